What follows belongs to an exercise in optimizing a design on an open flow for small area; a production flow would make more cautious choices. Only simulation tests tie the RTL to the original design; equivalence was not proved. The runs stand in the order in which they began. Some may have run side by side, so a run need not build on the results above it, and the first need not be the original design. Not every run is shown, and edits may drop behaviour that the tests do not exercise. No driver is modelled on the clock port, so clocking that relies on it looks cheaper here than on a real chip. No activity file was given, so power comes from the tool's default toggle rates.

===== design/flow/design.v =====
`timescale 1ns / 1ps
module Top_Module(clk,reset,op_WriteBack,imem_addr,imem_rdata,
                  dmem_addr,dmem_wdata,dmem_we,dmem_rdata,wb_we,wb_rd);
    input clk;
    input reset;
    output [31:0] op_WriteBack;
    output [31:0] imem_addr;
    input  [31:0] imem_rdata;
    output [9:0]  dmem_addr;
    output [31:0] dmem_wdata;
    output [3:0]  dmem_we;
    input  [31:0] dmem_rdata;
    output        wb_we;
    output [4:0]  wb_rd;
    reg [31:0] pc;           
    reg [31:0] if_ins;       
    reg [31:0] if_pc;        
    reg [31:0] rs1_q;        
    reg        ph_n, ph_p;   
    reg [31:0] e_d1;         
    reg [31:0] e_s2;         
    reg [31:7] e_ins;        
    reg        e_rw, e_mr, e_mw;             
    reg        e_jmp, e_ld;                  
    reg        e_src, e_immS, e_immJ;        
    reg        e_isig;                       
    reg        e_rri, e_subR;                
    reg [31:0] m_alu, m_d2, m_d1, m_pc;
    reg [4:0]  m_rd;
    reg [2:0]  m_f3;
    reg        m_rw, m_mw, m_ld, m_jmp, m_isig;
    reg [31:0] w_val;
    reg [4:0]  w_rd;
    reg        w_rw;
    wire [31:0] wdat = w_val & {32{~reset}};
    wire [31:0] rv [0:31];
    assign rv[0] = 32'd0;
    genvar gi;
    generate
        for (gi = 1; gi < 32; gi = gi + 1) begin : g_rf
            reg [31:0] r;
            always @(negedge clk)
                if (reset | (w_rw & (w_rd == gi)))
                    r <= wdat;
            assign rv[gi] = r;
        end
    endgenerate
    always @(negedge clk) ph_n <= ~reset & ~ph_n;
    always @(posedge clk) ph_p <= ph_n;
    wire first_half = ph_n ^ ph_p;
    wire [4:0] rs1 = if_ins[19:15];
    wire [4:0] rs2 = if_ins[24:20];
    wire [4:0] rsel = first_half ? rs1 : rs2;
    wire [31:0] rport = (w_rw & (w_rd == rsel)) ? w_val : rv[rsel];
    always @(posedge clk) rs1_q <= rport;
    wire [31:0] rs2_v = rport;
    wire [6:0] op = if_ins[6:0];
    wire [2:0] f3 = if_ins[14:12];
    wire isR    = (op == 7'b0110011);
    wire isI    = (op == 7'b0010011);
    wire isL    = (op == 7'b0000011);
    wire isJAL  = (op == 7'b1101111);
    wire isJALR = (op == 7'b1100111);
    wire isS    = (op == 7'b0100011);
    wire isB    = (op == 7'b1100011);
    wire isU    = (op == 7'b0110111) | (op == 7'b0010111);
    wire isJ    = isJAL | isJALR;
    wire c_rw   = isR | isI | isL | isJ;
    wire c_src  = isI | isL | isJ | isS;
    wire c_isig = isI | isL | isJALR | isS | isB | isU;
    wire [31:0] immB = {{20{if_ins[31]}}, if_ins[7], if_ins[30:25], if_ins[11:8], 1'b0};
    wire [31:0] immJ = {{12{if_ins[31]}}, if_ins[19:12], if_ins[20], if_ins[30:21], 1'b0};
    wire [31:0] immI = {{21{if_ins[31]}}, if_ins[30:20]};
    wire [31:0] imm_t = isB ? immB : (isJAL ? immJ : immI);
    wire [4:0] rs1E = e_ins[19:15];
    wire [4:0] rs2E = e_ins[24:20];
    wire mM  = m_rw & (m_rd != 5'd0);
    wire mW  = w_rw & (w_rd != 5'd0);
    wire fA_M = mM & (m_rd == rs1E);
    wire fA_W = mW & (w_rd == rs1E);
    wire mM2  = mM & (m_rd == rs2E);
    wire fB_M = mM2 & ~m_isig;
    wire fB_W = mW & ~mM2 & (w_rd == rs2E);
    wire [31:0] ba = fA_M ? m_d1 : rs1_q;
    wire [31:0] bb = (~fA_M & mM2) ? m_d2 : rs2_v;
    wire [32:0] bdiff = {1'b0, ba} - {1'b0, bb};
    wire b_eq  = (bdiff[31:0] == 32'd0);
    wire b_ltu = bdiff[32];
    wire b_lt  = (ba[31] ^ bb[31]) ? ba[31] : bdiff[31];
    reg  b_cond;
    always @(*) begin
        case (f3)
            3'd0: b_cond = b_eq;
            3'd1: b_cond = ~b_eq;
            3'd4: b_cond = b_lt;
            3'd5: b_cond = ~b_lt;
            3'd6: b_cond = b_ltu;
            3'd7: b_cond = ~b_ltu;
            default: b_cond = 1'b0;
        endcase
    end
    wire hz  = e_mr & ((e_ins[11:7] == rs1) | (e_ins[11:7] == rs2));
    wire sel = ~hz & ((isB & b_cond) | isJ);
    wire [31:0] target = if_pc + imm_t;
    assign imem_addr = sel ? target : pc;
    always @(negedge clk) begin
        if (reset) pc <= 32'd0;
        else if (hz) pc <= if_pc;
        else pc <= imem_addr + 32'd4;
        if_ins[31:1] <= imem_rdata[31:1];
        if_ins[0]    <= imem_rdata[0] & ~reset;
        if_pc        <= pc;
    end
    always @(negedge clk) begin
        e_rw  <= c_rw & ~hz & ~reset;
        e_mr  <= isL  & ~hz & ~reset;
        e_mw  <= isS  & ~hz & ~reset;
        e_d1  <= rs1_q;
        e_s2  <= c_src ? if_pc : rs2_v;
        e_ins <= if_ins[31:7];
        e_jmp <= isJ;
        e_ld  <= isL;
        e_src <= c_src;
        e_immS <= isS;
        e_immJ <= isJAL;
        e_isig <= c_isig;
        e_rri  <= isR | isI;
        e_subR <= isR & if_ins[30];
    end
    wire [2:0] ef3 = e_ins[14:12];
    wire [31:0] immE;
    assign immE[31:12] = e_immJ ? {{12{e_ins[31]}}, e_ins[19:12]} : {20{e_ins[31]}};
    assign immE[11]    = e_immJ ? e_ins[20] : e_ins[31];
    assign immE[10:5]  = e_ins[30:25];
    assign immE[4:1]   = e_immS ? e_ins[11:8] : e_ins[24:21];
    assign immE[0]     = e_immS ? e_ins[7] : (e_immJ ? 1'b0 : e_ins[20]);
    wire [31:0] A = fA_M ? m_alu : (fA_W ? w_val : e_d1);
    wire [31:0] B = fB_M ? m_alu : (fB_W ? w_val : (e_src ? immE : e_s2));
    wire sub = e_rri & (((ef3 == 3'd0) & e_subR) | (ef3 == 3'd2) | (ef3 == 3'd3));
    wire [32:0] sum = {1'b0, A} + {1'b0, B ^ {32{sub}}} + {32'd0, sub};
    wire slt  = sum[31];
    wire sltu = ~sum[32];
    wire shl = (ef3 == 3'd1);
    reg  [31:0] A_rev, sh_rev;
    wire [31:0] sh_in = shl ? A_rev : A;
    wire [31:0] sh_out = sh_in >> B[4:0];
    integer k;
    always @(*) begin
        for (k = 0; k < 32; k = k + 1) begin
            A_rev[k]  = A[31-k];
            sh_rev[k] = sh_out[31-k];
        end
    end
    reg [31:0] alu;
    always @(*) begin
        if (e_rri) begin
            case (ef3)
                3'd0: alu = sum[31:0];
                3'd1: alu = sh_rev;
                3'd2: alu = {31'd0, slt};
                3'd3: alu = {31'd0, sltu};
                3'd4: alu = A ^ B;
                3'd5: alu = sh_out;
                3'd6: alu = A | B;
                default: alu = A & B;
            endcase
        end else begin
            alu = ((ef3 == 3'd3) | (ef3 == 3'd6) | (ef3 == 3'd7)) ? 32'd0 : sum[31:0];
        end
    end
    always @(negedge clk) begin
        m_rw  <= e_rw & ~reset;
        m_mw  <= e_mw & ~reset;
        m_alu <= alu;
        m_d2  <= B;
        m_d1  <= e_d1;
        m_pc  <= e_s2;
        m_rd  <= e_ins[11:7];
        m_f3  <= ef3;
        m_ld  <= e_ld;
        m_jmp <= e_jmp;
        m_isig <= e_isig;
    end
    assign dmem_addr  = m_alu[9:0];
    assign dmem_wdata = m_d2;
    assign dmem_we = ~m_mw ? 4'b0000 :
                     (m_f3 == 3'd0) ? 4'b0001 :
                     (m_f3 == 3'd1) ? 4'b0011 :
                     (m_f3 == 3'd2) ? 4'b1111 : 4'b0000;
    reg [31:0] ld;
    always @(*) begin
        case (m_f3)
            3'd0: ld = {{24{dmem_rdata[7]}}, dmem_rdata[7:0]};
            3'd1: ld = {{16{dmem_rdata[15]}}, dmem_rdata[15:0]};
            3'd2: ld = dmem_rdata;
            3'd4: ld = {24'd0, dmem_rdata[7:0]};
            3'd5: ld = {16'd0, dmem_rdata[15:0]};
            default: ld = 32'd0;
        endcase
    end
    always @(negedge clk) begin
        w_rw  <= m_rw & ~reset;
        w_rd  <= m_rd;
        w_val <= m_jmp ? m_pc : (m_ld ? ld : m_alu);
    end
    assign op_WriteBack = w_val;
    assign wb_we = w_rw;
    assign wb_rd = w_rd;
endmodule

===== design/flow/run.sh =====
#!/bin/bash
# synth_recipe.tcl (not shown) runs the flow's synth.tcl, then flattens the netlist and writes it again
# the make line also repeats each setting of config.mk as NAME=value (left out here)
make -C /OpenROAD-flow-scripts/flow DESIGN_CONFIG=/design/flow/config.mk WORK_HOME=/design/flow/orfs CLKGATE_MAP_FILE= SYNTH_SCRIPT=/design/flow/synth_recipe.tcl finish

===== design/flow/config.mk =====
export PLATFORM = sky130hd
export DESIGN_NAME = Top_Module
export DESIGN_NICKNAME = Top_Module
export VERILOG_FILES = /design/flow/design.v
export SDC_FILE = /design/flow/constraint.sdc
export NUM_CORES = 4
export LEC_CHECK = 0
export CAP_MARGIN = 20
export CORE_MARGIN = 2
export CORE_UTILIZATION = 40
export SLEW_MARGIN = 20

===== design/flow/constraint.sdc =====
create_clock -name core_clock -period 30.0 [get_ports {clk}]
set_input_delay 6.0000 -clock core_clock [delete_from_list [all_inputs] [get_ports {clk}]]
set_output_delay 6.0000 -clock core_clock [all_outputs]
set_load 0.01 [all_outputs]

==> results.tsv, run 1 <==
metric	value	unit
status	no timing/DRC/antenna violations	
critPathMaxStageDelay	510	ps
critPathArrivalTime	23740	ps
drc_errors	0	
grt_antenna_before_repair	18	
fp.dieW	395	um
io_buffers	181	
cts.path.max_buffers	3	
relSlewSlack	24.3	%
worstSetupPathType	flop to output port	
fill_cells	13400	
dp_hpwl	168	mm
irDropWorstVdd	59.1	uV
ant_nets	0	
finalSetupViolCount	0	
cts_tree	built	
yosys.area_share.xor_xnor	2.26	%
dp_cells	7239	
intPower	0.00454	W
vias	53300	
postLayoutCoreUtil	52.3	%
cp-start-kind	flop	
netlist_top_cells_area	edfxtp_1 49%, dfxtp_1 13%, ha_1 3.3%	
path_buf_inv	10	
cts_buffers	157	
die-area	156000	sq um
p_switching	0.00275	W
io_pins	182	
yosys.cell_types.count	99	
ys_seq_area_share	62.1	%
worst_skew_pair.late_latency	820	ps
cts.clk_slew.worst_paths	30	ps
syn_nets	5232	
fin_cells	8976	
maxSlewViolCount	0	
crit_required	24000	ps
tightest_slew	1130	ps
routed_via_density	5.93	
powerDensity	91.7	nW/um^2
hp-class	flop to flop	
crit_path_frequent_cell	buf_4	
crit_slowest_cell	fa_1	
synth_top_family_by_area	compound AO/OA/AOI/OAI gates	
wl	260	mm
grt_pass1_vias	53400	
syn_avg_cell_area	12.2	sq um
holdBufCountCts	0	
synth_edf_count	992	
crit_fanout	9	
routedWlPerCell	28.9	um
end_kind	output port	
drive_gt1_share	13.9	%
grt_overflow	0	
grt_usage	32.3	%
fin_worst_skew	82.2	ps
r2r_slack	4260	ps
power_frac_seq	37.4	%
gp_congestion	1.01	
clock_sinks	1401	
rsz0062_at_grt	yes	
synth_common_cells	992 x edfxtp_1, 412 x nand2_1, 409 x dfxtp_1, 269 x a21oi_1, 244 x clkbuf_1	
synth_area	61200	sq um
ys_ff_latch	1401	
p_comb_share	25.6	%
synth_fa_ha_area_share	3.38	%
synth_largest_area_cell	edfxtp_1	
die_h	395	um
swShare	37.7	%
netlist_instances	5003	
cts_max_level	4	
synthArstFlopShare	0	%
num_rows	143	
drt-initial-drc-count	7497	
hold_viol	0	
crit_family	compound AO/OA/AOI/OAI gates	
core	152000	sq um
synth.most_common_cell	edfxtp_1	
start_util	40.3	%
final_nets	7046	
drt-pass1-iter-count	8	
synth-simple-area-share	8.91	%
ys.flop_type	edfxtp_1	
power.leakage	35.5	nW
grt_max_degree	66	
synth-compound-area-share	17.0	%
synth.area.mux_share	3.29	%
yosys.area.top_type_share	48.7	%
clockPowerShare	37.0	%
synth_warnings	1	
cap_viol_max_count	0	
area_growth	29.9	%
cts-root-buf	clkbuf_16	
grt_pass1_wl	364	mm
==> flip-flops by register name, indices dropped and copies added (netlist names), 3 cells and up <==
name,cells
w_val,32
m_pc,32
g_rf.r,992
pc,32
e_ins,25
m_d1,32
m_rd,5
rs1_q,32
m_d2,32
m_f3,3
e_d1,32
m_alu,32
w_rd,5
if_ins,32
if_pc,32
e_s2,32
==> cells in the final DEF, fill, tap and decap left out, drive strengths merged, types with 34 or more instances in the layout <==
master         count
inv             1591
edfxtp           992
nand2            414
dfxtp            409
buf              406
a21oi            271
o21ai            262
nor2             221
clkbuf           186
a22oi            176
a22o             160
ha               159
a221oi           154
clkdlybuf4s50    148
mux2i            148
xnor2            111
nand4            110
nand3            108
nor2b             69
a21o              52
a211oi            48
xor2              47
mux2              47
nor4              46
a31oi             46
o31ai             44
nor3              40
o22ai             36
a222oi            35
o31a              34
==> through the flow <==
step                      hold slack, ps  power (W)  TNS [ps]  instance area, sq um  setup slack (ps)
after floorplan                      310    0.00389         0                 61200              1640
after global placement               311    0.00475         0                 67600              31.9
after detailed placement             320    0.00475     -1800                 67600              -118
after CTS                            326    0.00723     -63.0                 78900             -63.0
after global routing                 317    0.00766      -324                 79400             -47.1
final                                325    0.00729         0                 79500               255
==> timing repair <==
| action | in CTS | in global routing |
|---|---|---|
| buffers inserted | 60 | 17 |
| setup endpoints to repair | 32 | 32 |
| pin swaps | 45 | 50 |
| cloned | 3 | 3 |
| resized for setup | 112 | 105 |
==> cells by family (layout without fill, tap and decap cells) <==
logic type	count (synthesis)	in the layout
AOI/OAI and AO/OA	1470	1470
xor gates and xnor gates	158	158
adders and majority gates	163	163
buffers and inverters	478	2412
DFF	1401	1401
muxes	195	195
other	0	7
and+or+nand+nor	1138	1140
==> routing by layer <==
| metal | global-route usage (%) | vias up | part of all wire (%) |
|---|---|---|---|
| li1 | - | 22900 | - |
| met1 | 41.3 | 26100 | 38 |
| met2 | 49.6 | 3554 | 45 |
| met3 | 9.93 | 638 | 12 |
| met4 | 16.4 | 18 | 4.7 |
| met5 | 0 | - | 0.045 |
==> area by class of cell <==
type                            instances  area (sq um)  share of cell area, %
Multi-Input combinational cell       3126         22600                   28.4
Clock buffer                          169          4090                   5.15
Antenna cell                            7          17.5                 0.0220
Tap cell                             2030          2540                   3.20
Inverter                              173           649                  0.817
Sequential cell                      1401         38000                   47.8
Clock inverter                       1480          6260                   7.88
Timing Repair Buffer                  590          5310                   6.68
==> path summary, 6_finish.rpt <==
| path | from | endpoint | depth (start not counted) |
|---|---|---|---|
| worst max-delay path | ph_n | imem_addr[31] | 44 |
| worst max register to register | ph_p | pc[28] | 53 |
| worst min register to register | e_jmp | m_jmp | 0 |
| worst min-delay path | e_jmp | m_jmp | 0 |
==> power groups by stage <==
stage	Clock [W]	Sequential [W]	Combinational, W
CTS	0.00273	0.00271	0.00179
global route	0.00294	0.00274	0.00197
global placement	0.000271	0.00273	0.00175
finish	0.00270	0.00272	0.00187
floorplan	0.000271	0.00264	0.000981
detailed placement	0.000271	0.00273	0.00175
==> run 2: changes to the inputs <==
--- a/design/flow/design.v
+++ b/design/flow/design.v
@@ -41,3 +41,3 @@
             reg [31:0] r;
-            always @(negedge clk)
+            always @(posedge clk)
                 if (reset | (w_rw & (w_rd == gi)))
@@ -52,4 +52,11 @@
     wire [4:0] rs2 = if_ins[24:20];
-    wire [4:0] rsel = first_half ? rs1 : rs2;
-    wire [31:0] rport = (w_rw & (w_rd == rsel)) ? w_val : rv[rsel];
+    reg  [31:0] rsum;
+    integer j;
+    always @(*) begin
+        rsum = 32'd0;
+        for (j = 1; j < 32; j = j + 1)
+            rsum = rsum | (rv[j] & {32{first_half ? (rs1 == j) : (rs2 == j)}});
+    end
+    wire hit = w_rw & (first_half ? (w_rd == rs1) : (w_rd == rs2));
+    wire [31:0] rport = hit ? w_val : rsum;
     always @(posedge clk) rs1_q <= rport;
@@ -85,6 +92,5 @@
     wire [31:0] bb = (~fA_M & mM2) ? m_d2 : rs2_v;
-    wire [32:0] bdiff = {1'b0, ba} - {1'b0, bb};
-    wire b_eq  = (bdiff[31:0] == 32'd0);
-    wire b_ltu = bdiff[32];
-    wire b_lt  = (ba[31] ^ bb[31]) ? ba[31] : bdiff[31];
+    wire b_eq  = (ba == bb);
+    wire b_ltu = (ba < bb);
+    wire b_lt  = (ba[31] ^ bb[31]) ? ba[31] : b_ltu;
     reg  b_cond;
@@ -105,2 +111,4 @@
     assign imem_addr = sel ? target : pc;
+    wire [31:2] pc_inc;
+    inc30 u_inc(.a(imem_addr[31:2]), .s(pc_inc));
     always @(negedge clk) begin
@@ -108,3 +116,3 @@
         else if (hz) pc <= if_pc;
-        else pc <= imem_addr + 32'd4;
+        else pc <= {pc_inc, imem_addr[1:0]};
         if_ins[31:1] <= imem_rdata[31:1];
@@ -139,3 +147,4 @@
     wire sub = e_rri & (((ef3 == 3'd0) & e_subR) | (ef3 == 3'd2) | (ef3 == 3'd3));
-    wire [32:0] sum = {1'b0, A} + {1'b0, B ^ {32{sub}}} + {32'd0, sub};
+    wire [32:0] sum;
+    rca #(32) u_alu_add(.a(A), .b(B ^ {32{sub}}), .ci(sub), .s(sum[31:0]), .co(sum[32]));
     wire slt  = sum[31];
@@ -209 +218,30 @@
 endmodule
+module rca #(parameter W = 32) (a, b, ci, s, co);
+    input  [W-1:0] a, b;
+    input          ci;
+    output [W-1:0] s;
+    output         co;
+    wire [W:0] c;
+    assign c[0] = ci;
+    genvar i;
+    generate
+        for (i = 0; i < W; i = i + 1) begin : g
+            assign s[i]   = a[i] ^ b[i] ^ c[i];
+            assign c[i+1] = (a[i] & b[i]) | (c[i] & (a[i] ^ b[i]));
+        end
+    endgenerate
+    assign co = c[W];
+endmodule
+module inc30(a, s);
+    input  [29:0] a;
+    output [29:0] s;
+    wire [30:0] c;
+    assign c[0] = 1'b1;
+    genvar i;
+    generate
+        for (i = 0; i < 30; i = i + 1) begin : g
+            assign s[i]   = a[i] ^ c[i];
+            assign c[i+1] = a[i] & c[i];
+        end
+    endgenerate
+endmodule
--- a/design/flow/config.mk
+++ b/design/flow/config.mk
@@ -9,3 +9,5 @@
 export CORE_MARGIN = 2
-export CORE_UTILIZATION = 40
+export CORE_UTILIZATION = 60
+export CTS_CLUSTER_DIAMETER = 60
+export CTS_CLUSTER_SIZE = 20
 export SLEW_MARGIN = 20
==> results.tsv, run 2 <==
metric	value	unit
status	no timing/DRC/antenna violations	
die_h	319	um
holdBufCountCts	0	
io_buffers	181	
powerDensity	83.6	nW/um^2
fin_cells	6543	
relSlewSlack	9.56	%
placed_area	63900	sq um
end_kind	output port	
worst_skew_pair.late_latency	740	ps
area_growth	15.9	%
grt_antenna_before_repair	22	
finalSetupViolCount	0	
crit_fanout	62	
io_pins	182	
drive_gt1_share	11.5	%
largest_register_ffs	992	
fin_area	68900	sq um
synth_largest_area_cell	edfxtp_1	
maxSlewViolCount	0	
use_met1	63.1	%
routedWlPerCell	36.1	um
r2r_cells	53	
drt-pass1-iter-count	9	
ys.flop_type	edfxtp_1	
min_from	e_ld	
die-area	102000	sq um
gr-usage-met3	14.1	%
regMostFlops	g_rf.r	
gp_congestion	1.05	
cp-start-kind	flop	
grt_busiest_layer	met2	
grt_overflow	0	
r2r_start	ph_p	
cts_max_level	3	
cts_tree	built	
syn_avg_cell_area	12.9	sq um
synth_area	59500	sq um
fill_cells	6784	
cap_viol_max_count	0	
vias	46500	
netlist_top_cells_area	edfxtp_1 50%, dfxtp_1 14%, ha_1 3.3%	
crit_required	24000	ps
timing.rr.end	pc[31]	
postLayoutCoreUtil	70.1	%
final_nets	5428	
routed_via_density	7.11	
grt_usage	45.6	%
worstSetupPathType	flop to output port	
synth.most_common_cell	edfxtp_1	
dp_hpwl	152	mm
fin_worst_skew	45.5	ps
final_common_cell	edfxtp_1	
critPathArrivalTime	23690	ps
finalSetupTns	0	ps
dp_cells	5968	
netlist_instances	4593	
clock_sinks	1401	
drt-initial-drc-count	9030	
use_met2	64.2	%
yosys.area.top_type_share	50.1	%
synth_common_cells	992 x edfxtp_1, 409 x dfxtp_1, 351 x nand2_1, 266 x a21oi_1, 223 x nor2_1	
drc_errors	0	
irDropWorstVdd	83.2	uV
fp.dieW	319	um
ys_seq_area_share	63.9	%
grt_pass1_wl	325	mm
grt_max_degree	88	
tightest_slew	1350	ps
ys_ff_latch	1401	
synth_warnings	1	
yosys.cell_types.count	85	
wl	236	mm
syn_nets	4846	
hp-class	flop to flop	
hold_viol	0	
start_util	60.5	%
hold_path_end	m_ld	
power.leakage	27.5	nW
synthArstFlopShare	0	%
synth_edf_count	992	
core	98300	sq um
cts-root-buf	clkbuf_16	
cts.path.max_buffers	3	
num_rows	115	
grt_pass1_vias	43900	
cts.clk_slew.worst_paths	40	ps
holdPathStages	0	
ant_nets	0	
cts_buffers	96	
r2r_slack	1080	ps
final_cell_mix	992 x edfxtp_1, 481 x inv_1, 406 x dfxtp_1	
[run 2: cell types whose count changed in the layout (fill, tap and decap cells not counted), moves of 33 or more]
cell       previous run  this run
a22oi_1             175       213
buf_4               357       199
clkbuf_16           164       102
inv_1              1574       481
mux2_2               44        90
mux2i_1             146       179
nand2_1             387       334
nand4_1             109        71
nor3_1               35        71
o21ai_0             218       142
xnor2_1             110        58
[run 2: kinds of logic (layout without fill, tap and decap cells)]
| group | after synthesis | count (layout) | synth area share [%] |
|---|---|---|---|
| simple gates | 969 | 971 | 7.57 |
| buf+inv | 394 | 1047 | 2.68 |
| other cells | 0 | 8 | 0 |
| flops | 1401 | 1401 | 63.9 |
| compound gates | 1263 | 1263 | 15.0 |
| mux | 277 | 277 | 4.99 |
| xor+xnor | 102 | 102 | 1.50 |
| fa+ha+maj | 187 | 187 | 4.34 |
[run 2: stage by stage]
step	worst slack (ps)	hold slack, ps	total power, W
after global routing	-11.5	331	0.00592
final	310	315	0.00576
after detailed placement	1250	314	0.00414
after CTS	430	326	0.00566
after floorplan	3630	310	0.00343
after global placement	1290	310	0.00413
[run 2: how the worst max path moves through the flow]
stage | slack, ps | to | from
after floorplan | 3630 | imem_addr[2] | ph_n
after global placement | 1290 | imem_addr[27] | ph_n
after detailed placement | 1250 | imem_addr[27] | ph_n
after CTS | 430 | imem_addr[27] | ph_n
after global routing | -10 | imem_addr[26] | ph_n
final | 310 | imem_addr[27] | ph_n
[run 2: cell type report]
class                   count  area [sq um]  share of cell area (%)
clock inverters           431          2110                    3.07
diodes                      8          20.0                  0.0290
inverters                 106           398                   0.577
flip-flops and latches   1401         38000                    55.1
well taps                1287          1610                    2.34
repair buffers            394          3590                    5.21
multi-input cells        2800         20600                    29.9
clock buffers             116          2620                    3.80
[run 2: power by group]
group,switching [W],internal (W),total (W)
logic,0.000952,0.000479,0.00143
registers,0.000237,0.00247,0.00271
clock network,0.000872,0.000754,0.00163
[run 2: routing by layer]
layer / part of all wire, % / up-vias / routed length [um]
li1: - / 18900 / -
met1: 36 / 22600 / 84200
met2: 42 / 4293 / 98100
met3: 16 / 749 / 38800
met4: 6.4 / 16 / 15100
met5: 0.045 / - / 107
[run 2: worst max-delay path, cell delays in order (launching register included)]
cell and delay (ps):
dfxtp_1 380, xor2_2 460, nor3b_1 140, a31oi_2 860
nor2_4 360, buf_4 370, a22o_1 280, a221oi_1 280
nand4_1 280, nor3_1 690, a21oi_1 290, mux2i_1 230
ha_1 180, nand4_1 220, nor2_1 150, nand2_1 80
nor4_1 420, nand3_1 270, xnor2_1 190, a31oi_1 170
o21ai_1 130, nand2_2 80, buf_4 460, mux2_2 420
clkdlybuf4s50_1 490
[run 2: what timing repair did]
action / in CTS / in global routing
buffers inserted: 0 / 16
setup endpoints to repair: 0 / 32
resized for setup: 0 / 1
==> run 3: changes to the inputs <==
==> design/flow/flow/run.sh (new file) <==
#!/bin/bash
# Layout flow: the standard ORFS flow (standard.sh, standard synthesis
# unchanged), except that the port buffers are the smallest buffer cell
# (sky130_fd_sc_hd__buf_1) instead of the cell buffer_ports picks itself.
# The full make output, which holds every tool's output, goes to
# standard_flow.log in the folder this runs in; ORFS's per-step logs are
# under orfs/logs/.
set -euo pipefail
bash standard.sh "BUFFER_PORTS_ARGS=-buffer_cell sky130_fd_sc_hd__buf_1" finish > standard_flow.log 2>&1
==> design/flow/standard.sh (new file) <==
#!/bin/bash
# synth_recipe.tcl (not shown) runs the flow's synth.tcl, then flattens the netlist and writes it again
# the make line also repeats each setting of config.mk as NAME=value (left out here)
make -C /OpenROAD-flow-scripts/flow DESIGN_CONFIG=/design/flow/config.mk WORK_HOME=/design/flow/orfs CLKGATE_MAP_FILE= SYNTH_SCRIPT=/design/flow/synth_recipe.tcl "${@:-finish}"
removed: design/flow/run.sh
==> results.tsv, run 3 <==
metric	value	unit
status	no timing/DRC/antenna violations	
cts-root-buf	clkbuf_16	
fill_cells	6993	
cts_max_level	3	
powerDensity	85.4	nW/um^2
cts.clk_slew.worst_paths	40	ps
io_buffers	181	
drt-pass1-iter-count	8	
cts_buffers	104	
yosys.cell_types.count	85	
ys_seq_area_share	63.9	%
swShare	35.9	%
syn_nets	4846	
crit_slowest_cell	nor2_4	
ys.flop_type	edfxtp_1	
p_comb_share	23.7	%
crit_fanout	32	
io_pins	182	
synth_edf_count	992	
intPower	0.00373	W
routed_via_density	7.07	
cts_tree	built	
relSlewSlack	10.1	%
cp-start-kind	flop	
fin_area	68000	sq um
cts.path.max_buffers	3	
finalSetupTns	0	ps
die_h	319	um
synth_common_cells	992 x edfxtp_1, 409 x dfxtp_1, 351 x nand2_1, 266 x a21oi_1, 223 x nor2_1	
critPathArrivalTime	23880	ps
ys_ff_latch	1401	
clockPowerShare	29.8	%
worst_skew_pair.late_latency	750	ps
final_nets	5433	
rsz0062_at_grt	no	
maxSlewViolCount	0	
irDropWorstVdd	60.0	uV
largest_register_ffs	992	
yosys.area.top_type_share	50.1	%
hold_viol	0	
routedWlPerCell	35.7	um
gp_congestion	1.08	
netlist_instances	4593	
synth_area	59500	sq um
drc_errors	0	
start_util	60.5	%
worstSetupPathType	flop to output port	
cap_viol_max_count	0	
final_cell_mix	992 x edfxtp_1, 479 x inv_1, 406 x dfxtp_1	
power.leakage	27.2	nW
netlist_top_cells_area	edfxtp_1 50%, dfxtp_1 14%, ha_1 3.3%	
num_rows	115	
path_buf_inv	5	
fin_worst_skew	44.1	ps
grt_pass1_vias	43700	
drt-initial-drc-count	9064	
power_frac_seq	46.5	%
crit_path_frequent_cell	buf_4	
clock_sinks	1401	
end_kind	output port	
synthArstFlopShare	0	%
hp-class	flop to flop	
critPathMaxStageDelay	880	ps
regMostFlops	g_rf.r	
holdBufCountCts	0	
grt_max_degree	65	
tightest_slew	1350	ps
crit_required	24000	ps
vias	46300	
wl	234	mm
syn_avg_cell_area	12.9	sq um
area_growth	14.4	%
grt_overflow	0	
grt_pass1_wl	323	mm
core	98300	sq um
drive_gt1_share	11.8	%
die-area	102000	sq um
grt_usage	45.2	%
synth_warnings	1	
final_common_cell	edfxtp_1	
crit_family	compound AO/OA/AOI/OAI gates	
fp.dieW	319	um
synth_largest_area_cell	edfxtp_1	
grt_antenna_before_repair	22	
ant_nets	0	
p_switching	0.00208	W
synth.most_common_cell	edfxtp_1	
dp_hpwl	151	mm
placed_area	62800	sq um
finalSetupViolCount	0	
==> run 3: cell counts after synthesis <==
No cell type changed its count.
==> run 3: area by class of cell <==
cell class	instances	area, sq um	share of cell area, %
Clock buffer	112	2690	3.95
Tap cell	1287	1610	2.37
Timing Repair Buffer	392	2340	3.44
Inverter	106	398	0.585
Clock inverter	447	2410	3.54
Multi-Input combinational cell	2799	20600	30.3
Antenna cell	5	12.5	0.0184
Sequential cell	1401	38000	55.8
==> run 3: logic make-up (layout without fill, tap and decap cells) <==
family          Yosys count  in the layout  share of synthesized area [%]
simple gates            969            970                           7.57
mux                     277            277                           4.99
xor+xnor                102            102                           1.50
other cells               0              5                              0
buf+inv                 394           1057                           2.68
fa+ha+maj               187            187                           4.34
compound gates         1263           1263                           15.0
flops                  1401           1401                           63.9
==> run 3: timing repair <==
action	CTS	global route
gates resized for setup	0	2
hold endpoints to repair	0	0
endpoints found under the setup margin	0	17
buffers inserted	0	13
==> run 3: path summary, 6_finish.rpt <==
check        slack [ps]  cells after the start             to    from
max reg2reg         880                     56         pc[31]    ph_p
min reg2reg         310                      0         m_isig  e_isig
min                 310                      0         m_isig  e_isig
max                 120                     27  imem_addr[21]    ph_n
==> run 3: per-layer routing <==
| metal | up-vias | global-route usage (%) | part of all wire (%) |
|---|---|---|---|
| met2 | 4192 | 63.6 | 42 |
| met4 | 20 | 22.1 | 5.8 |
| li1 | 18900 | - | - |
| met1 | 22400 | 63.2 | 37 |
| met5 | - | 0 | 0.056 |
| met3 | 734 | 14.6 | 16 |
==> run 3: power groups by stage <==
stage	logic [W]	registers [W]	clock network, W
finish	0.00138	0.00270	0.00173
global route	0.00142	0.00271	0.00183
CTS	0.00130	0.00269	0.00173
detailed placement	0.00129	0.00272	0.0000758
global placement	0.00128	0.00272	0.0000758
floorplan	0.000726	0.00263	0.0000758
==> run 3: metrics by stage <==
stage / utilization (%) / hold WS, ps / power (W) / cells / worst slack [ps]
final: 69.2 / 310 / 0.00581 / 6549 / 121
after global routing: 69.2 / 318 / 0.00596 / 6546 / 10.2
after CTS: 69.0 / 312 / 0.00571 / 6530 / 156
after detailed placement: 63.9 / 312 / 0.00409 / 5972 / 925
after global placement: 63.8 / 310 / 0.00408 / 5972 / 981
after floorplan: - / 310 / 0.00343 / 4593 / 3630
==> run 4: changes to the inputs <==
==> design/flow/flow/run.sh (replaced) <==
#!/bin/bash
# Layout flow: the standard ORFS flow (standard.sh, standard synthesis
# unchanged) with two changes:
#  - the port buffers are the smallest buffer cell (sky130_fd_sc_hd__buf_1)
#    instead of the cell buffer_ports picks itself;
#  - CTS keeps the one clock inverter of the falling-edge registers and
#    builds a clock tree for its output (flow/keep_clock_inverter.tcl),
#    instead of copying the inverter once per register.
# The full make output, which holds every tool's output, goes to
# standard_flow.log in the folder this runs in; ORFS's per-step logs are
# under orfs/logs/.
set -euo pipefail
here=$(pwd)
bash standard.sh \
  "BUFFER_PORTS_ARGS=-buffer_cell sky130_fd_sc_hd__buf_1" \
  "PRE_CTS_TCL=$here/flow/keep_clock_inverter.tcl" \
  finish > standard_flow.log 2>&1
==> design/flow/flow/keep_clock_inverter.tcl (new file) <==
# Sourced by ORFS's cts.tcl as PRE_CTS_TCL, before it calls
# repair_clock_inverters. That step would copy the single clock inverter
# (which feeds the falling-edge registers) next to every one of those
# registers. Instead the inverter is kept, and clock_tree_synthesis builds a
# buffer tree for its output net as it does for clk.
proc repair_clock_inverters {args} {
  puts "repair_clock_inverters: skipped; the clock inverter's net gets its own tree"
}
--- a/design/flow/config.mk
+++ b/design/flow/config.mk
@@ -12,2 +12,3 @@
 export CTS_CLUSTER_SIZE = 20
+export SETUP_SLACK_MARGIN = 0.1
 export SLEW_MARGIN = 20
==> results.tsv, run 4 <==
metric	value	unit
finalSetupViolCount	0	
hold_viol	0	
die-area	102000	sq um
io_pins	182	
io_buffers	181	
r2r_slack	1970	ps
synth_area	59500	sq um
grt_pass1_vias	41900	
grt_pass1_wl	323	mm
fin_worst_skew	190	ps
synth_largest_area_cell	edfxtp_1	
yosys.area.top_type_share	50.1	%
grt_usage	45.4	%
final_nets	5123	
ys.flop_type	edfxtp_1	
synth_common_cells	992 x edfxtp_1, 409 x dfxtp_1, 351 x nand2_1, 266 x a21oi_1, 223 x nor2_1	
irDropWorstVdd	55.6	uV
largest_register_ffs	992	
synthArstFlopShare	0	%
synth.most_common_cell	edfxtp_1	
cap_viol_max_count	0	
yosys.cell_types.count	85	
drive_gt1_share	13.5	%
drt-pass1-iter-count	10	
hp-class	flop to flop	
gr-usage-met3	14.3	%
hold_path_end	m_d1[31]	
die_h	319	um
crit_required	24000	ps
rsz0062_at_grt	no	
gp_congestion	1.08	
synth_warnings	1	
netlist_instances	4593	
regMostFlops	g_rf.r	
num_rows	115	
ant_nets	0	
end_kind	output port	
cp-start-kind	flop	
dp_hpwl	151	mm
vias	45200	
grt_busiest_layer	met1	
syn_avg_cell_area	12.9	sq um
wl	234	mm
grt_max_degree	65	
syn_nets	4846	
hold_slack	323	ps
drc_errors	0	
start_util	60.5	%
ys_ff_latch	1401	
powerDensity	83.5	nW/um^2
netlist_top_cells_area	edfxtp_1 50%, dfxtp_1 14%, ha_1 3.3%	
critPathArrivalTime	23660	ps
worst_skew_pair.late_latency	1510	ps
cts.clk_slew.worst_paths	90	ps
cts_tree	built	
finalSetupTns	0	ps
r2r_cells	55	
final_cell_mix	992 x edfxtp_1, 406 x dfxtp_1, 332 x nand2_1	
grt_overflow	0	
use_met1	64.2	%
power.leakage	25.5	nW
routedWlPerCell	37.7	um
drt-initial-drc-count	9224	
synth_edf_count	992	
final_common_cell	edfxtp_1	
worstSetupPathType	flop to output port	
core	98300	sq um
routed_via_density	7.28	
r2r_start	ph_p	
timing.rr.end	pc[31]	
fp.dieW	319	um
min_from	e_d1[31]	
ys_seq_area_share	63.9	%
tightest_slew	1240	ps
grt_antenna_before_repair	19	
maxSlewViolCount	0	
relSlewSlack	17.4	%
area_growth	12.8	%
crit_fanout	32	
status	no timing/DRC/antenna violations	
use_met2	63.3	%
holdPathStages	0	
[run 4: cells by family (layout without fill, tap and decap cells)]
kind of cell	Yosys count	count (layout)	share of synthesized area, %
flops	1401	1401	63.9
compound gates	1263	1263	15.0
simple gates	969	972	7.57
buf+inv	394	711	2.68
mux	277	277	4.99
fa+ha+maj	187	187	4.34
xor+xnor	102	102	1.50
other cells	0	7	0
[run 4: power breakdown]
part           switching [W]  internal (W)  total (W)
logic               0.000948      0.000433    0.00138
clock network       0.000745      0.000779    0.00152
registers           0.000231       0.00247    0.00270
[run 4: critical path, stage by stage, from the launching register on]
cell and delay [ps]:
dfxtp_1 440, xor2_4 420, buf_4 270, o21ai_0 180, nand2_2 400, nor2_4 100, buf_4 300, a22o_1 290
a221oi_1 250, nand4_1 230, nor3_2 340, a21oi_1 180, mux2i_1 230, ha_1 290, a21o_1 190, a21o_1 170
a211oi_1 510, o31ai_1 150, a21o_1 190, o21ai_1 370, xnor2_1 110, o21ai_1 250, buf_4 230, nand2_4 200
buf_4 330, o21ai_0 300, buf_1 200
[run 4: cell type report]
type	count	area, sq um
antenna	7	17.5
clock buffer	129	3080
clock inverter	36	518
fill	7002	31200
inverter	107	402
multi-input combinational	2801	20700
sequential	1401	38000
tap	1287	1610
timing repair buffer	439	2780
[run 4: how the worst max path moves through the flow]
| stage | cells after the start | start | to |
|---|---|---|---|
| finish | 26 | ph_n | imem_addr[23] |
| global route | 25 | ph_n | imem_addr[20] |
| CTS | 27 | ph_n | imem_addr[23] |
| detailed placement | 23 | ph_n | imem_addr[23] |
| global placement | 23 | ph_n | imem_addr[17] |
| floorplan | 24 | ph_n | imem_addr[2] |
[run 4: routing by layer]
metal,vias to the layer above,share of wire (%)
li1,18200,-
met1,22000,36
met2,4154,41
met3,764,16
met4,16,6.2
met5,-,0.053
[run 4: through the flow]
stage          std cells  util, %  total power (W)  setup WS, ps  instance area (sq um)
2_1_floorplan       4593        -          0.00343          3630                  59500
3_3_place_gp        5972     63.8          0.00408           981                  62700
3_5_place_dp        5972     63.9          0.00409           925                  62800
4_1_cts             6168     67.9          0.00551           101                  66700
5_1_grt             6200     68.2          0.00573           105                  67100
6_report            6207     68.2          0.00560           345                  67100
[run 4: what timing repair did]
action | 4_1_cts | 5_1_grt
cloned | 3 | 0
gates resized for setup | 9 | 8
hold buffers | 0 | 0
pin swaps | 14 | 14
setup buffers | 28 | 32
setup endpoints to repair | 32 | 32
==> run 5: changes to the inputs <==
--- a/design/flow/design.v
+++ b/design/flow/design.v
@@ -52,8 +52,11 @@
     wire [4:0] rs2 = if_ins[24:20];
+    reg  [31:1] rterm [0:31];    
     reg  [31:0] rsum;
-    integer j;
-    always @(*) begin
-        rsum = 32'd0;
-        for (j = 1; j < 32; j = j + 1)
-            rsum = rsum | (rv[j] & {32{first_half ? (rs1 == j) : (rs2 == j)}});
+    integer j, b;
+    always @(*) begin
+        for (b = 0; b < 32; b = b + 1) begin
+            for (j = 1; j < 32; j = j + 1)
+                rterm[b][j] = rv[j][b] & (first_half ? (rs1 == j) : (rs2 == j));
+            rsum[b] = |rterm[b];
+        end
     end
==> design/flow/flow/run.sh (replaced) <==
#!/bin/bash
# Layout flow: the standard ORFS flow (standard.sh) with two changes.
#  - Synthesis is the standard synthesis script (synth_recipe.tcl), run
#    as is, except that Yosys's abc step maps the logic with an area-oriented
#    ABC script (flow/abc_area.script: &dch -f then &nf -a) instead of ORFS's
#    delay-oriented abc_speed.script. abc only maps combinational logic, so
#    the registers (names, count, cell types) are those of the standard
#    synthesis.
#  - The port buffers are the smallest buffer cell (sky130_fd_sc_hd__buf_1)
#    instead of the cell buffer_ports picks itself.
# The full make output, which holds every tool's output, goes to
# standard_flow.log in the folder this runs in; ORFS's per-step logs are
# under orfs/logs/.
set -euo pipefail
here=$(pwd)
{
  echo "# synth_recipe.tcl, with Yosys's abc given flow/abc_area.script"
  echo "proc abc {args} {"
  echo "  set i [lsearch -exact \$args -script]"
  echo "  if {\$i >= 0} { lset args [expr {\$i + 1}] {$here/flow/abc_area.script} }"
  echo "  yosys abc {*}\$args"
  echo "}"
  cat synth_recipe.tcl
} > area_synth.tcl
bash standard.sh \
  "SYNTH_SCRIPT=$here/area_synth.tcl" \
  "BUFFER_PORTS_ARGS=-buffer_cell sky130_fd_sc_hd__buf_1" \
  finish > standard_flow.log 2>&1
==> design/flow/flow/abc_area.script (new file) <==
&get -n
&st
&dch -f
&nf -a -R 1000
&put
topo
stime -c
buffer -c
upsize -c
dnsize -c
--- a/design/flow/config.mk
+++ b/design/flow/config.mk
@@ -12,3 +12,2 @@
 export CTS_CLUSTER_SIZE = 20
-export SETUP_SLACK_MARGIN = 0.1
 export SLEW_MARGIN = 20
removed: design/flow/flow/keep_clock_inverter.tcl
==> results.tsv, run 5 <==
metric	value	unit
io_buffers	181	
netlist_top_cells_area	edfxtp_1 52%, dfxtp_1 14%, ha_1 3.4%	
synth_largest_area_cell	edfxtp_1	
p_comb_share	21.6	%
num_rows	112	
crit_required	24000	ps
fin_area	64700	sq um
critPathArrivalTime	23470	ps
grt_usage	35.9	%
r2r_start	ph_p	
fill_cells	6807	
regArea	38000	sq um
irDropWorstVdd	73.3	uV
cts.clk_slew.worst_paths	50	ps
drt-pass1-iter-count	9	
final_cell_mix	992 x edfxtp_1, 480 x inv_1, 407 x dfxtp_1	
start_util	60.7	%
tightest_slew	1130	ps
ant_nets	0	
wl	176	mm
synth.most_common_cell	edfxtp_1	
hold_viol	0	
cts_max_level	3	
cts-root-buf	clkbuf_16	
final_common_cell	edfxtp_1	
swShare	34.2	%
drt-initial-drc-count	6243	
netlist_instances	4302	
cts_tree	built	
clock_sinks	1401	
gp_congestion	1.01	
crit_fanout	61	
clockPowerShare	30.3	%
synthArstFlopShare	0	%
drive_gt1_share	9.79	%
synth_warnings	2	
maxSlewViolCount	0	
min_from	e_d1[18]	
holdPathStages	0	
syn_nets	4555	
multi_input_area	17900	sq um
rsz0062_at_grt	no	
cts_buffers	105	
worstSetupPathType	flop to output port	
grt_overflow	0	
placed_area	59400	sq um
power.total	0.00569	W
hp-class	flop to flop	
vias	39800	
synth_area	56800	sq um
critPathLaunch	ph_n	
relSlewSlack	24.5	%
die_h	312	um
yosys.area.top_type_share	52.4	%
r2r_cells	55	
core	93600	sq um
io_pins	182	
final_nets	5077	
p_switching	0.00194	W
grt_max_degree	97	
drc_errors	0	
ys.flop_type	edfxtp_1	
yosys.cell_types.count	63	
grt_pass1_wl	256	mm
die-area	97200	sq um
cts.path.max_buffers	3	
dp_hpwl	116	mm
fp.dieW	312	um
grt_antenna_before_repair	13	
syn_avg_cell_area	13.2	sq um
largest_register_ffs	992	
powerDensity	87.9	nW/um^2
holdBufCountCts	0	
finalSetupViolCount	0	
synth_common_cells	992 x edfxtp_1, 409 x dfxtp_1, 338 x nand2_1, 287 x nor2_1, 240 x a21oi_1	
cap_viol_max_count	0	
status	no timing/DRC/antenna violations	
post_cts_buffers	0	
power_frac_seq	48.2	%
ys_ff_latch	1401	
grt_pass1_vias	38500	
power.leakage	26.1	nW
area_growth	13.9	%
routedWlPerCell	28.5	um
intPower	0.00374	W
routed_via_density	6.45	
synth_edf_count	992	
fin_worst_skew	43.7	ps
finalSetupTns	0	ps
worst_skew_pair.late_latency	730	ps
cp-start-kind	flop	
regMostFlops	g_rf.r	
ys_seq_area_share	66.9	%
end_kind	output port	
## run 5: changes by cell type in the layout (fill, tap and decap cells not counted), moves of 46 or more
cell | previous run | this run
a22o_1 | 138 | 48
nor2_1 | 189 | 280
a22oi_1 | 213 | 167
inv_1 | 103 | 480
a221oi_1 | 147 | 36
a222oi_1 | 34 | 175
buf_4 | 244 | 124
## run 5: layout make-up
class | count | share of cell area [%]
timing repair buffer | 311 | 2.66
antenna | 4 | 0.0155
inverter | 105 | 0.617
multi-input combinational | 2524 | 27.6
tap | 1254 | 2.43
sequential | 1401 | 58.7
clock buffer | 110 | 4.20
clock inverter | 453 | 3.75
## run 5: cell families after synthesis
family	count (synthesis)	synth area share (%)
fa+ha+maj	187	4.54
compound gates	1053	12.9
mux	202	3.66
xor+xnor	99	1.53
buf+inv	377	2.68
flops	1401	66.9
simple gates	983	7.88
## run 5: path summary, 6_finish.rpt
kind / end / slack, ps
max: imem_addr[6] / 530
min: m_d1[18] / 320
max reg2reg: pc[30] / 1770
min reg2reg: m_d1[18] / 320
## run 5: worst max-delay path, stage by stage, from the launching register on
cell and delay, ps:
dfxtp_1 380, xor2_2 390, mux2i_1 500, nand2b_1 520
nor3_4 210, buf_4 310, a22oi_1 240, nand3_1 150
a2111oi_1 1000, nand4_1 190, o21ai_0 210, nand2_1 90
o21ai_0 100, ha_1 150, and2_1 190, nand4_1 150
nor4_1 600, o31ai_1 210, nand4_1 140, nor2_1 70
mux2_2 280, o21ai_0 190, a31oi_1 230, o21ai_4 200
buf_4 450, mux2_2 420, buf_1 130
## run 5: what timing repair did
item                                   CTS  global route
setup endpoints to repair                0            32
endpoints found under the hold margin    0             0
gates resized for setup                  0             2
## run 5: power by group through the flow
stage	clock, W	sequential, W	combinational, W
after global placement	0.0000758	0.00276	0.00117
final	0.00172	0.00274	0.00123
after floorplan	0.0000758	0.00267	0.000748
after detailed placement	0.0000758	0.00277	0.00118
after global routing	0.00184	0.00276	0.00132
after CTS	0.00173	0.00273	0.00119
## run 5: through the flow
step           util (%)  hold WS, ps  setup WS [ps]  instances
2_1_floorplan         -          310           2870       4302
3_3_place_gp       63.5          310           1430       5594
3_5_place_dp       63.5          316           1200       5594
4_1_cts            69.0          322            377       6156
5_1_grt            69.1          311           50.0       6159
6_report           69.1          325            528       6162
## run 5: metal layers
| layer | up-vias | GRT usage, % | part of all wire, % |
|---|---|---|---|
| met5 | - | 0 | 0.071 |
| met4 | 18 | 16.5 | 4.7 |
| met3 | 407 | 8.07 | 11 |
| met2 | 2252 | 54.0 | 45 |
| met1 | 19600 | 50.2 | 40 |
| li1 | 17500 | - | - |
==> run 6: changes to the inputs <==
--- a/design/flow/design.v
+++ b/design/flow/design.v
@@ -65,3 +65,4 @@
     always @(posedge clk) rs1_q <= rport;
-    wire [31:0] rs2_v = rport;
+    wire        hit0  = w_rw & (w_rd == 5'd0) & (rs2 == 5'd0);
+    wire [31:0] rs2_v = rsum | (w_val & {32{hit0}});
     wire [6:0] op = if_ins[6:0];
--- a/design/flow/flow/run.sh
+++ b/design/flow/flow/run.sh
@@ -1,3 +1,3 @@
 #!/bin/bash
-# Layout flow: the standard ORFS flow (standard.sh) with two changes.
+# Layout flow: the standard ORFS flow (standard.sh) with three changes.
 #  - Synthesis is the standard synthesis script (synth_recipe.tcl), run
@@ -10,2 +10,5 @@
 #    instead of the cell buffer_ports picks itself.
+#  - CTS keeps the one clock inverter of the falling-edge registers and
+#    builds a clock tree for its output (flow/keep_clock_inverter.tcl),
+#    instead of copying the inverter once per register.
 # The full make output, which holds every tool's output, goes to
@@ -27,2 +30,3 @@
   "BUFFER_PORTS_ARGS=-buffer_cell sky130_fd_sc_hd__buf_1" \
+  "PRE_CTS_TCL=$here/flow/keep_clock_inverter.tcl" \
   finish > standard_flow.log 2>&1
==> design/flow/flow/abc_area.script (replaced) <==
&get -n
&st
&dch -f
&nf -a -R 1000
&put
==> design/flow/flow/keep_clock_inverter.tcl (new file) <==
# Sourced by ORFS's cts.tcl as PRE_CTS_TCL, before it calls
# repair_clock_inverters. That step would copy the single clock inverter
# (which feeds the falling-edge registers) next to every one of those
# registers. Instead the inverter is kept, and clock_tree_synthesis builds a
# buffer tree for its output net as it does for clk.
proc repair_clock_inverters {args} {
  puts "repair_clock_inverters: skipped; the clock inverter's net gets its own tree"
}
--- a/design/flow/config.mk
+++ b/design/flow/config.mk
@@ -12,2 +12,3 @@
 export CTS_CLUSTER_SIZE = 20
+export SETUP_SLACK_MARGIN = 0.1
 export SLEW_MARGIN = 20
==> results.tsv, run 6 <==
metric	value	unit
status	no timing/DRC/antenna violations	
io_buffers	181	
ant_nets	0	
synth_area	56100	sq um
cap_viol_max_count	0	
synth_largest_area_cell	edfxtp_1	
crit_required	24000	ps
grt_pass1_wl	245	mm
hp-class	flop to flop	
postLayoutCoreUtil	68.4	%
worstSetupPathType	flop to output port	
final_nets	4690	
timing.rr.end	pc[30]	
ys.flop_type	edfxtp_1	
dp_hpwl	111	mm
core	93000	sq um
num_rows	112	
hold_viol	0	
maxSlewViolCount	0	
dp_cells	5564	
drive_gt1_share	8.84	%
final_common_cell	edfxtp_1	
yosys.cell_types.count	51	
grt_antenna_before_repair	0	
finalSetupTns	0	ps
place_ws	1570	ps
gp_congestion	0.991	
area_growth	13.4	%
start_util	60.3	%
min_from	e_jmp	
post_cts_buffers	0	
use_met2	52.9	%
yosys.area.top_type_share	53.1	%
hold_slack	328	ps
netlist_instances	4020	
cts_tree	built	
largest_register_ffs	992	
netlist_top_cells_area	edfxtp_1 53%, dfxtp_1 15%, ha_1 3.5%	
setup_ws	435	ps
syn_nets	4273	
worst_skew_pair.late_latency	1700	ps
r2r_slack	2120	ps
powerDensity	86.5	nW/um^2
synth_edf_count	992	
crit_fanout	62	
grt_usage	35.4	%
grt_pass1_vias	35600	
synth_common_cells	992 x edfxtp_1, 409 x dfxtp_1, 362 x nand2_1, 228 x o21ai_0, 226 x nor2_1	
relSlewSlack	25.5	%
hold_path_end	m_jmp	
routedWlPerCell	29.7	um
drc_errors	0	
synth_warnings	2	
fin_cells	5736	
irDropWorstVdd	65.2	uV
end_kind	output port	
gr-usage-met3	6.42	%
r2r_cells	55	
wl	170	mm
routed_via_density	6.62	
grt_busiest_layer	met1	
die-area	96000	sq um
drt-pass1-iter-count	8	
vias	38000	
holdPathStages	0	
ys_ff_latch	1401	
syn_avg_cell_area	14.0	sq um
rsz0062_at_grt	no	
finalSetupViolCount	0	
tightest_slew	1120	ps
fp.dieW	310	um
fin_worst_skew	401	ps
cts.clk_slew.worst_paths	80	ps
grt_max_degree	98	
cp-start-kind	flop	
r2r_start	ph_p	
ys_seq_area_share	67.6	%
use_met1	53.0	%
synthArstFlopShare	0	%
die_h	310	um
regMostFlops	g_rf.r	
synth.most_common_cell	edfxtp_1	
critPathArrivalTime	23560	ps
final_cell_mix	992 x edfxtp_1, 407 x dfxtp_1, 361 x nand2_1	
power.leakage	24.0	nW
io_pins	182	
grt_overflow	0	
drt-initial-drc-count	5704	
run 6: cell types whose count changed in the layout (fill, tap and decap cells not counted), sizes merged, moves of 10 or more:
| cell | previous run | this run |
|---|---|---|
| a21o | 54 | 85 |
| a21oi | 241 | 213 |
| a222oi | 175 | 158 |
| a22o | 48 | 20 |
| a22oi | 167 | 185 |
| clkbuf | 111 | 136 |
| clkinv | 28 | 85 |
| inv | 516 | 19 |
| mux2 | 45 | 102 |
| mux2i | 157 | 189 |
| nand2 | 338 | 362 |
| nand4 | 106 | 87 |
| nor2 | 287 | 226 |
| o22ai | 22 | 12 |
run 6: cells by family (layout without fill, tap and decap cells):
logic type      count (synthesis)  in the layout  synth area share, %
xor+xnor                       98             98                 1.53
buf+inv                        88            548                0.662
mux                           291            291                 5.42
other cells                     0              2                    0
flops                        1401           1401                 67.6
simple gates                  936            936                 7.61
fa+ha+maj                     187            187                 4.60
compound gates               1019           1019                 12.5
run 6: area by class of cell:
| class | instances | area, sq um |
|---|---|---|
| antenna | 2 | 5.00 |
| clock buffer | 135 | 3270 |
| clock inverter | 34 | 556 |
| fill | 6780 | 29400 |
| inverter | 77 | 289 |
| multi-input combinational | 2531 | 18400 |
| sequential | 1401 | 38000 |
| tap | 1254 | 1570 |
| timing repair buffer | 302 | 1630 |
run 6: what timing repair did:
item / CTS / global route
setup endpoints to repair: 0 / 32
hold buffers: 0 / 0
gates resized for setup: 0 / 12
endpoints found under the hold margin: 0 / 0
run 6: worst max-delay path: stages (launching register included):
cell       delay (ps)
dfxtp_1           390
xor2_2            410
mux2i_1           560
nand2b_2          420
nor3_2            150
buf_4             280
a222oi_1          410
nand4_1           290
nor2_1            160
nand4_1           410
a21o_1            350
mux2i_1           200
ha_1              290
nand4_1           200
a21oi_1            60
a2111oi_1         600
nor3_1            120
o31ai_1           260
and3_1            230
mux2i_1           110
mux2i_1           170
a31oi_1           150
o21ai_4           170
buf_12            260
mux2_1            380
buf_1             140
run 6: worst max path at each step:
stage | from | end
after floorplan | m_rd[1] | imem_addr[2]
after global placement | ph_n | imem_addr[31]
after detailed placement | ph_n | imem_addr[0]
after CTS | ph_n | imem_addr[0]
after global routing | ph_n | imem_addr[2]
final | ph_n | imem_addr[0]
run 6: metrics by stage:
stage	instance area (sq um)	total power, W
2_1_floorplan	56100	0.00347
6_report	63700	0.00551
3_3_place_gp	59700	0.00397
5_1_grt	63700	0.00571
4_1_cts	63500	0.00548
3_5_place_dp	59700	0.00399
run 6: report_power, final:
group | switching [W] | internal (W) | total, W | leakage [nW]
sequential | 0.000202 | 0.00251 | 0.00271 | 13.6
combinational | 0.000809 | 0.000402 | 0.00121 | 8.49
clock | 0.000737 | 0.000848 | 0.00158 | 1.87
run 6: layer usage:
layer,vias to the layer above,part of all wire [%]
met3,268,11
li1,16700,-
met1,18800,41
met5,-,0
met4,0,3.2
met2,2204,45
==> run 7: changes to the inputs <==
--- a/design/flow/design.v
+++ b/design/flow/design.v
@@ -113,3 +113,4 @@
     wire sel = ~hz & ((isB & b_cond) | isJ);
-    wire [31:0] target = if_pc + imm_t;
+    wire [31:0] target;
+    add_bk u_target(.a(if_pc), .b(imm_t), .s(target));
     assign imem_addr = sel ? target : pc;
@@ -151,6 +152,16 @@
     wire sub = e_rri & (((ef3 == 3'd0) & e_subR) | (ef3 == 3'd2) | (ef3 == 3'd3));
-    wire [32:0] sum;
-    rca #(32) u_alu_add(.a(A), .b(B ^ {32{sub}}), .ci(sub), .s(sum[31:0]), .co(sum[32]));
+    wire [31:0] Bx = B ^ {32{sub}};
+    wire [31:0] p  = A ^ Bx;
+    wire [31:0] g  = A & Bx;
+    wire [32:0] c;
+    assign c[0] = sub;
+    genvar ci;
+    generate
+        for (ci = 0; ci < 32; ci = ci + 1) begin : g_carry
+            assign c[ci+1] = g[ci] | (p[ci] & c[ci]);
+        end
+    endgenerate
+    wire [31:0] sum = p ^ c[31:0];
     wire slt  = sum[31];
-    wire sltu = ~sum[32];
+    wire sltu = ~c[32];
     wire shl = (ef3 == 3'd1);
@@ -170,3 +181,3 @@
             case (ef3)
-                3'd0: alu = sum[31:0];
+                3'd0: alu = sum;
                 3'd1: alu = sh_rev;
@@ -174,9 +185,9 @@
                 3'd3: alu = {31'd0, sltu};
-                3'd4: alu = A ^ B;
+                3'd4: alu = p;
                 3'd5: alu = sh_out;
-                3'd6: alu = A | B;
-                default: alu = A & B;
+                3'd6: alu = p | g;
+                default: alu = g;
             endcase
         end else begin
-            alu = ((ef3 == 3'd3) | (ef3 == 3'd6) | (ef3 == 3'd7)) ? 32'd0 : sum[31:0];
+            alu = ((ef3 == 3'd3) | (ef3 == 3'd6) | (ef3 == 3'd7)) ? 32'd0 : sum;
         end
@@ -222,18 +233,2 @@
 endmodule
-module rca #(parameter W = 32) (a, b, ci, s, co);
-    input  [W-1:0] a, b;
-    input          ci;
-    output [W-1:0] s;
-    output         co;
-    wire [W:0] c;
-    assign c[0] = ci;
-    genvar i;
-    generate
-        for (i = 0; i < W; i = i + 1) begin : g
-            assign s[i]   = a[i] ^ b[i] ^ c[i];
-            assign c[i+1] = (a[i] & b[i]) | (c[i] & (a[i] ^ b[i]));
-        end
-    endgenerate
-    assign co = c[W];
-endmodule
 module inc30(a, s);
@@ -251 +246,24 @@
 endmodule
+module add_bk(a, b, s);
+    input  [31:0] a, b;
+    output [31:0] s;
+    wire [31:0] p0 = a ^ b;
+    wire [31:0] g0 = a & b;
+    reg  [31:0] G, P;       
+    integer i, d;
+    always @(*) begin
+        G = g0;
+        P = p0;
+        for (d = 1; d < 32; d = d * 2)
+            for (i = 2*d-1; i < 32; i = i + 2*d) begin
+                G[i] = G[i] | (P[i] & G[i-d]);
+                P[i] = P[i] & P[i-d];
+            end
+        for (d = 8; d >= 1; d = d / 2)
+            for (i = 3*d-1; i < 32; i = i + 2*d) begin
+                G[i] = G[i] | (P[i] & G[i-d]);
+                P[i] = P[i] & P[i-d];
+            end
+    end
+    assign s = p0 ^ {G[30:0], 1'b0};
+endmodule
--- a/design/flow/config.mk
+++ b/design/flow/config.mk
@@ -10,4 +10,5 @@
 export CORE_UTILIZATION = 60
-export CTS_CLUSTER_DIAMETER = 60
-export CTS_CLUSTER_SIZE = 20
+export CTS_BUF_LIST = sky130_fd_sc_hd__clkbuf_8
+export CTS_CLUSTER_DIAMETER = 50
+export CTS_CLUSTER_SIZE = 15
 export SETUP_SLACK_MARGIN = 0.1
==> results.tsv, run 7 <==
metric	value	unit
crit_path_frequent_cell	a21oi_1	
netlist_instances	3900	
drive_gt1_share	10.6	%
io_pins	182	
routed_via_density	6.63	
cts_tree	built	
synth_largest_area_cell	edfxtp_1	
irDropWorstVdd	48.3	uV
yosys.cell_types.count	53	
hp-class	flop to flop	
num_rows	111	
place_ws	1270	ps
fin_worst_skew	703	ps
regArea	38000	sq um
grt_overflow	0	
crit_slowest_cell	or4_1	
hold_slack	330	ps
finalSetupTns	0	ps
critPathMaxStageDelay	600	ps
multi_input_area	17900	sq um
synth.most_common_cell	edfxtp_1	
ant_nets	0	
synth_edf_count	992	
critPathArrivalTime	23570	ps
area_growth	12.3	%
start_util	60.7	%
grt_max_degree	84	
yosys.area.top_type_share	53.5	%
largest_register_ffs	992	
io_buffers	181	
powerDensity	84.2	nW/um^2
final_nets	4639	
wl	177	mm
rsz0062_at_grt	no	
holdPathStages	0	
die_h	309	um
final_common_cell	edfxtp_1	
drc_errors	0	
setup_ws	427	ps
ys_seq_area_share	68.2	%
regMostFlops	g_rf.r	
cp-start-kind	flop	
worstSetupPathType	flop to output port	
r2r_start	ph_p	
r2r_cells	57	
final_cell_mix	992 x edfxtp_1, 407 x dfxtp_1, 312 x nand2_1	
fp.dieW	309	um
synthArstFlopShare	0	%
path_buf_inv	4	
syn_avg_cell_area	14.3	sq um
post_cts_buffers	0	
syn_nets	4166	
timing.rr.end	pc[30]	
cts.clk_slew.worst_paths	90	ps
r2r_slack	1610	ps
crit_family	compound AO/OA/AOI/OAI gates	
cap_viol_max_count	0	
tightest_slew	1240	ps
power.leakage	23.0	nW
netlist_top_cells_area	edfxtp_1 53%, dfxtp_1 15%, ha_1 3.4%	
min_from	e_ld	
drt-pass1-iter-count	9	
worst_skew_pair.late_latency	2010	ps
die-area	95300	sq um
vias	37700	
grt_antenna_before_repair	10	
grt_pass1_vias	36200	
hold_path_end	m_ld	
end_kind	output port	
crit_required	24000	ps
status	no timing/DRC/antenna violations	
ys.flop_type	edfxtp_1	
dp_hpwl	116	mm
gp_congestion	0.940	
maxSlewViolCount	0	
crit_fanout	49	
core	91800	sq um
power.total	0.00527	W
grt_pass1_wl	254	mm
ys_ff_latch	1401	
grt_usage	37.3	%
synth_warnings	3	
holdBufCountCts	0	
finalSetupViolCount	0	
hold_viol	0	
fill_cells	6675	
relSlewSlack	16.2	%
drt-initial-drc-count	5619	
synth_common_cells	992 x edfxtp_1, 409 x dfxtp_1, 313 x nand2_1, 231 x a21oi_1, 219 x o21ai_0	
synth_area	55700	sq um
routedWlPerCell	31.1	um
-- run 7: cells by family after synthesis --
kind of cell,Yosys count,synth area share [%]
compound gates,1058,13.1
simple gates,800,6.68
fa+ha+maj,200,5.12
buf+inv,101,0.754
flops,1401,68.2
xor+xnor,85,1.34
mux,255,4.83
-- run 7: final cells by class --
type                       count  area share [%]
sequential                  1401            60.7
clock inverter                63            1.06
timing repair buffer         315            2.75
multi-input combinational   2398            28.7
antenna                        2         0.00800
tap                         1243            2.49
inverter                      90           0.540
clock buffer                 172            3.78
-- run 7: worst reg2reg max path: cells and delay by family (launching register included) --
| kind | cells | cell delay (ps) |
|---|---|---|
| AO/OA/AOI/OAI | 11 | 2460 |
| XOR/XNOR | 2 | 500 |
| adder cells (fa/ha/maj) | 29 | 5720 |
| buffers and inverters | 3 | 860 |
| flip-flops | 1 | 430 |
| multiplexers | 3 | 1040 |
| AND/OR/NAND/NOR | 9 | 1730 |
-- run 7: metal layers --
layer  routed length [um]  track usage [%]  vias up  part of all wire (%)
li1                     -                -    16400                     -
met1                67500             50.4    18700                    38
met2                82100             58.4     2214                    46
met3                17200             6.37      409                   9.7
met4                10100             19.6        2                   5.7
met5                   17                0        -                0.0096
-- run 7: worst max-delay path by stage --
stage                          endpoint  slack [ps]  cells past startpoint  startpoint
final                      imem_addr[4]         430                     28        ph_n
after global routing      imem_addr[31]          80                     28        ph_n
after CTS                  imem_addr[4]         150                     27        ph_n
after detailed placement   imem_addr[4]        1270                     27        ph_n
after global placement     imem_addr[2]        1500                     25        ph_n
after floorplan           imem_addr[11]         860                     25        ph_n
-- run 7: metrics by stage --
step / area (sq um) / instances / utilization, %
2_1_floorplan: 55700 / 3900 / -
3_3_place_gp: 59400 / 5446 / 64.7
3_5_place_dp: 59400 / 5447 / 64.7
4_1_cts: 62500 / 5682 / 68.0
5_1_grt: 62600 / 5684 / 68.1
6_report: 62600 / 5684 / 68.1
-- run 7: power by group --
group / internal, W / total, W / switching [W]
clock: 0.000601 / 0.00132 / 0.000718
sequential: 0.00251 / 0.00272 / 0.000211
combinational: 0.000400 / 0.00123 / 0.000826
-- run 7: what timing repair did --
item,4_1_cts,5_1_grt
setup endpoints to repair,32,32
pin swaps,0,0
resized for setup,4,18
==> run 8: changes to the inputs <==
==> design/flow/flow/run.sh (replaced) <==
#!/bin/bash
set -euo pipefail
here=$(pwd)
{
  echo "# synth_recipe.tcl, with Yosys's abc given flow/abc_area.script"
  echo "proc abc {args} {"
  echo "  set i [lsearch -exact \$args -script]"
  echo "  if {\$i >= 0} { lset args [expr {\$i + 1}] {$here/flow/abc_area.script} }"
  echo "  yosys abc {*}\$args"
  echo "}"
  cat synth_recipe.tcl
} > area_synth.tcl
cts_args="-sink_clustering_enable -repair_clock_nets"
cts_args="$cts_args -sink_clustering_size 15 -sink_clustering_max_diameter 50"
cts_args="$cts_args -buf_list sky130_fd_sc_hd__clkbuf_8 -dont_use_dummy_load"
bash standard.sh \
  "SYNTH_SCRIPT=$here/area_synth.tcl" \
  "BUFFER_PORTS_ARGS=-buffer_cell sky130_fd_sc_hd__buf_1" \
  "PRE_CTS_TCL=$here/flow/keep_clock_inverter.tcl" \
  "CTS_ARGS=$cts_args" \
  finish > standard_flow.log 2>&1
==> results.tsv, run 8 <==
metric	value	unit
status	no timing/DRC/antenna violations	
synth_warnings	3	
grt_max_degree	84	
vias	37600	
grt_usage	37.1	%
worstSetupPathType	flop to output port	
ant_nets	0	
routedWlPerCell	31.4	um
drt-pass1-iter-count	8	
crit_family	compound AO/OA/AOI/OAI gates	
crit_required	24000	ps
rsz0062_at_grt	no	
multi_input_area	17900	sq um
synth_largest_area_cell	edfxtp_1	
grt_pass1_wl	252	mm
maxSlewViolCount	0	
critPathMaxStageDelay	480	ps
drive_gt1_share	9.49	%
die_h	309	um
critPathArrivalTime	23570	ps
ys_ff_latch	1401	
dp_cells	5447	
drt-initial-drc-count	5575	
path_buf_inv	3	
hp-class	flop to flop	
wl	176	mm
tightest_slew	1250	ps
finalSetupViolCount	0	
io_buffers	181	
crit_slowest_cell	mux2i_2	
final_cell_mix	992 x edfxtp_1, 407 x dfxtp_1, 312 x nand2_1	
yosys.area.top_type_share	53.5	%
relSlewSlack	15.7	%
cts_tree	built	
syn_avg_cell_area	14.3	sq um
regArea	38000	sq um
final_nets	4631	
post_cts_buffers	0	
placed_area	59400	sq um
io_pins	182	
fin_area	61700	sq um
core	91800	sq um
ys_seq_area_share	68.2	%
cp-start-kind	flop	
num_rows	111	
finalSetupTns	0	ps
gp_congestion	0.940	
hold_viol	0	
netlist_top_cells_area	edfxtp_1 53%, dfxtp_1 15%, ha_1 3.4%	
powerDensity	81.8	nW/um^2
worst_skew_pair.late_latency	1850	ps
cap_viol_max_count	0	
syn_nets	4166	
ys.flop_type	edfxtp_1	
synthArstFlopShare	0	%
grt_pass1_vias	35900	
drc_errors	0	
regMostFlops	g_rf.r	
synth_area	55700	sq um
synth.most_common_cell	edfxtp_1	
fill_cells	6766	
fp.dieW	309	um
routed_via_density	6.70	
fin_cells	5610	
power.leakage	22.6	nW
grt_overflow	0	
synth_edf_count	992	
cts.clk_slew.worst_paths	90	ps
area_growth	10.8	%
start_util	60.7	%
fin_worst_skew	630	ps
netlist_instances	3900	
crit_fanout	49	
synth_common_cells	992 x edfxtp_1, 409 x dfxtp_1, 313 x nand2_1, 231 x a21oi_1, 219 x o21ai_0	
grt_antenna_before_repair	8	
irDropWorstVdd	46.8	uV
die-area	95300	sq um
yosys.cell_types.count	53	
largest_register_ffs	992	
end_kind	output port	
final_common_cell	edfxtp_1	
dp_hpwl	116	mm
-- run 8: cell counts after synthesis --
Identical to the previous run, type by type.
-- run 8: timing repair --
action | 4_1_cts | 5_1_grt
endpoints found under the hold margin | 0 | 0
hold buffers | 0 | 0
setup endpoints to repair | 30 | 32
gates resized for setup | 4 | 14
-- run 8: kinds of logic (layout without fill, tap and decap cells) --
family          count (synthesis)  in the layout  synth area share (%)
flops                        1401           1401                  68.2
buf+inv                       101            564                 0.754
simple gates                  800            800                  6.68
other cells                     0              4                     0
fa+ha+maj                     200            200                  5.12
compound gates               1058           1058                  13.1
xor+xnor                       85             85                  1.34
mux                           255            255                  4.83
-- run 8: final cells by class --
type                            instances  share of cell area [%]
Antenna cell                            4                  0.0162
Clock buffer                          159                    3.55
Multi-Input combinational cell       2398                    29.0
Tap cell                             1243                    2.52
Sequential cell                      1401                    61.5
Inverter                               90                   0.547
Timing Repair Buffer                  315                    2.78
-- run 8: path summary, 6_finish.rpt --
kind                   to     start  slack (ps)  cells after the start
max          imem_addr[4]      ph_n         430                     27
min              m_pc[17]  e_s2[17]         320                      0
max reg2reg        pc[30]      ph_p        1820                     56
min reg2reg      m_pc[17]  e_s2[17]         320                      0
-- run 8: report_power, final --
| part | switching (W) | internal [W] | leakage (nW) |
|---|---|---|---|
| clock | 0.000633 | 0.000468 | 1.14 |
| combinational | 0.000828 | 0.000401 | 7.85 |
| sequential | 0.000211 | 0.00251 | 13.6 |
-- run 8: routing by layer --
| metal | vias up | global-route usage [%] | routed length (um) |
|---|---|---|---|
| li1 | 16300 | - | - |
| met5 | - | 0 | 0 |
| met3 | 406 | 6.26 | 17100 |
| met1 | 18600 | 50.1 | 67200 |
| met4 | 0 | 19.9 | 10000 |
| met2 | 2251 | 58.1 | 81700 |
-- run 8: per-stage QoR --
stage               setup slack, ps  total power, W  hold slack (ps)  utilization [%]
CTS                             256         0.00503              307             67.1
global route                   90.5         0.00525              317             67.2
finish                          426         0.00505              321             67.2
global placement               1500         0.00401              311             64.7
detailed placement             1270         0.00403              314             64.7
floorplan                       857         0.00347              310                -
==> run 9: changes to the inputs <==
--- a/design/flow/config.mk
+++ b/design/flow/config.mk
@@ -9,3 +9,3 @@
 export CORE_MARGIN = 2
-export CORE_UTILIZATION = 60
+export CORE_UTILIZATION = 65
 export CTS_BUF_LIST = sky130_fd_sc_hd__clkbuf_8
==> results.tsv, run 9 <==
metric	value	unit
hp-class	flop to flop	
largest_register_ffs	992	
final_nets	4623	
grt_max_degree	84	
cts_resized	4	
min_from	e_d1[19]	
intPower	0.00339	W
worstSetupPathType	flop to output port	
r2r_start	ph_p	
tightest_slew	1180	ps
r2r_cells	52	
rsz0062_at_grt	no	
grt_usage	39.0	%
post_cts_buffers	0	
timing.rr.end	pc[31]	
synth_warnings	3	
netlist_instances	3900	
area_growth	10.7	%
finalSetupTns	0	ps
ant_nets	0	
num_rows	107	
grt_pass1_wl	249	mm
routedWlPerCell	31.4	um
maxSlewViolCount	0	
fin_worst_skew	666	ps
worstPathCellList	xor2_2, mux2i_1, nand2b_2, nor3_2, buf_4, a22oi_1, nand3_1, a221oi_1, nand4_1, a21o_1, mux2i_1, ha_1, nand4_1, or4_1, nor4_1, xnor2_1, nor3_1, a21oi_1, nor3_1, o21ai_4, buf_6, mux2_1, buf_1	
yosys.cell_types.count	53	
die-area	88100	sq um
crit_family	simple AND/OR/NAND/NOR gates	
wl	173	mm
syn_nets	4166	
end_kind	output port	
synth.most_common_cell	edfxtp_1	
power_frac_seq	54.0	%
vias	37800	
clockPowerShare	22.0	%
hold_path_end	m_d1[19]	
cts_tree	built	
drive_gt1_share	9.28	%
path_buf_inv	3	
crit_slowest_cell	a221oi_1	
status	no timing/DRC/antenna violations	
grt_antenna_before_repair	7	
drt-initial-drc-count	5730	
gp_congestion	0.968	
ys.flop_type	edfxtp_1	
r2r_slack	1740	ps
crit_required	24000	ps
powerDensity	81.7	nW/um^2
power.leakage	22.6	nW
holdBufCountCts	0	
synthArstFlopShare	0	%
start_util	65.5	%
yosys.area.top_type_share	53.5	%
irDropWorstVdd	54.7	uV
netlist_top_cells_area	edfxtp_1 53%, dfxtp_1 15%, ha_1 3.4%	
finalSetupViolCount	0	
hold_slack	298	ps
die_h	297	um
cap_viol_max_count	0	
cp-start-kind	flop	
relSlewSlack	21.5	%
dp_hpwl	113	mm
final_cell_mix	992 x edfxtp_1, 407 x dfxtp_1, 312 x nand2_1	
hold_viol	0	
critPathMaxStageDelay	810	ps
ys_ff_latch	1401	
final_common_cell	edfxtp_1	
regMostFlops	g_rf.r	
ys_seq_area_share	68.2	%
drt-pass1-iter-count	9	
holdPathStages	0	
routed_via_density	6.87	
synth_largest_area_cell	edfxtp_1	
synth_edf_count	992	
cp.depth	23	
critPathArrivalTime	23570	ps
synth_common_cells	992 x edfxtp_1, 409 x dfxtp_1, 313 x nand2_1, 231 x a21oi_1, 219 x o21ai_0	
io_pins	182	
worst_skew_pair.late_latency	1920	ps
swShare	32.7	%
grt_overflow	0	
grt_pass1_vias	36400	
crit_fanout	49	
p_switching	0.00165	W
io_buffers	181	
drc_errors	0	
synth_area	55700	sq um
core	85000	sq um
p_comb_share	24.0	%
syn_avg_cell_area	14.3	sq um
fp.dieW	297	um
cts.clk_slew.worst_paths	100	ps
==> run 9: cell counts after synthesis <==
No cell type changed its count.
==> run 9: final cells by class <==
cell class,count,area [sq um]
Sequential cell,1401,38000
Fill cell,5701,23300
Multi-Input combinational cell,2398,17900
Clock buffer,162,2230
Timing Repair Buffer,304,1770
Tap cell,1144,1430
Inverter,90,338
Antenna cell,2,5.00
==> run 9: cells by family after synthesis <==
group                    Yosys count  share of synthesized area (%)
flip-flops                      1401                           68.2
AO/OA/AOI/OAI                   1058                           13.1
AND/OR/NAND/NOR                  800                           6.68
multiplexers                     255                           4.83
adder cells (fa/ha/maj)          200                           5.12
buffers and inverters            101                          0.754
XOR/XNOR                          85                           1.34
==> run 9: worst max path at each step <==
stage	start	endpoint
floorplan	ph_n	imem_addr[11]
global route	ph_n	imem_addr[2]
global placement	ph_n	imem_addr[2]
finish	ph_n	imem_addr[2]
detailed placement	ph_n	imem_addr[2]
CTS	if_ins[1]	imem_addr[31]
==> run 9: power groups by stage <==
| stage | Combinational [W] | Clock, W | Sequential [W] |
|---|---|---|---|
| after global routing | 0.00131 | 0.00118 | 0.00274 |
| final | 0.00121 | 0.00111 | 0.00272 |
| after global placement | 0.00115 | 0.0000764 | 0.00274 |
| after detailed placement | 0.00117 | 0.0000764 | 0.00275 |
| after CTS | 0.00118 | 0.00112 | 0.00271 |
| after floorplan | 0.000726 | 0.0000764 | 0.00267 |
==> run 9: through the flow <==
stage	power [W]	util (%)	cells	setup WS, ps	instance area, sq um
floorplan	0.00347	-	3900	857	55700
global placement	0.00397	69.7	5334	1470	59300
detailed placement	0.00400	69.8	5337	1310	59400
CTS	0.00500	72.5	5499	264	61600
global route	0.00523	72.6	5500	51.5	61700
finish	0.00504	72.6	5501	435	61700
==> run 9: layer usage <==
layer  track usage [%]  wire, um  part of all wire [%]
met1              51.0     63000                    37
met5                 0        59                 0.034
met2              61.9     81100                    47
met4              21.5     10300                   6.0
met3              7.41     18100                    10
==> run 10: changes to the inputs <==
--- a/design/flow/config.mk
+++ b/design/flow/config.mk
@@ -7,5 +7,5 @@
 export LEC_CHECK = 0
-export CAP_MARGIN = 20
+export CAP_MARGIN = 0
 export CORE_MARGIN = 2
-export CORE_UTILIZATION = 65
+export CORE_UTILIZATION = 70
 export CTS_BUF_LIST = sky130_fd_sc_hd__clkbuf_8
@@ -14,2 +14,2 @@
 export SETUP_SLACK_MARGIN = 0.1
-export SLEW_MARGIN = 20
+export SLEW_MARGIN = 0
==> results.tsv, run 10 <==
metric	value	unit
rsz0062_at_grt	no	
critPathArrivalTime	23520	ps
fill_cells	4766	
synth_common_cells	992 x edfxtp_1, 409 x dfxtp_1, 313 x nand2_1, 231 x a21oi_1, 219 x o21ai_0	
synth_area	55700	sq um
synth.most_common_cell	edfxtp_1	
grt_usage	42.5	%
ys_seq_area_share	68.2	%
drc_errors	0	
grt_antenna_before_repair	8	
synth_largest_area_cell	edfxtp_1	
ys_ff_latch	1401	
grt_overflow	0	
synthArstFlopShare	0	%
synth_edf_count	992	
crit_fanout	8	
regMostFlops	g_rf.r	
core	78900	sq um
syn_avg_cell_area	14.3	sq um
status	no timing/DRC/antenna violations	
drt-pass1-iter-count	10	
finalSetupTns	0	ps
largest_register_ffs	992	
power.total	0.00505	W
critPathMaxStageDelay	520	ps
hold_viol	0	
gp_congestion	0.969	
routedWlPerCell	31.9	um
powerDensity	82.0	nW/um^2
worstSetupPathType	flop to output port	
vias	38500	
tightest_slew	1430	ps
final_cell_mix	992 x edfxtp_1, 407 x dfxtp_1, 312 x nand2_1	
die_h	286	um
grt_pass1_vias	37700	
netlist_top_cells_area	edfxtp_1 53%, dfxtp_1 15%, ha_1 3.4%	
fp.dieW	286	um
die-area	81900	sq um
relSlewSlack	4.06	%
end_kind	output port	
syn_nets	4166	
final_nets	4640	
yosys.area.top_type_share	53.5	%
crit_path_frequent_cell	nor2_1	
grt_pass1_wl	250	mm
final_common_cell	edfxtp_1	
drive_gt1_share	9.63	%
crit_required	24000	ps
start_util	70.7	%
yosys.cell_types.count	53	
finalSetupViolCount	0	
synth_warnings	3	
hp-class	flop to flop	
cts.clk_slew.worst_paths	100	ps
crit_slowest_cell	a211oi_1	
io_pins	182	
netlist_instances	3900	
cts_tree	built	
irDropWorstVdd	71.5	uV
ys.flop_type	edfxtp_1	
ant_nets	0	
fin_worst_skew	709	ps
cp-start-kind	flop	
maxSlewViolCount	0	
routed_via_density	7.10	
wl	173	mm
area_growth	10.5	%
grt_max_degree	84	
worst_skew_pair.late_latency	1930	ps
power.leakage	22.6	nW
num_rows	103	
cap_viol_max_count	0	
dp_hpwl	113	mm
io_buffers	181	
drt-initial-drc-count	6154	
## run 10: cell types whose count changed in the layout (fill, tap and decap cells not counted), moves of 3 or more
cell      before  now
nor2b_4       12    0
nor2b_2        9   21
a211oi_2       3    0
diode_2        2    7
a211oi_1      19   22
buf_12        10    5
buf_4        109  131
## run 10: final cells by class
| type | count | area [sq um] | share of cell area, % |
|---|---|---|---|
| diodes | 7 | 17.5 | 0.0284 |
| clock buffers | 162 | 2230 | 3.62 |
| inverters | 90 | 338 | 0.549 |
| multi-input cells | 2401 | 17900 | 29.1 |
| flip-flops and latches | 1401 | 38000 | 61.7 |
| well taps | 1050 | 1310 | 2.13 |
| repair buffers | 318 | 1780 | 2.89 |
## run 10: power by group
| group | switching (W) | internal (W) |
|---|---|---|
| logic | 0.000812 | 0.000400 |
| clock network | 0.000629 | 0.000478 |
| registers | 0.000219 | 0.00251 |
## run 10: critical path: cells and delay by family (launching register included)
family	cells	cell delay (ps)
compound gates	12	3480
simple gates	10	1600
fa+ha+maj	2	860
mux	2	730
flops	1	320
xor+xnor	1	140
buf+inv	1	140
## run 10: worst paths after layout
| check | from | end | slack [ps] | cells past startpoint |
|---|---|---|---|---|
| max | if_ins[0] | imem_addr[31] | 480 | 28 |
| min | e_s2[20] | m_pc[20] | 300 | 0 |
| max reg2reg | ph_p | pc[31] | 2060 | 57 |
| min reg2reg | e_s2[20] | m_pc[20] | 300 | 0 |
## run 10: repair_timing
item,CTS,global route
cloned,3,0
buffers inserted,0,4
setup endpoints to repair,32,32
gates resized for setup,7,17
hold buffers,0,0
pin swaps,3,2
## run 10: metal layers
layer,GRT usage (%),wire length [um],share of wire (%)
met1,53.8,58600,34
met2,67.5,81100,47
met3,8.79,20700,12
met4,27.5,12700,7.3
met5,0,9,0.0052
## run 10: logic make-up (layout without fill, tap and decap cells)
logic type,count (synthesis),after routing,share of synthesized area (%)
flip-flops,1401,1401,68.2
buffers and inverters,101,570,0.754
other,0,7,0
AO/OA/AOI/OAI,1058,1058,13.1
multiplexers,255,255,4.83
AND/OR/NAND/NOR,800,803,6.68
XOR/XNOR,85,85,1.34
adder cells (fa/ha/maj),200,200,5.12
## run 10: through the flow
step	hold WS [ps]	area [sq um]	utilization [%]	instances	worst slack, ps
2_1_floorplan	310	55700	-	3900	857
3_3_place_gp	314	59200	75.0	5253	1210
3_5_place_dp	312	59200	75.0	5253	995
4_1_cts	302	61400	77.9	5418	113
5_1_grt	307	61600	78.1	5423	102
6_report	302	61600	78.1	5429	479
